From an optimization exercise on the open Yosys and OpenROAD flow, aimed at small area; shortcuts taken in it are not production practice. Only simulation tests tie the RTL to the original design; equivalence was not proved. Runs are listed by start time; runs that overlapped did not see each other's results, and the first one shown may already differ from the original design. Some runs may be left out. An edit can pass the tests and still lose a function that they never use. No driver is modelled on the clock port, so clock power and skew are understated where the tree is cut down; a real chip needs a root buffer or a tree.

`flow/run.sh`:
```
#!/bin/bash
# synth_recipe.tcl (not shown) runs the flow's synth.tcl, then flattens the netlist and writes it again
# the make line also repeats each setting of config.mk as NAME=value (left out here)
make -C /OpenROAD-flow-scripts/flow DESIGN_CONFIG=/design/flow/config.mk WORK_HOME=/design/flow/orfs CLKGATE_MAP_FILE= SYNTH_SCRIPT=/design/flow/synth_recipe.tcl finish
```
`flow/config.mk`:
```
export PLATFORM = sky130hd
export DESIGN_NAME = lcd_rgb_colorbar
export DESIGN_NICKNAME = lcd_rgb_colorbar
export VERILOG_FILES = /design/flow/design.v
export SDC_FILE = /design/flow/constraint.sdc
export NUM_CORES = 4
export LEC_CHECK = 0
export CAP_MARGIN = 20
export CORE_MARGIN = 2
export CORE_UTILIZATION = 40
export SLEW_MARGIN = 20
```
`flow/constraint.sdc`:
```
create_clock -name core_clock -period 12.5 [get_ports {clk}]
set_input_delay 2.5000 -clock core_clock [delete_from_list [all_inputs] [get_ports {clk}]]
set_output_delay 2.5000 -clock core_clock [all_outputs]
set_load 0.01 [all_outputs]
```
`flow/design.v`:
```
module rd_id (
    input clk,
    input rst_n,
    input [23:0] lcd_rgb,
    output reg [15:0] lcd_id
);
    reg rd_flag;
    always @(posedge clk or negedge rst_n) begin
        if (!rst_n) begin
            rd_flag <= 1'b0;
        end else begin
            if (!rd_flag) begin
                rd_flag <= 1'b1;
            end
        end
    end
     always @(posedge clk or negedge rst_n) begin
        if (!rst_n) begin
            lcd_id <= 16'b0;
        end else begin
            if (!rd_flag) begin
                case ({lcd_rgb [7], lcd_rgb [15], lcd_rgb [23]})
                    3'b000 : lcd_id <= 16'h4342;
                    3'b001 : lcd_id <= 16'h7084;
                    3'b010 : lcd_id <= 16'h7016;
                    3'b100 : lcd_id <= 16'h4384;
                    3'b101 : lcd_id <= 16'h1018;
                    default: lcd_id <= 16'b0;
                endcase
            end
        end
    end
endmodule
module lcd_drive (
    input lcd_pclk,
    input rst_n,
    input [23:0] pixel_data,
    input [15:0] lcd_id,
    output reg [10:0] pixel_xpos,
    output reg [10:0] pixel_ypos,
    output reg [10:0] h_disp,
    output reg [10:0] v_disp,
    output lcd_clk,
    output reg lcd_de,
    output [23:0] lcd_rgb,
    output lcd_bl,
    output lcd_rst,
    output lcd_hs,
    output lcd_vs
);
    parameter  H_SYNC_4342 = 11'd41;
    parameter  H_BACK_4342 = 11'd2;
    parameter  H_DISP_4342 = 11'd480;
    parameter  H_FRONT_4342 = 11'd2;
    parameter  H_TOTAL_4342 = 11'd525;
    parameter  V_SYNC_4342 = 11'd10;
    parameter  V_BACK_4342 = 11'd2;
    parameter  V_DISP_4342 = 11'd272;
    parameter  V_FRONT_4342 = 11'd2;
    parameter  V_TOTAL_4342 = 11'd286;
    parameter  H_SYNC_7084   = 11'd128;   
    parameter  H_BACK_7084   = 11'd88;    
    parameter  H_DISP_7084   = 11'd800;   
    parameter  H_FRONT_7084  = 11'd40;    
    parameter  H_TOTAL_7084  = 11'd1056;  
    parameter  V_SYNC_7084   = 11'd2;     
    parameter  V_BACK_7084   = 11'd33;    
    parameter  V_DISP_7084   = 11'd480;   
    parameter  V_FRONT_7084  = 11'd10;    
    parameter  V_TOTAL_7084  = 11'd525;   
    parameter  H_SYNC_7016   = 11'd20;    
    parameter  H_BACK_7016   = 11'd140;   
    parameter  H_DISP_7016   = 11'd1024;  
    parameter  H_FRONT_7016  = 11'd160;   
    parameter  H_TOTAL_7016  = 11'd1344;  
    parameter  V_SYNC_7016   = 11'd3;     
    parameter  V_BACK_7016   = 11'd20;    
    parameter  V_DISP_7016   = 11'd600;   
    parameter  V_FRONT_7016  = 11'd12;    
    parameter  V_TOTAL_7016  = 11'd635;   
    parameter  H_SYNC_1018    = 11'd10;    
    parameter  H_BACK_1018    = 11'd80;    
    parameter  H_DISP_1018    = 11'd1280;  
    parameter  H_FRONT_1018   = 11'd70;    
    parameter  H_TOTAL_1018   = 11'd1440;  
    parameter  V_SYNC_1018    = 11'd3;     
    parameter  V_BACK_1018    = 11'd10;    
    parameter  V_DISP_1018    = 11'd800;   
    parameter  V_FRONT_1018   = 11'd10;    
    parameter  V_TOTAL_1018   = 11'd823;   
    parameter  H_SYNC_4384    = 11'd128;   
    parameter  H_BACK_4384    = 11'd88;    
    parameter  H_DISP_4384    = 11'd800;   
    parameter  H_FRONT_4384   = 11'd40;    
    parameter  H_TOTAL_4384   = 11'd1056;  
    parameter  V_SYNC_4384    = 11'd2;     
    parameter  V_BACK_4384    = 11'd33;    
    parameter  V_DISP_4384    = 11'd480;   
    parameter  V_FRONT_4384   = 11'd10;    
    parameter  V_TOTAL_4384   = 11'd525;   
    reg [10:0] cnt_h;
    reg [9:0] cnt_v;
    reg data_req;
    reg [10:0] h_sync;
    reg [10:0] h_back;
    reg [10:0] h_front;
    reg [10:0] h_total;
    reg [10:0] v_sync;
    reg [10:0] v_back;
    reg [10:0] v_front;
    reg [10:0] v_total;
    reg cfg_valid;
    assign lcd_clk = lcd_pclk;
    assign lcd_bl  = 1'b1;
    assign lcd_rst = 1'b1;
    assign lcd_hs  = 1'b1;
    assign lcd_vs  = 1'b1;
    assign lcd_rgb = lcd_de ? pixel_data : 24'b0;
    always @(posedge lcd_pclk or negedge rst_n) begin
        if (!rst_n) begin
            cfg_valid <= 1'b0;
        end else begin
            cfg_valid <= |lcd_id;
        end
    end
    always @(posedge lcd_pclk or negedge rst_n) begin
        if (!rst_n) begin
            cnt_h <= 11'b0;
        end else if (cfg_valid) begin
            if (cnt_h == h_total - 1) begin
                cnt_h <= 11'b0;
            end else begin
                cnt_h <= cnt_h + 1'b1;
            end
        end
    end
    always @(posedge lcd_pclk or negedge rst_n ) begin
        if (!rst_n) begin
            cnt_v <= 10'b0;
        end else if (cfg_valid) begin
            if (cnt_h == h_total - 1) begin
                if (cnt_v == v_total - 1) begin
                    cnt_v <= 10'b0;
                end else begin
                    cnt_v <= cnt_v + 1'b1;
                end
            end else begin
                cnt_v <= cnt_v;
            end
        end
    end
    always @(posedge lcd_pclk or negedge rst_n) begin
        if (!rst_n) begin
           lcd_de <= 1'b0;
        end else if (cfg_valid) begin
           if ((cnt_h > h_sync + h_back - 1) && (cnt_h < h_sync + h_back + h_disp) && (cnt_v > v_sync + v_back - 1) && (cnt_v < v_sync + v_back + v_disp))begin
                lcd_de <= 1'b1;
           end else begin
                lcd_de <= 1'b0;
           end
        end
    end
    always @(posedge lcd_pclk or negedge rst_n) begin
        if (!rst_n) begin
          data_req <= 1'b0;
        end else if (cfg_valid) begin
           if ((cnt_h > h_sync + h_back - 2) && (cnt_h < h_sync + h_back + h_disp - 1) && (cnt_v >v_sync + v_back - 1) && (cnt_v <v_sync + v_back + v_disp))begin
                data_req <= 1'b1;
           end else begin
                data_req <= 1'b0;
           end
        end
    end
    always @(posedge lcd_pclk or negedge rst_n) begin
        if (!rst_n) begin
            pixel_xpos <= 10'b0;
        end else if (data_req) begin
            pixel_xpos <= pixel_xpos + 1'b1;
        end else begin
            pixel_xpos <= 10'b0;
        end 
    end
    always @(posedge lcd_pclk or negedge rst_n) begin
        if (!rst_n) begin
            pixel_ypos <= 10'b0;
        end else if (!cfg_valid) begin
            pixel_ypos <= pixel_ypos;
        end else if ((cnt_v >=v_sync + v_back) && (cnt_v <v_sync + v_back + v_disp)) begin
            pixel_ypos <= cnt_v + 1'b1 - (v_sync + v_back);
        end else begin
            pixel_ypos <= 10'b0;
        end 
    end
    always @(posedge lcd_pclk) begin
        case (lcd_id)
            16'h4342 : begin
                h_disp <= H_DISP_4342;
                v_disp <= V_DISP_4342;
                h_sync <= H_SYNC_4342;
                h_back <= H_BACK_4342;
                h_front<= H_FRONT_4342;
                h_total<= H_TOTAL_4342;
                v_sync <= V_SYNC_4342;
                v_back <= V_BACK_4342;
                v_front<= V_FRONT_4342;
                v_total<= V_TOTAL_4342;
            end 
            16'h7084 : begin
                h_disp <= H_DISP_7084;
                v_disp <= V_DISP_7084;
                h_sync <= H_SYNC_7084;
                h_back <= H_BACK_7084;
                h_front<= H_FRONT_7084;
                h_total<= H_TOTAL_7084;
                v_sync <= V_SYNC_7084;
                v_back <= V_BACK_7084;
                v_front<= V_FRONT_7084;
                v_total<= V_TOTAL_7084;
            end 
            16'h7016 : begin
                h_disp <= H_DISP_7016;
                v_disp <= V_DISP_7016;
                h_sync <= H_SYNC_7016;
                h_back <= H_BACK_7016;
                h_front<= H_FRONT_7016;
                h_total<= H_TOTAL_7016;
                v_sync <= V_SYNC_7016;
                v_back <= V_BACK_7016;
                v_front<= V_FRONT_7016;
                v_total<= V_TOTAL_7016;
            end 
            16'h1018 : begin
                h_disp <= H_DISP_1018;
                v_disp <= V_DISP_1018;
                h_sync <= H_SYNC_1018;
                h_back <= H_BACK_1018;
                h_front<= H_FRONT_1018;
                h_total<= H_TOTAL_1018;
                v_sync <= V_SYNC_1018;
                v_back <= V_BACK_1018;
                v_front<= V_FRONT_1018;
                v_total<= V_TOTAL_1018;
            end 
            16'h4384 : begin
                h_disp <= H_DISP_4384;
                v_disp <= V_DISP_4384;
                h_sync <= H_SYNC_4384;
                h_back <= H_BACK_4384;
                h_front<= H_FRONT_4384;
                h_total<= H_TOTAL_4384;
                v_sync <= V_SYNC_4384;
                v_back <= V_BACK_4384;
                v_front<= V_FRONT_4384;
                v_total<= V_TOTAL_4384;
            end 
            default: ;
        endcase
    end
endmodule
module lcd_display (
    input lcd_pclk,
    input rst_n,    
    input [10:0] pixel_xpos,
    input [10:0] pixel_ypos,
    input [10:0] h_disp,
    input [10:0] v_disp,
    output reg [23:0] pixel_data
);
    parameter WHITE = 24'hFFFFFF;
    parameter BLACK = 24'h000000;
    parameter RED   = 24'hFF0000;
    parameter GREEN = 24'h00FF00;
    parameter BLUE  = 24'h0000FF;
    always@(posedge lcd_pclk or negedge rst_n)begin
        if(!rst_n)
            pixel_data <= BLACK;
        else begin
            if((pixel_xpos >= 0) && (pixel_xpos < h_disp/5*1)) begin
                pixel_data <= WHITE;
            end else if((pixel_xpos >= h_disp/5*1) && (pixel_xpos < h_disp/5*2)) begin
                pixel_data <= BLACK;
            end else if((pixel_xpos >= h_disp/5*2) && (pixel_xpos < h_disp/5*3)) begin
                pixel_data <= RED;
            end else if((pixel_xpos >= h_disp/5*3) && (pixel_xpos < h_disp/5*4)) begin
                pixel_data <= GREEN;
            end else begin
                pixel_data <= BLUE;
            end
        end
    end 
endmodule
module lcd_rgb_colorbar (
    input clk,
    input rst_n,
    input  [23:0] lcd_rgb_i,
    output lcd_de,
    output [23:0] lcd_rgb_o,
    output lcd_bl,
    output lcd_rst,
    output lcd_hs,
    output lcd_vs
);
    wire [23:0] pixel_data;
    wire [10:0] pixel_xpos;
    wire [10:0] pixel_ypos;
    wire [10:0] h_disp;
    wire [10:0] v_disp;
    wire [15:0] lcd_id;
    lcd_drive u_lcd_drive(
        .lcd_pclk (clk),
        .rst_n (rst_n),
        .lcd_id (lcd_id),
        .pixel_data (pixel_data),
        .pixel_xpos (pixel_xpos),
        .pixel_ypos (pixel_ypos),
        .h_disp (h_disp),
        .v_disp (v_disp),
        .lcd_clk (),
        .lcd_de (lcd_de),
        .lcd_rgb (lcd_rgb_o),
        .lcd_bl (lcd_bl),
        .lcd_rst (lcd_rst),
        .lcd_hs (lcd_hs),
        .lcd_vs (lcd_vs)
    );
    lcd_display u_lcd_display (
        .lcd_pclk (clk),
        .rst_n (rst_n),
        .pixel_xpos (pixel_xpos),
        .pixel_ypos (pixel_ypos),
        .h_disp (h_disp),
        .v_disp (v_disp),
        .pixel_data (pixel_data)
    );
    rd_id u_rd_id (
        .clk (clk),
        .rst_n (rst_n),
        .lcd_rgb (lcd_rgb_i),
        .lcd_id (lcd_id)
    );
endmodule
```
==> impl_results.md, run 1 <==
* Final std cells w/o fill at approximately 1500
* Async SR Flop Fraction at 0.754
* CP max FO at 12
* Tightest Hold Check Type: reg2reg
* Netlist cell types at 97
* Max Fclk at between 0.08 and 0.09 GHz
* Min Tclk post-route at around 11 ns
* Final worst slack at about 1.2 ns
* Initial antenna violation count at 0
* Gr ovfl total at 0
* Dpl hpwl at around 18000 um
* GRT Max-Usage Layer: met2
* Final non-filler cell area at approximately 0.011 sq mm
* Relative slew slack at 0.390
* DIE AREA at approximately 0.026 sq mm
* Clk root buf: clkbuf_16
* Final ANT Viol Nets at 0
* Global-route wire length before repair at roughly 40000 um
* FF-to-FF End: u_lcd_display.pixel_data[15]
* Placer Congestion at between 0.9 and 1
* Number of I/O pins at 55
* Mean Syn Cell Area at 8.18 sq um
* Post-synth EDFFs at 16
* Layout area overhead at 9.68%
* Placed cells at roughly 1500
* Synth top area share at 0.218
* CTS Hold Buffers Added at 0
* TritonCTS clock tree: done
* Flop-to-flop setup slack at roughly 1.2 ns
* Std-Cell Rows at 57
* Seq/Total Area, Yosys at 0.176
* DIE WIDTH at between 150 and 200 um
* CP max-delay cell: fa_1
* Top cell by count, worst path: ha_1
* CP arrival at 11.55 ns
* Initial Util at 0.403
* Synth area leaders: ha_1 22%, dfrtp_1 13%, xnor2_1 5.3%
* Worst Hold Depth at 1
* Max-cap violations at 0
* GR Layer Usage met1 at 0.263
* Layout cells sized above 1 at 0.0761
* Worst slew pin tran at between 0.9 and 1 ns
* GRT Util Overall at 0.188
* Worst r2r src: u_lcd_drive.v_back[0]
* Hold Path Sink: u_lcd_drive.pixel_xpos[0]
* CP Launch Type: register
* Vias in the first global route at approximately 8100
* Final net count at 1406
* DR iter-0 viols at ~510
* Yosys reg bits at 65
* Synth area leader: ha_1
* CP max stage delay at about 0.48 ns
* Clock Latency Late Sink at approximately 0.34 ns
* CP required at 12.71 ns
* First drt pass iteration count at 5
* Hold_ws at 0.497 ns
* H-tree Lvls at 3
* Die Span Y at 160 um
* WS Path Type: reg2reg
* Detailed-route via count at around 8500
* Period Utilization, post-route at 0.907
* Dpl cell area at roughly 0.01 sq mm
* Fill count at around 2500
* Place WS at ~0.29 ns
* Clk_skew at 0.00716 ns
* Final Hold Violating Endpoints at 0
* IO Port Bufs at 29
* CTS Sinks at 65
* Largest net degree at the start of global routing at 50
* Floorplan core area at ~0.024 sq mm
* Main synth FF type: dfrtp_1
* Crit path max-delay family: compound AO/OA/AOI/OAI gates
* Final setup fails at 0
* Met2 usage at 0.311
* Hold Crit Start: u_lcd_drive.pixel_xpos[0]
* Routed wire length at between 20000 and 25000 um
* Syn Inst Count at between 1000 and 1500
* Clock tree buffer depth at 2
* Vias/cell at between 5 and 6
* Outcome: finished clean
* Register-to-Register Path Depth at 64
* Final Max Tran Viols at 0
* Critical Path Start: u_lcd_drive.v_back[0]
* Syn. warnings at 3
* CP endpoint kind: register
* CTS buffer count at 9
* ANT cells at 0
* Mapped Area at 0.00971 sq mm
* Wire length per cell at between 15 and 20 um
* Grt met3 use at 0.0210
* Number of buffers and inverters on the critical path at 7
* # DRC at 0
* Reg clk slew, reported paths at around 0.050 ns
## sequential cells by signal, summed over array words and instances (netlist names)
name / flops
u_lcd_drive.cfg_valid: 1
u_lcd_drive.h_back: 1
u_lcd_drive.lcd_de: 1
u_lcd_drive.cnt_h: 11
u_lcd_drive.v_sync: 2
u_lcd_drive.cnt_v: 10
u_rd_id.rd_flag: 1
u_lcd_drive.h_disp: 1
u_lcd_drive.v_disp: 1
u_lcd_display.pixel_data: 3
u_lcd_drive.data_req: 1
u_lcd_drive.v_total: 7
u_lcd_drive.v_back: 2
u_lcd_drive.h_total: 2
u_rd_id.lcd_id: 10
u_lcd_drive.pixel_xpos: 11
## area by class of cell
type / instances / area, sq um / area share
inverter: 75 / 287 / 0.0269
clock buffer: 10 / 239 / 0.0224
sequential: 65 / 1710 / 0.160
clock inverter: 6 / 41.3 / 0.00388
timing repair buffer: 57 / 495 / 0.0465
tap: 324 / 405 / 0.0381
multi-input combinational: 996 / 7470 / 0.702
## layout by cell type (no fill, tap or decap), types with 5 or more instances in the layout
master,synthesis,routed
a211oi_1,7,6
a21boi_0,8,7
a21o_1,15,15
a21oi_1,78,76
a31oi_1,14,14
a41oi_1,6,6
and2_1,16,16
and3_1,11,10
buf_4,26,28
clkbuf_16,0,9
clkdlybuf4s50_1,0,28
conb_1,1,5
dfrtp_1,49,49
edfxtp_1,16,16
fa_1,7,7
ha_1,169,166
inv_1,70,70
mux2_2,5,5
mux2i_1,6,5
nand2_1,77,76
nand2b_1,41,41
nand3_1,32,32
nand4_1,27,27
nor2_1,86,85
nor2b_1,45,45
nor3_1,21,21
nor4_1,9,8
o211ai_1,6,6
o21a_1,7,7
o21ai_0,80,78
o21bai_1,8,7
o22ai_1,7,7
o31ai_1,7,7
or3_1,12,12
xnor2_1,59,59
xor2_1,28,28
## layer usage
layer	up-vias	share of wire
met1	3953	0.50
li1	4321	-
met2	165	0.45
met4	0	0.017
met5	-	0
met3	25	0.035
## worst max-delay path by stage
stage / to / slack [ns] / cells after the start
2_1_floorplan: u_lcd_display.pixel_data[7] / 0.86 / 68
3_3_place_gp: u_lcd_display.pixel_data[15] / 0.41 / 62
3_5_place_dp: u_lcd_display.pixel_data[15] / 0.29 / 62
4_1_cts: u_lcd_display.pixel_data[15] / 0.20 / 62
5_1_grt: u_lcd_display.pixel_data[15] / -0.04 / 64
6_report: u_lcd_display.pixel_data[15] / 1.16 / 64
## cell usage after synthesis, drive strengths merged (4+ instances only)
cell and instances:
a211oi 7, a21boi 10, a21o 15, a21oi 79, a22o 4, a311oi 4, a31oi 15, a41oi 6
and2 16, and3 11, buf 39, clkbuf 16, dfrtp 49, edfxtp 16, fa 7, ha 169
inv 74, mux2 5, mux2i 6, nand2 79, nand2b 41, nand3 33, nand4 27, nor2 87
nor2b 45, nor3 22, nor4 10, nor4b 4, o211ai 6, o21a 8, o21ai 86, o21bai 8
o22ai 7, o31ai 9, or2 5, or3 12, xnor2 59, xor2 28
## through the flow
stage | utilization | TNS (ns)
after floorplan | - | 0
after global placement | 0.426 | 0
after detailed placement | 0.426 | 0
after CTS | 0.438 | 0
after global routing | 0.442 | -0.0532
final | 0.442 | 0
## repair_timing
item	4_1_cts	5_1_grt
setup endpoints to repair	0	3
buffers inserted	0	3
resized for setup	0	20
## logic make-up (layout without fill, tap and decap cells)
group,Yosys count,count (layout),synth area share
flip-flops,65,65,0.176
XOR/XNOR,89,89,0.0831
adder cells (fa/ha/maj),176,176,0.232
AO/OA/AOI/OAI,307,307,0.208
multiplexers,11,11,0.0120
buffers and inverters,130,148,0.0642
AND/OR/NAND/NOR,408,408,0.224
other,1,5,0.000386
Power of run 1 is not shown: the default activity estimate is doubtful for this run.
==> inputs of run 2 (changes only) <==
==> flow/design.v (replaced) <==
module lcd_rgb_colorbar (
    input clk,
    input rst_n,
    input  [23:0] lcd_rgb_i,
    output lcd_de,
    output [23:0] lcd_rgb_o,
    output lcd_bl,
    output lcd_rst,
    output lcd_hs,
    output lcd_vs
);
    reg        run;
    reg  [2:0] pan;      
    reg [10:0] hc;       
    reg  [9:0] vc;       
    reg [10:0] ht1, hb, he, b1, b2, b3, b4;
    reg  [9:0] vt1, vb, ve;
    reg        pv;
    always @(*) begin
        pv = 1'b1;
        case (pan)
        3'b000:         begin ht1 = 524;  hb = 43+2;  he = 523+2;  b1 = 43+2+96;  b2 = 43+2+192;  b3 = 43+2+288;  b4 = 43+2+384;
                              vt1 = 285;  vb = 12;  ve = 284; end
        3'b001, 3'b100: begin ht1 = 1055; hb = 216+2; he = 1016+2; b1 = 216+2+160; b2 = 216+2+320; b3 = 216+2+480; b4 = 216+2+640;
                              vt1 = 524;  vb = 35;  ve = 515; end
        3'b010:         begin ht1 = 1343; hb = 160+2; he = 1184+2; b1 = 160+2+204; b2 = 160+2+408; b3 = 160+2+612; b4 = 160+2+816;
                              vt1 = 634;  vb = 23;  ve = 623; end
        3'b101:         begin ht1 = 1439; hb = 90+2;  he = 1370+2; b1 = 90+2+256;  b2 = 90+2+512;  b3 = 90+2+768;  b4 = 90+2+1024;
                              vt1 = 822;  vb = 13;  ve = 813; end
        default:        begin ht1 = 11'bx; hb = 11'bx; he = 11'bx; b1 = 11'bx; b2 = 11'bx; b3 = 11'bx; b4 = 11'bx;
                              vt1 = 10'bx; vb = 10'bx; ve = 10'bx; pv = 1'b0; end
        endcase
    end
    wire hwrap = (hc == ht1);
    wire vwrap = (vc == vt1);
    always @(posedge clk or negedge rst_n)
        if (!rst_n) run <= 1'b0;
        else        run <= 1'b1;
    always @(posedge clk) begin
        if (!run) pan <= {lcd_rgb_i[7], lcd_rgb_i[15], lcd_rgb_i[23]};
        if (!run || hwrap) hc <= 11'd0;
        else               hc <= hc + 11'd1;
        if (!run || (hwrap && vwrap)) vc <= 10'd0;
        else if (hwrap)               vc <= vc + 10'd1;
    end
    wire de = run && pv && (hc >= hb) && (hc < he) && (vc >= vb) && (vc < ve);
    wire [2:0] col = (hc < b1) ? 3'b111 : (hc < b2) ? 3'b000 : (hc < b3) ? 3'b100 :
                     (hc < b4) ? 3'b010 : 3'b001;
    wire [2:0] c = de ? col : 3'b000;
    assign lcd_de    = de;
    assign lcd_rgb_o = {{8{c[2]}}, {8{c[1]}}, {8{c[0]}}};
    assign lcd_bl  = 1'b1;
    assign lcd_rst = 1'b1;
    assign lcd_hs  = 1'b1;
    assign lcd_vs  = 1'b1;
endmodule
==> run 2 against run 1 <==
Net effect:
- cell area down 74%
- worst hold slack worse by 0.011 ns
- register-to-register slack better by 7.8 ns
- sequential share of layout area up 3.1 points
- highest routed layer unchanged
==> impl_results.md, run 2 <==
* Placer Congestion at 0.922 (+2.4%)
* Netlist cell types at 57 (-41%)
* Mean Syn Cell Area at 8.25 sq um (+0.82%)
* Floorplan core area at 0.00628 sq mm (-74%)
* Die Span Y at 84.3 um (-47%)
* Crit path max-delay family: simple AND/OR/NAND/NOR gates
* Routed wire length at 5740 um (-76%)
* Max FFs per register at 11
* Clock Latency Late Sink at 0.27 ns (-0.07 ns)
* Initial antenna violation count at 0 (unchanged)
* CTS buffer count at 3 (-6)
* Wire length per cell at 14.5 um (-5.2%)
* CP Launch Type: register
* Max-cap violations at 0 (unchanged)
* Largest net degree at the start of global routing at 15 (-70%)
* First drt pass iteration count at 4 (-1)
* Period Utilization, post-route at 0.571 (-0.336)
* Relative slew slack at 0.498 (+0.108)
* Detailed-route via count at 2257 (-73%)
* Main synth FF type: dfxtp_1
* RSZ-0062 raised after global routing: no
* CP max stage delay at 0.67 ns (+0.19 ns)
* Post-cts gate resize count at 0 (unchanged)
* Layout area overhead at 8.63%
* Gr ovfl total at 0 (unchanged)
* Vias/cell at 5.70 (+3.2%)
* # DRC at 0 (unchanged)
* Synth area leader: ha_1
* Number of buffers and inverters on the critical path at 3 (-4)
* CP endpoint kind: output port
* Syn Inst Count at 313 (-74%)
* Final ANT Viol Nets at 0 (unchanged)
* Final Hold Violating Endpoints at 0 (unchanged)
* GRT Util Overall at 0.164 (-0.0237)
* Clk root buf: clkbuf_8
* Register-to-Register Path Depth at 12 (-81%)
* Reg clk slew, reported paths at 0.09 ns (+0.04 ns)
* Clk_skew at 0.00409 ns (-0.00307 ns)
* WS Path Type: reg2out
* Max Fclk at 0.140 GHz (+59%)
* Number of I/O pins at 55 (unchanged)
* TritonCTS clock tree: done
* Outcome: finished clean
* Vias in the first global route at 2070 (-74%)
* Most frequent cells after synthesis: 42 x ha_1, 27 x nor2_1, 25 x buf_4
* CTS Sinks at 25 (-62%)
* Commonest non-fill, non-tap cell in the layout: ha_1
* Synth top area share at 0.204 (-0.0142)
* Count leader, synth: ha_1
* ANT cells at 0 (unchanged)
* Setup TNS at 0 ns (unchanged)
* H-tree Lvls at 1 (-2)
* CP max-delay cell: clkdlybuf4s50_1
* # Post-CTS Setup Buffers at 0 (unchanged)
* Yosys reg bits at 25 (-62%)
* Largest register by flop count: hc
* CP arrival at 4.64 ns (-6.91 ns)
* CP required at 10.00 ns (-2.71 ns)
* DR iter-0 viols at 110 (-78%)
* DIE AREA at 0.00711 sq mm (-72%)
* Worst Hold Depth at 1 (unchanged)
* Final setup fails at 0 (unchanged)
* Post-synth EDFFs at 3 (-13)
* Final net count at 388 (-72%)
* CP max FO at 8 (-4)
* CP Depth at 13 (-80%)
* DIE WIDTH at 84.3 um (-47%)
* Async SR Flop Fraction at 0.0400 (-0.714)
* Largest registers: hc x11, vc x10, pan x3
* Tightest Hold Check Type: reg2reg
* Initial Util at 0.411 (+0.00842)
* Clock tree buffer depth at 2 (unchanged)
* CTS Hold Buffers Added at 0 (unchanged)
* Final Max Tran Viols at 0 (unchanged)
* Mapped Area at 0.00258 sq mm (-73%)
* Commonest cells after routing, fill and taps aside: 42 x ha_1, 29 x clkdlybuf4s50_1, 27 x nor2_1
* Dpl hpwl at 4620 um (-75%)
* Min Tclk post-route at 7.14 ns (-4.20 ns)
* Seq/Total Area, Yosys at 0.207 (+0.0317)
* Global-route wire length before repair at 9800 um (-76%)
* Worst slew pin tran at 0.747 ns (-0.157 ns)
* Layout cells sized above 1 at 0.0408 (-0.0353)
* Std-Cell Rows at 29 (-49%)
* Synth area leaders: ha_1 20%, dfxtp_1 16%, buf_4 7.3%
* IO Port Bufs at 29 (unchanged)
* Syn. warnings at 1 (-2)
* Critical path cell sequence: xor2_1 -> nand2b_1 -> inv_1 -> nor2_1 -> inv_1 -> ha_1 -> nor2_1 -> a211oi_1 -> o221ai_1 -> nand4_1 -> and4b_1 -> a21boi_0 -> clkdlybuf4s50_1
==> run 2: cell count changes in the layout (fill, tap and decap cells not counted), moves of 22 or more <==
cell,previous run,this run
ha_1,166,42
nand2b_1,41,6
nor2b_1,45,3
xor2_1,28,6
dfrtp_1,49,1
xnor2_1,59,8
inv_1,70,15
buf_4,28,0
o21ai_0,78,14
a21oi_1,76,22
nor2_1,85,27
nand2_1,76,15
==> run 2: cell type report <==
| class | instances | area [sq um] |
|---|---|---|
| Fill cell | 622 | 3470 |
| Multi-Input combinational cell | 244 | 1770 |
| Sequential cell | 25 | 536 |
| Timing Repair Buffer | 29 | 290 |
| Tap cell | 77 | 96.3 |
| Inverter | 17 | 63.8 |
| Clock buffer | 3 | 41.3 |
| Clock inverter | 1 | 5.00 |
==> run 2: kinds of logic (layout without fill, tap and decap cells) <==
logic type / after synthesis / in the layout / synth area share
flops: 25 / 25 / 0.207
xor+xnor: 14 / 14 / 0.0475
compound gates: 76 / 76 / 0.201
simple gates: 104 / 104 / 0.215
mux: 3 / 3 / 0.0116
other cells: 1 / 5 / 0.00145
buf+inv: 48 / 50 / 0.112
fa+ha+maj: 42 / 42 / 0.204
==> run 2: worst paths after layout <==
path / start / end / slack (ns)
hold / removal: hc[0] / hc[0] / 0.49
min in group asynchronous: rst_n / run / 2.36
setup reg to reg: pan[0] / vc[2] / 8.94
setup / recovery: pan[0] / lcd_rgb_o[7] / 5.36
hold reg to reg: hc[0] / hc[0] / 0.49
max in group asynchronous: rst_n / run / 10.05
==> run 2: per-layer routing <==
metal	global-route usage	wire [um]
met5	0	0
met1	0.223	2770
met4	0.0548	84
met2	0.271	2640
met3	0.0197	244
==> run 2: stage by stage <==
stage / utilization / worst slack [ns] / cell area [sq um] / hold slack, ns / std cells
2_1_floorplan: - / 6.67 / 2600 / 0.441 / 317
3_3_place_gp: 0.439 / 5.61 / 2760 / 0.466 / 392
3_5_place_dp: 0.439 / 5.61 / 2760 / 0.471 / 392
4_1_cts: 0.447 / 5.30 / 2800 / 0.493 / 396
5_1_grt: 0.447 / 4.95 / 2800 / 0.509 / 396
6_report: 0.447 / 5.36 / 2800 / 0.485 / 396
Power of run 2 is not shown: the default activity estimate is doubtful for this run.
==> inputs of run 3 (changes only) <==
==> flow/design.v (replaced) <==
module lcd_rgb_colorbar (
    input clk,
    input rst_n,
    input  [23:0] lcd_rgb_i,
    output lcd_de,
    output [23:0] lcd_rgb_o,
    output lcd_bl,
    output lcd_rst,
    output lcd_hs,
    output lcd_vs
);
    reg run;
    reg [1:0] pan;
    reg [2:0] s;
    reg [7:0] p;
    reg [1:0] vs;
    reg [9:0] q;
    wire [2:0] st = {lcd_rgb_i[7], lcd_rgb_i[15], lcd_rgb_i[23]};
    reg [1:0] pan_in;
    reg ok_in;
    always @(*) begin
        ok_in = 1'b1;
        case (st)
        3'b000: pan_in = 2'd0;
        3'b001: pan_in = 2'd1;
        3'b010: pan_in = 2'd2;
        3'b100: pan_in = 2'd1;
        3'b101: pan_in = 2'd3;
        default: begin pan_in = 2'bx; ok_in = 1'b0; end
        endcase
    end
    reg [2:0] s_nx;
    reg [7:0] p_ld;
    always @(*) begin
        case ({pan, s})
        5'b00_000: begin s_nx = 3'd1; p_ld = 8'd42; end
        5'b00_001: begin s_nx = 3'd2; p_ld = 8'd95; end
        5'b00_010: begin s_nx = 3'd3; p_ld = 8'd95; end
        5'b00_011: begin s_nx = 3'd4; p_ld = 8'd95; end
        5'b00_100: begin s_nx = 3'd5; p_ld = 8'd95; end
        5'b00_101: begin s_nx = 3'd6; p_ld = 8'd95; end
        5'b00_110: begin s_nx = 3'd0; p_ld = 8'd1; end
        5'b00_111: begin s_nx = 3'd7; p_ld = 8'bx; end
        5'b01_000: begin s_nx = 3'd1; p_ld = 8'd215; end
        5'b01_001: begin s_nx = 3'd2; p_ld = 8'd159; end
        5'b01_010: begin s_nx = 3'd3; p_ld = 8'd159; end
        5'b01_011: begin s_nx = 3'd4; p_ld = 8'd159; end
        5'b01_100: begin s_nx = 3'd5; p_ld = 8'd159; end
        5'b01_101: begin s_nx = 3'd6; p_ld = 8'd159; end
        5'b01_110: begin s_nx = 3'd0; p_ld = 8'd39; end
        5'b01_111: begin s_nx = 3'd7; p_ld = 8'bx; end
        5'b10_000: begin s_nx = 3'd1; p_ld = 8'd159; end
        5'b10_001: begin s_nx = 3'd2; p_ld = 8'd203; end
        5'b10_010: begin s_nx = 3'd3; p_ld = 8'd203; end
        5'b10_011: begin s_nx = 3'd4; p_ld = 8'd203; end
        5'b10_100: begin s_nx = 3'd5; p_ld = 8'd203; end
        5'b10_101: begin s_nx = 3'd6; p_ld = 8'd207; end
        5'b10_110: begin s_nx = 3'd0; p_ld = 8'd159; end
        5'b10_111: begin s_nx = 3'd7; p_ld = 8'bx; end
        5'b11_000: begin s_nx = 3'd1; p_ld = 8'd89; end
        5'b11_001: begin s_nx = 3'd2; p_ld = 8'd255; end
        5'b11_010: begin s_nx = 3'd3; p_ld = 8'd255; end
        5'b11_011: begin s_nx = 3'd4; p_ld = 8'd255; end
        5'b11_100: begin s_nx = 3'd5; p_ld = 8'd255; end
        5'b11_101: begin s_nx = 3'd6; p_ld = 8'd255; end
        5'b11_110: begin s_nx = 3'd0; p_ld = 8'd69; end
        5'b11_111: begin s_nx = 3'd7; p_ld = 8'bx; end
        default: begin s_nx = 3'bx; p_ld = 8'bx; end
        endcase
    end
    reg [1:0] vs_nx;
    reg [9:0] q_ld;
    always @(*) begin
        case ({pan, vs})
        4'b00_00: begin vs_nx = 2'd1; q_ld = 10'd271; end
        4'b00_01: begin vs_nx = 2'd2; q_ld = 10'd1; end
        4'b00_10: begin vs_nx = 2'd0; q_ld = 10'd11; end
        4'b01_00: begin vs_nx = 2'd1; q_ld = 10'd479; end
        4'b01_01: begin vs_nx = 2'd2; q_ld = 10'd9; end
        4'b01_10: begin vs_nx = 2'd0; q_ld = 10'd34; end
        4'b10_00: begin vs_nx = 2'd1; q_ld = 10'd599; end
        4'b10_01: begin vs_nx = 2'd2; q_ld = 10'd11; end
        4'b10_10: begin vs_nx = 2'd0; q_ld = 10'd22; end
        4'b11_00: begin vs_nx = 2'd1; q_ld = 10'd799; end
        4'b11_01: begin vs_nx = 2'd2; q_ld = 10'd9; end
        4'b11_10: begin vs_nx = 2'd0; q_ld = 10'd12; end
        default: begin vs_nx = 2'bx; q_ld = 10'bx; end
        endcase
    end
    wire pe = (p == 8'd0);
    wire qe = (q == 10'd0);
    wire le = pe && (s == 3'd0);   
    always @(posedge clk or negedge rst_n)
        if (!rst_n) run <= 1'b0;
        else        run <= 1'b1;
    always @(posedge clk) begin
        if (!run) begin
            pan <= pan_in;
            s   <= ok_in ? 3'd0 : 3'd7;
            p   <= 8'd1;
            vs  <= 2'd2;
            q   <= 10'd0;
        end else begin
            if (pe) begin s <= s_nx; p <= p_ld; end
            else p <= p - 8'd1;
            if (le) begin
                if (qe) begin vs <= vs_nx; q <= q_ld; end
                else q <= q - 10'd1;
            end
        end
    end
    wire de = run && (vs == 2'd1) && (s == 3'd2 || s == 3'd3 || s == 3'd4 || s == 3'd5 || s == 3'd6);
    wire cr = de && (s == 3'd2 || s == 3'd4);
    wire cg = de && (s == 3'd2 || s == 3'd5);
    wire cb = de && (s == 3'd2 || s == 3'd6);
    assign lcd_de    = de;
    assign lcd_rgb_o = {{8{cr}}, {8{cg}}, {8{cb}}};
    assign lcd_bl  = 1'b1;
    assign lcd_rst = 1'b1;
    assign lcd_hs  = 1'b1;
    assign lcd_vs  = 1'b1;
endmodule
==> run 3 against run 2 <==
Net effect:
- sequential cell count increased by 1
- via count decreased by 27%
- synthesized cell count decreased by 20%
- die area decreased by 20%
- cell count decreased by 21%
- maximum frequency increased by 46%
- area after synthesis decreased by 21%
==> impl_results.md, run 3 <==
* CTS buffer count at 3 (unchanged)
* Flop-to-flop setup slack at 10.03 ns (+1.09 ns)
* IO Port Bufs at 29 (unchanged)
* Synth top area share at 0.197 (-0.00630)
* Commonest non-fill, non-tap cell in the layout: clkdlybuf4s50_1
* H-tree Lvls at 1 (unchanged)
* CTS Sinks at 26 (+4.0%)
* CTS Hold Buffers Added at 0 (unchanged)
* Final setup fails at 0 (unchanged)
* Seq/Total Area, Yosys at 0.284 (+0.0761)
* Relative slew slack at 0.601 (+0.103)
* Hold Path Sink: q[8]
* Netlist cell types at 55 (-3.5%)
* Worst Hold Depth at 2 (+1)
* DR iter-0 viols at 99 (-10%)
* Vias/cell at 5.22 (-8.4%)
* Mean Syn Cell Area at 8.12 sq um (-1.6%)
* Hold Crit Start: q[8]
* Tightest Hold Check Type: reg2reg
* CP arrival at 2.39 ns (-2.25 ns)
* Finished Core Util at 0.459 (+0.0128)
* CP endpoint kind: output port
* Worst slew pin tran at 0.599 ns (-0.148 ns)
* Fill count at 485 (-22%)
* Register-to-Register Path Depth at 6 (-6)
* Outcome: finished clean
* Mapped Area at 0.00203 sq mm (-21%)
* Count leader, synth: buf_4
* Syn Inst Count at 250 (-20%)
* Std-Cell Rows at 25 (-14%)
* RSZ-0062 raised after global routing: no
* Hold_ws at 0.502 ns (+0.0173 ns)
* Die Span Y at 75.2 um (-11%)
* Clock tree buffer depth at 2 (unchanged)
* Synth area leader: dfxtp_1
* # Post-CTS Setup Buffers at 0 (unchanged)
* Syn. warnings at 1 (unchanged)
* Most frequent cells after synthesis: 28 x buf_4, 21 x nand2_1, 20 x dfxtp_1
* CP max-delay cell: clkdlybuf4s50_1
* Yosys reg bits at 26 (+4.0%)
* CP max stage delay at 0.65 ns (-0.02 ns)
* Final Max Tran Viols at 0 (unchanged)
* Final ANT Viol Nets at 0 (unchanged)
* Max Fclk at 0.205 GHz (+46%)
* Clk root buf: clkbuf_8
* Max FFs per register at 10 (-1)
* Period Utilization, post-route at 0.391 (-0.180)
* Vias in the first global route at 1427 (-31%)
* Final Hold Violating Endpoints at 0 (unchanged)
* Gr ovfl total at 0 (unchanged)
* FF-to-FF End: q[8]
* Async SR Flop Fraction at 0.0385 (-0.00154)
* First drt pass iteration count at 4 (unchanged)
* Routed wire length at 4210 um (-27%)
* Min Tclk post-route at 4.89 ns (-2.25 ns)
* Detailed-route via count at 1639 (-27%)
* CP required at 10.00 ns (about the same)
* Layout cells sized above 1 at 0.0567 (+0.0159)
* # DRC at 0 (unchanged)
* DIE AREA at 0.00566 sq mm (-20%)
* WS Path Type: reg2out
* Wire length per cell at 13.4 um (-7.6%)
* Main synth FF type: dfxtp_1
* Floorplan core area at 0.00482 sq mm (-23%)
* Initial Util at 0.421 (+0.0101)
* Final net count at 283 (-27%)
* Dpl hpwl at 3040 um (-34%)
* TritonCTS clock tree: done
* Largest net degree at the start of global routing at 19 (+4)
* Post-cts gate resize count at 0 (unchanged)
* Critical path cell sequence: inv_1 -> ha_1 -> nand2_1 -> a21oi_1 -> clkdlybuf4s50_1
* Initial antenna violation count at 0 (unchanged)
* Placer Congestion at 0.784 (-15%)
* ANT cells at 0 (unchanged)
* Layout area overhead at 9.06%
* Largest register by flop count: q
* Post-synth EDFFs at 5 (+2)
* GRT Util Overall at 0.159 (-0.00547)
* Global-route wire length before repair at 7040 um (-28%)
* Reg clk slew, reported paths at 0.10 ns (about the same)
* CP Launch Type: register
* DIE WIDTH at 75.2 um (-11%)
* Commonest cells after routing, fill and taps aside: 29 x clkdlybuf4s50_1, 21 x nand2_1, 20 x dfxtp_1
* Largest registers: q x10, p x8, s x3
* CP max FO at 8 (unchanged)
* Number of I/O pins at 55 (unchanged)
* Worst r2r src: s[1]
* Clk_skew at 0.00157 ns (-0.00252 ns)
* Max-cap violations at 0 (unchanged)
* Clock Latency Late Sink at 0.27 ns (about the same)
* Synth area leaders: dfxtp_1 20%, buf_4 10%, edfxtp_1 7.4%
* Setup TNS at 0 ns (unchanged)
-- run 3: cell types whose count changed in the layout (fill, tap and decap cells not counted), moves of 4 or more --
| cell | before | now |
|---|---|---|
| or4_1 | 4 | 0 |
| a21boi_0 | 5 | 1 |
| o31ai_1 | 4 | 0 |
| nand2_1 | 15 | 21 |
| nand4_1 | 6 | 0 |
| mux2i_1 | 3 | 8 |
| ha_1 | 42 | 9 |
| nand3_1 | 16 | 8 |
| nor2_1 | 27 | 13 |
| nor3b_1 | 0 | 5 |
| a21oi_1 | 22 | 17 |
| xnor2_1 | 8 | 1 |
-- run 3: cell type report --
cell class | instances | area [sq um] | area share
multi-input cells | 175 | 1160 | 0.524
well taps | 67 | 83.8 | 0.0379
flip-flops and latches | 26 | 576 | 0.260
clock buffers | 4 | 55.1 | 0.0249
repair buffers | 29 | 290 | 0.131
inverters | 13 | 48.8 | 0.0220
-- run 3: per-stage QoR --
step	cells	instance area [sq um]	setup slack [ns]
5_1_grt	314	2210	7.44
4_1_cts	314	2210	7.62
3_5_place_dp	310	2160	7.92
3_3_place_gp	310	2160	7.95
6_report	314	2210	7.61
2_1_floorplan	254	2040	8.56
-- run 3: worst max-delay path by stage --
stage	depth (start not counted)	slack, ns	from	to
after floorplan	5	8.56	s[2]	lcd_rgb_o[16]
after global placement	5	7.95	s[1]	lcd_rgb_o[18]
after detailed placement	5	7.92	s[1]	lcd_rgb_o[20]
after CTS	5	7.62	s[1]	lcd_rgb_o[20]
after global routing	5	7.44	s[1]	lcd_rgb_o[21]
final	5	7.61	s[1]	lcd_rgb_o[20]
-- run 3: cell families after synthesis --
group / share of synthesized area
and+or+nand+nor: 0.210
AOI/OAI and AO/OA: 0.219
buffers and inverters: 0.152
DFF: 0.284
muxes: 0.0561
adders and majority gates: 0.0555
xor gates and xnor gates: 0.0216
other: 0.00185
-- run 3: critical path, delay by kind of cell (launching register included) --
family / cells / cell delay (ns)
AO/OA/AOI/OAI: 1 / 0.45
adder cells (fa/ha/maj): 1 / 0.26
buffers and inverters: 2 / 0.80
flip-flops: 1 / 0.52
AND/OR/NAND/NOR: 1 / 0.07
-- run 3: metal layers --
| layer | part of all wire | up-vias | global-route usage | routed length [um] |
|---|---|---|---|---|
| li1 | - | 856 | - | - |
| met1 | 0.51 | 745 | 0.242 | 2150 |
| met2 | 0.45 | 33 | 0.236 | 1900 |
| met3 | 0.029 | 5 | 0.0201 | 122 |
| met4 | 0.0095 | 0 | 0.0409 | 40 |
| met5 | 0 | - | 0 | 0 |
Power of run 3 is not shown: the default activity estimate is doubtful for this run.
==> inputs of run 4 (changes only) <==
==> flow/design.v (replaced) <==
module lcd_rgb_colorbar (
    input clk,
    input rst_n,
    input  [23:0] lcd_rgb_i,
    output lcd_de,
    output [23:0] lcd_rgb_o,
    output lcd_bl,
    output lcd_rst,
    output lcd_hs,
    output lcd_vs
);
    reg run;
    reg [1:0] pan;
    reg [2:0] s;
    reg [7:0] p;
    reg [0:0] vs;
    reg [9:0] q;
    wire [2:0] st = {lcd_rgb_i[7], lcd_rgb_i[15], lcd_rgb_i[23]};
    reg [1:0] pan_in;
    reg ok_in;
    always @(*) begin
        ok_in = 1'b1;
        case (st)
        3'b000: pan_in = 2'd3;
        3'b001: pan_in = 2'd0;
        3'b010: pan_in = 2'd2;
        3'b100: pan_in = 2'd0;
        3'b101: pan_in = 2'd1;
        default: begin pan_in = 2'bx; ok_in = 1'b0; end
        endcase
    end
    reg [7:0] p_in;
    reg [9:0] q_in;
    always @(*) begin
        case (pan_in)
        2'd0: begin p_in = 8'd254; q_in = 10'd46; end
        2'd1: begin p_in = 8'd254; q_in = 10'd319; end
        2'd2: begin p_in = 8'd254; q_in = 10'd280; end
        2'd3: begin p_in = 8'd254; q_in = 10'd639; end
        endcase
    end
    reg [2:0] s_nx;
    reg [7:0] p_ld;
    always @(*) begin
        case ({pan, s})
        5'b00_100: begin s_nx = 3'd3; p_ld = 8'd40; end
        5'b00_011: begin s_nx = 3'd7; p_ld = 8'd96; end
        5'b00_111: begin s_nx = 3'd6; p_ld = 8'd96; end
        5'b00_110: begin s_nx = 3'd5; p_ld = 8'd96; end
        5'b00_101: begin s_nx = 3'd2; p_ld = 8'd96; end
        5'b00_010: begin s_nx = 3'd1; p_ld = 8'd96; end
        5'b00_001: begin s_nx = 3'd4; p_ld = 8'd216; end
        5'b00_000: begin s_nx = 3'd0; p_ld = 8'bx; end
        5'b01_100: begin s_nx = 3'd3; p_ld = 8'd166; end
        5'b01_011: begin s_nx = 3'd7; p_ld = 8'd0; end
        5'b01_111: begin s_nx = 3'd6; p_ld = 8'd0; end
        5'b01_110: begin s_nx = 3'd5; p_ld = 8'd0; end
        5'b01_101: begin s_nx = 3'd2; p_ld = 8'd0; end
        5'b01_010: begin s_nx = 3'd1; p_ld = 8'd0; end
        5'b01_001: begin s_nx = 3'd4; p_ld = 8'd186; end
        5'b01_000: begin s_nx = 3'd0; p_ld = 8'bx; end
        5'b10_100: begin s_nx = 3'd3; p_ld = 8'd96; end
        5'b10_011: begin s_nx = 3'd7; p_ld = 8'd52; end
        5'b10_111: begin s_nx = 3'd6; p_ld = 8'd52; end
        5'b10_110: begin s_nx = 3'd5; p_ld = 8'd52; end
        5'b10_101: begin s_nx = 3'd2; p_ld = 8'd52; end
        5'b10_010: begin s_nx = 3'd1; p_ld = 8'd48; end
        5'b10_001: begin s_nx = 3'd4; p_ld = 8'd96; end
        5'b10_000: begin s_nx = 3'd0; p_ld = 8'bx; end
        5'b11_100: begin s_nx = 3'd3; p_ld = 8'd213; end
        5'b11_011: begin s_nx = 3'd7; p_ld = 8'd160; end
        5'b11_111: begin s_nx = 3'd6; p_ld = 8'd160; end
        5'b11_110: begin s_nx = 3'd5; p_ld = 8'd160; end
        5'b11_101: begin s_nx = 3'd2; p_ld = 8'd160; end
        5'b11_010: begin s_nx = 3'd1; p_ld = 8'd160; end
        5'b11_001: begin s_nx = 3'd4; p_ld = 8'd254; end
        5'b11_000: begin s_nx = 3'd0; p_ld = 8'bx; end
        default: begin s_nx = 3'bx; p_ld = 8'bx; end
        endcase
    end
    reg [0:0] vs_nx;
    reg [9:0] q_ld;
    always @(*) begin
        case ({pan, vs})
        3'b00_0: begin vs_nx = 1'd1; q_ld = 10'd750; end
        3'b00_1: begin vs_nx = 1'd0; q_ld = 10'd854; end
        3'b01_0: begin vs_nx = 1'd1; q_ld = 10'd144; end
        3'b01_1: begin vs_nx = 1'd0; q_ld = 10'd560; end
        3'b10_0: begin vs_nx = 1'd1; q_ld = 10'd726; end
        3'b10_1: begin vs_nx = 1'd0; q_ld = 10'd93; end
        3'b11_0: begin vs_nx = 1'd1; q_ld = 10'd37; end
        3'b11_1: begin vs_nx = 1'd0; q_ld = 10'd319; end
        default: begin vs_nx = 1'bx; q_ld = 10'bx; end
        endcase
    end
    wire pe = (p == 8'd255);
    wire qe = (q == 10'd798);
    wire le = pe && (s == 3'd4);   
    always @(posedge clk or negedge rst_n)
        if (!rst_n) run <= 1'b0;
        else        run <= 1'b1;
    always @(posedge clk) begin
        if (!run) begin
            pan <= pan_in;
            s   <= ok_in ? 3'd4 : 3'd0;
            p   <= p_in;
            vs  <= 1'd0;
            q   <= q_in;
        end else begin
            if (pe) begin s <= s_nx; p <= p_ld; end
            else p <= p + 8'd1;
            if (le) begin
                if (qe) begin vs <= vs_nx; q <= q_ld; end
                else q <= {q[8:0], q[9] ^ q[2]};
            end
        end
    end
    wire de = run && (vs == 1'd1) && (s == 3'd7 || s == 3'd6 || s == 3'd5 || s == 3'd2 || s == 3'd1);
    wire cr = de && (s == 3'd7 || s == 3'd5);
    wire cg = de && (s == 3'd7 || s == 3'd2);
    wire cb = de && (s == 3'd7 || s == 3'd1);
    assign lcd_de    = de;
    assign lcd_rgb_o = {{8{cr}}, {8{cg}}, {8{cb}}};
    assign lcd_bl  = 1'b1;
    assign lcd_rst = 1'b1;
    assign lcd_hs  = 1'b1;
    assign lcd_vs  = 1'b1;
endmodule
==> flow/flow/run.sh (new file) <==
#!/bin/bash
# Own layout flow: the standard ORFS flow with three changes.
#  1. Synthesis is synth_recipe.tcl unchanged except that ABC maps the logic
#     with an area-oriented script (flow/abc_area.script); registers are
#     mapped before ABC, so they are the standard synthesis's.
#  2. Port buffers are sky130_fd_sc_hd__buf_1 (buffer_ports -buffer_cell).
#  3. CTS builds the clock tree from clkbuf_8 buffers, without dummy loads.
# Each tool's full output is kept in a log file in this folder.
set -euo pipefail
W=$(pwd)
F=$W/flow
{ echo "set ::own_abc_script $F/abc_area.script"; cat "$F/abc_hook.tcl" "$W/synth_recipe.tcl"; } > "$W/own_synth.tcl"
sed "s#SYNTH_SCRIPT=[^ ]*#SYNTH_SCRIPT=$W/own_synth.tcl ADDER_MAP_FILE=#" "$W/standard.sh" > "$W/own_standard.sh"
export BUFFER_PORTS_ARGS="-buffer_cell sky130_fd_sc_hd__buf_1"
export CTS_ARGS="-sink_clustering_enable -repair_clock_nets -dont_use_dummy_load -buf_list sky130_fd_sc_hd__clkbuf_8"
bash "$W/own_standard.sh" synth > "$W/log_synth.txt" 2>&1
bash "$W/own_standard.sh" finish > "$W/log_layout.txt" 2>&1
test -f "$W/out/final.def"
==> flow/flow/abc_area.script (new file) <==
strash
&get -n
&deepsyn -T 20
&put
dch -f
map -a
topo
==> flow/flow/abc_hook.tcl (new file) <==
# Replace the ABC script that ORFS's synth.tcl passes to yosys abc.
proc abc {args} {
  set out {}
  set skip 0
  foreach a $args {
    if {$skip} { set skip 0; continue }
    if {$a eq "-script"} { set skip 1; continue }
    lappend out $a
  }
  yosys abc -script $::own_abc_script {*}$out
}
==> flow/standard.sh (new file) <==
#!/bin/bash
# synth_recipe.tcl (not shown) runs the flow's synth.tcl, then flattens the netlist and writes it again
# the make line also repeats each setting of config.mk as NAME=value (left out here)
make -C /OpenROAD-flow-scripts/flow DESIGN_CONFIG=/design/flow/config.mk WORK_HOME=/design/flow/orfs CLKGATE_MAP_FILE= SYNTH_SCRIPT=/design/flow/synth_recipe.tcl "${@:-finish}"
removed: flow/run.sh
==> run 4 against run 3 <==
Net effect:
- worst hold slack better by 0.014 ns
- clock-buffer cell count is 1 lower
- routed wire length is 32% lower
- highest routed layer unchanged
- area after synthesis is 26% lower
- cell count is 22% lower
==> impl_results.md, run 4 <==
* Mean Syn Cell Area at 7.96 sq um (-2.0%)
* Synth top area share at 0.300 (+0.102)
* Syn. warnings at 1 (unchanged)
* Final worst slack at 7.87 ns (+0.260 ns)
* Min Tclk post-route at 4.63 ns (-0.260 ns)
* DIE AREA at 0.00427 sq mm (-25%)
* Dpl hpwl at 2190 um (-28%)
* Syn Inst Count at 189 (-24%)
* Crit path to: lcd_rgb_o[4]
* Largest register by flop count: q
* WS Path Type: reg2out
* Largest net degree at the start of global routing at 23 (+4)
* Vias/cell at 4.72 (-9.5%)
* Final net count at 226 (-20%)
* Main synth FF type: edfxtp_1
* Netlist cell types at 27 (-51%)
* IO Port Bufs at 29 (unchanged)
* CP required at 10.00 ns (about the same)
* Most frequent cells after synthesis: 28 x buf_4, 28 x nor2_1, 27 x clkinv_1
* Yosys reg bits at 25 (-3.8%)
* Number of I/O pins at 55 (unchanged)
* Synth area leaders: edfxtp_1 30%, buf_4 14%, dfxtp_1 12%
* Final setup fails at 0 (unchanged)
* ANT cells at 0 (unchanged)
* Commonest non-fill, non-tap cell in the layout: buf_1
* Max Fclk at 0.216 GHz (+5.6%)
* Period Utilization, post-route at 0.370 (-0.0208)
* First drt pass iteration count at 4 (unchanged)
* Layout area overhead at 1.50%
* Register-to-Register Path Depth at 11 (+5)
* Vias in the first global route at 1041 (-27%)
* CTS Sinks at 25 (-3.8%)
* Clk root buf: clkbuf_8
* CTS buffer count at 3 (unchanged)
* Dpl cell area at 0.00149 sq mm (-31%)
* Fill count at 420 (-13%)
* Reg clk slew, reported paths at 0.09 ns (about the same)
* CP endpoint kind: output port
* Hold Crit Start: p[5]
* Critical Path Start: run
* FF-to-FF End: q[2]
* Clock Latency Late Sink at 0.27 ns (about the same)
* Worst slew pin tran at 0.734 ns (+0.135 ns)
* Async SR Flop Fraction at 0.0400 (+0.00154)
* Worst r2r src: p[0]
* Final non-filler cell area at 0.00153 sq mm (-31%)
* Max-cap violations at 0 (unchanged)
* Layout cells sized above 1 at 0.0253 (-0.0314)
* # Post-CTS Setup Buffers at 0 (unchanged)
* CP Launch Type: register
* Finished Core Util at 0.420 (-0.0394)
* Placer Congestion at 0.772 (-1.4%)
* Max FFs per register at 10 (unchanged)
* Clock tree buffer depth at 2 (unchanged)
* Detailed-route via count at 1162 (-29%)
* Post-cts gate resize count at 0 (unchanged)
* Post-synth EDFFs at 15 (+10)
* CP max-delay cell: dfrtp_1
* GRT Util Overall at 0.151 (-0.00773)
* Outcome: finished clean
* Die Span Y at 65.3 um (-13%)
* TritonCTS clock tree: done
* Place WS at 8.17 ns (+0.244 ns)
* Final Max Tran Viols at 0 (unchanged)
* DIE WIDTH at 65.3 um (-13%)
* Setup TNS at 0 ns (unchanged)
* Final Hold Violating Endpoints at 0 (unchanged)
* Floorplan core area at 0.00363 sq mm (-25%)
* Seq/Total Area, Yosys at 0.436 (+0.152)
* Std-Cell Rows at 22 (-12%)
* CP arrival at 2.13 ns (-0.26 ns)
* # DRC at 0 (unchanged)
* CTS Hold Buffers Added at 0 (unchanged)
* Clk_skew at 0.00529 ns (+0.00373 ns)
* CP max FO at 22 (+14)
* RSZ-0062 raised after global routing: no
* Final ANT Viol Nets at 0 (unchanged)
* Largest registers: q x10, p x8, s x3
* Initial antenna violation count at 0 (unchanged)
* H-tree Lvls at 1 (unchanged)
* Tightest Hold Check Type: reg2reg
* DR iter-0 viols at 39 (-61%)
* Global-route wire length before repair at 5020 um (-29%)
* Gr ovfl total at 0 (unchanged)
* Commonest cells after routing, fill and taps aside: 29 x buf_1, 28 x nor2_1, 27 x clkinv_1
* Flop-to-flop setup slack at 9.82 ns (-0.21 ns)
* Relative slew slack at 0.510 (-0.0901)
* Wire length per cell at 11.7 um (-13%)
* Initial Util at 0.414 (-0.00739)
* CP max stage delay at 0.82 ns (+0.17 ns)
* Critical path cell sequence: nand2_1 -> a21oi_1 -> nand2_1 -> a21oi_1 -> buf_1
* Mapped Area at 0.00150 sq mm (-26%)
* Routed wire length at 2880 um (-32%)
* Synth area leader: edfxtp_1
-- run 4: cell types whose count changed after synthesis, sizes merged, moves of 8 or more --
cell,change
clkinv,+27
dfxtp,-11
edfxtp,+10
ha,-9
inv,-13
mux2i,-8
nor2,+15
-- run 4: critical path: cells and delay by family (launching register included) --
family,cells,cell delay (ns)
DFF,1,0.82
AOI/OAI and AO/OA,2,0.56
and+or+nand+nor,2,0.26
buffers and inverters,1,0.20
-- run 4: worst min-delay path by stage --
stage	endpoint	slack, ns	cells after the start
final	p[5]	0.52	2
after global routing	p[5]	0.57	2
after CTS	p[5]	0.52	2
after detailed placement	p[5]	0.51	2
after global placement	p[5]	0.50	2
after floorplan	p[5]	0.49	2
-- run 4: stage by stage --
step / hold WS, ns / std cells
after floorplan: 0.487 / 193
after global placement: 0.502 / 243
after detailed placement: 0.508 / 243
after CTS: 0.518 / 246
after global routing: 0.566 / 246
final: 0.517 / 246
-- run 4: logic make-up (layout without fill, tap and decap cells) --
group                  count (synthesis)  in the layout  synth area share
XOR/XNOR                               3              3            0.0175
other                                  1              5           0.00249
buffers and inverters                 55             60             0.207
flip-flops                            25             25             0.436
AO/OA/AOI/OAI                         40             40             0.159
AND/OR/NAND/NOR                       65             65             0.178
-- run 4: area by class of cell --
| cell class | instances | area, sq um | share of cell area |
|---|---|---|---|
| inverter | 27 | 101 | 0.0664 |
| sequential | 25 | 656 | 0.430 |
| timing repair buffer | 30 | 116 | 0.0762 |
| tap | 48 | 60.1 | 0.0393 |
| clock buffer | 3 | 41.3 | 0.0270 |
| multi-input combinational | 113 | 552 | 0.361 |
-- run 4: layer usage --
metal  up-vias  part of all wire  global-route usage
li1        615                 -                   -
met1       531              0.51               0.226
met2        12              0.45               0.224
met4         0             0.011              0.0391
met5         -                 0                   0
met3         4             0.020              0.0257
Power of run 4 is not shown: the default activity estimate is doubtful for this run.
==> inputs of run 5 (changes only) <==
==> flow/design.v (replaced) <==
module lcd_rgb_colorbar (
    input clk,
    input rst_n,
    input  [23:0] lcd_rgb_i,
    output lcd_de,
    output [23:0] lcd_rgb_o,
    output lcd_bl,
    output lcd_rst,
    output lcd_hs,
    output lcd_vs
);
    wire run = (s != 3'd7);
    reg [1:0] pan;
    reg [2:0] s;
    reg [8:0] p;
    reg [0:0] vs;
    reg [9:0] q;
    wire [2:0] st = {lcd_rgb_i[7], lcd_rgb_i[15], lcd_rgb_i[23]};
    reg [1:0] pan_in;
    reg ok_in;
    always @(*) begin
        ok_in = 1'b1;
        case (st)
        3'b000: pan_in = 2'd2;
        3'b001: pan_in = 2'd3;
        3'b010: pan_in = 2'd0;
        3'b100: pan_in = 2'd3;
        3'b101: pan_in = 2'd1;
        default: begin pan_in = 2'bx; ok_in = 1'b0; end
        endcase
    end
    reg [8:0] p_in;
    reg [9:0] q_in;
    always @(*) begin
        case (pan_in)
        2'd0: begin p_in = 9'd144; q_in = 10'd364; end
        2'd1: begin p_in = 9'd219; q_in = 10'd520; end
        2'd2: begin p_in = 9'd402; q_in = 10'd17; end
        2'd3: begin p_in = 9'd355; q_in = 10'd359; end
        endcase
    end
    reg [2:0] s_nx;
    reg [8:0] p_ld;
    always @(*) begin
        case ({pan, s})
        5'b00_101: begin s_nx = 3'd4; p_ld = 9'd84; end
        5'b00_100: begin s_nx = 3'd0; p_ld = 9'd84; end
        5'b00_000: begin s_nx = 3'd1; p_ld = 9'd84; end
        5'b00_001: begin s_nx = 3'd3; p_ld = 9'd84; end
        5'b00_011: begin s_nx = 3'd6; p_ld = 9'd37; end
        5'b00_110: begin s_nx = 3'd5; p_ld = 9'd161; end
        5'b01_101: begin s_nx = 3'd4; p_ld = 9'd16; end
        5'b01_100: begin s_nx = 3'd0; p_ld = 9'd16; end
        5'b01_000: begin s_nx = 3'd1; p_ld = 9'd16; end
        5'b01_001: begin s_nx = 3'd3; p_ld = 9'd16; end
        5'b01_011: begin s_nx = 3'd6; p_ld = 9'd16; end
        5'b01_110: begin s_nx = 3'd5; p_ld = 9'd65; end
        5'b10_101: begin s_nx = 3'd4; p_ld = 9'd205; end
        5'b10_100: begin s_nx = 3'd0; p_ld = 9'd205; end
        5'b10_000: begin s_nx = 3'd1; p_ld = 9'd205; end
        5'b10_001: begin s_nx = 3'd3; p_ld = 9'd205; end
        5'b10_011: begin s_nx = 3'd6; p_ld = 9'd205; end
        5'b10_110: begin s_nx = 3'd5; p_ld = 9'd402; end
        5'b11_101: begin s_nx = 3'd4; p_ld = 9'd65; end
        5'b11_100: begin s_nx = 3'd0; p_ld = 9'd65; end
        5'b11_000: begin s_nx = 3'd1; p_ld = 9'd65; end
        5'b11_001: begin s_nx = 3'd3; p_ld = 9'd65; end
        5'b11_011: begin s_nx = 3'd6; p_ld = 9'd65; end
        5'b11_110: begin s_nx = 3'd5; p_ld = 9'd16; end
        default: begin s_nx = 3'bx; p_ld = 9'bx; end
        endcase
    end
    reg [0:0] vs_nx;
    reg [9:0] q_ld;
    always @(*) begin
        case ({pan, vs})
        3'b00_0: begin vs_nx = 1'd1; q_ld = 10'd492; end
        3'b00_1: begin vs_nx = 1'd0; q_ld = 10'd719; end
        3'b01_0: begin vs_nx = 1'd1; q_ld = 10'd984; end
        3'b01_1: begin vs_nx = 1'd0; q_ld = 10'd729; end
        3'b10_0: begin vs_nx = 1'd1; q_ld = 10'd647; end
        3'b10_1: begin vs_nx = 1'd0; q_ld = 10'd520; end
        3'b11_0: begin vs_nx = 1'd1; q_ld = 10'd757; end
        3'b11_1: begin vs_nx = 1'd0; q_ld = 10'd538; end
        default: begin vs_nx = 1'bx; q_ld = 10'bx; end
        endcase
    end
    wire pe = (p == 9'd320);
    wire qe = (q == 10'd608);
    wire le = pe && (s == 3'd5);   
    always @(posedge clk or negedge rst_n)
        if (!rst_n) s <= 3'd7;
        else if (!run) s <= 3'd5;
        else if (pe) s <= s_nx;
    always @(posedge clk) begin
        if (!run) begin
            pan <= pan_in;
            p   <= p_in;
            vs  <= 1'd0;
            q   <= ok_in ? q_in : 10'd0;
        end else begin
            if (pe) begin p <= p_ld; end
            else p <= {p[7:0], p[8] ^ p[3]};
            if (le) begin
                if (qe) begin vs <= vs_nx; q <= q_ld; end
                else q <= {q[8:0], q[9] ^ q[6]};
            end
        end
    end
    wire de = (vs == 1'd1) && (s == 3'd4 || s == 3'd0 || s == 3'd1 || s == 3'd3 || s == 3'd6);
    wire cr = de && (s == 3'd4 || s == 3'd1);
    wire cg = de && (s == 3'd4 || s == 3'd3);
    wire cb = de && (s == 3'd4 || s == 3'd6);
    assign lcd_de    = de;
    assign lcd_rgb_o = {{8{cr}}, {8{cg}}, {8{cb}}};
    assign lcd_bl  = 1'b1;
    assign lcd_rst = 1'b1;
    assign lcd_hs  = 1'b1;
    assign lcd_vs  = 1'b1;
endmodule
==> flow/flow/run.sh (replaced) <==
#!/bin/bash
# Own layout flow: the standard ORFS flow with these changes.
#  1. Synthesis is synth_recipe.tcl unchanged except that ABC maps the logic
#     with an area-oriented script (flow/abc_area.script); registers are
#     mapped before ABC, so they are the standard synthesis's.
#  2. Port buffers are sky130_fd_sc_hd__buf_1 (buffer_ports -buffer_cell).
#  3. CTS builds the clock tree from clkbuf_8 buffers, without dummy loads.
#  4. After CTS the root clock buffer is removed when it only drives the
#     few leaf buffers, which the clock port then drives (flow/post_cts.tcl).
# Each tool's full output is kept in a log file in this folder.
set -euo pipefail
W=$(pwd)
F=$W/flow
{ echo "set ::own_abc_script $F/abc_area.script"; cat "$F/abc_hook.tcl" "$W/synth_recipe.tcl"; } > "$W/own_synth.tcl"
sed "s#SYNTH_SCRIPT=[^ ]*#SYNTH_SCRIPT=$W/own_synth.tcl ADDER_MAP_FILE=#" "$W/standard.sh" > "$W/own_standard.sh"
export BUFFER_PORTS_ARGS="-buffer_cell sky130_fd_sc_hd__buf_1"
export CTS_ARGS="-sink_clustering_enable -repair_clock_nets -dont_use_dummy_load -buf_list sky130_fd_sc_hd__clkbuf_8"
export POST_CTS_TCL="$F/post_cts.tcl"
bash "$W/own_standard.sh" synth > "$W/log_synth.txt" 2>&1
bash "$W/own_standard.sh" finish > "$W/log_layout.txt" 2>&1
test -f "$W/out/final.def"
==> flow/flow/abc_area.script (replaced) <==
strash
&get -n
&deepsyn -T 20
&put
dch -f
amap
topo
==> flow/flow/post_cts.tcl (new file) <==
# After CTS: the tree is one root buffer driving the leaf buffers. Drive the
# leaf buffers from the clock port directly and remove the root buffer (the
# port then feeds only the leaf buffers), then re-legalize.
set block [ord::get_db_block]
set clk_port_net [$block findNet clk]
foreach it [$clk_port_net getITerms] {
  set inst [$it getInst]
  set master [[$inst getMaster] getName]
  if {![string match "sky130_fd_sc_hd__clkbuf_*" $master]} { continue }
  set out_net ""
  foreach o [$inst getITerms] {
    if {[$o isOutputSignal]} { set out_net [$o getNet] }
  }
  if {$out_net eq ""} { continue }
  set loads {}
  set only_bufs 1
  foreach l [$out_net getITerms] {
    if {[$l getInst] eq $inst} { continue }
    lappend loads $l
    if {![string match "sky130_fd_sc_hd__clkbuf_*" [[[$l getInst] getMaster] getName]]} { set only_bufs 0 }
  }
  if {!$only_bufs || [llength $loads] > 4 || [llength $loads] == 0} { continue }
  puts "post_cts: removing root clock buffer [$inst getName] ([llength $loads] leaf buffers)"
  foreach l $loads { $l disconnect; $l connect $clk_port_net }
  $it disconnect
  odb::dbInst_destroy $inst
  odb::dbNet_destroy $out_net
}
detailed_placement
estimate_parasitics -placement
==> run 5 against run 4 <==
Net effect:
- synthesized cell count decreased by 11%
- die area shrank 5.9%
- highest routed layer unchanged
- area after synthesis down 6.3%
- cell count fell by 10%
- critical path depth grew 1
- utilization decreased by 0.27 points
- non-clock buffer count is 1 lower
- sequential cell count is the same
- clock-buffer cell count decreased by 1
- maximum frequency rose by 15%
- routed wire length fell by 8.9%
==> impl_results.md, run 5 <==
* DIE AREA at 0.00401 sq mm (-5.9%)
* Top cell by count, worst path: nor2_1
* Largest register by flop count: q
* Commonest non-fill, non-tap cell in the layout: nor2_1
* Global-route wire length before repair at 4480 um (-11%)
* Initial antenna violation count at 0 (unchanged)
* Die Span Y at 63.3 um (-3.0%)
* Critical path cell sequence: nand2_1 -> clkinv_1 -> nor2_1 -> o21ai_0 -> nor2_1 -> buf_1
* Largest net degree at the start of global routing at 15 (-35%)
* Initial Util at 0.419 (+0.00499)
* Outcome: finished clean
* Routed wire length at 2620 um (-8.9%)
* Vias/cell at 4.90 (+3.8%)
* Finished Core Util at 0.417 (-0.00270)
* Final net count at 203 (-10%)
* Synth area leaders: edfxtp_1 26%, buf_4 15%, dfxtp_1 14%
* Clk_skew at 0.0156 ns (+0.0103 ns)
* Syn Inst Count at 169 (-11%)
* Tightest Hold Check Type: reg2reg
* Async SR Flop Fraction at 0.120 (+0.0800)
* Gr ovfl total at 0 (unchanged)
* Setup TNS at 0 ns (unchanged)
* Dpl cell area at 0.00138 sq mm (-7.3%)
* WS Path Type: reg2out
* RSZ-0062 raised after global routing: no
* Count leader, synth: nor2_1
* Final setup fails at 0 (unchanged)
* Std-Cell Rows at 21 (-4.5%)
* Relative slew slack at 0.431 (-0.0798)
* CP endpoint kind: output port
* CP max-delay cell: dfstp_2
* Mapped Area at 0.00141 sq mm (-6.3%)
* CP arrival at 1.53 ns (-0.60 ns)
* Number of I/O pins at 55 (unchanged)
* DIE WIDTH at 63.3 um (-3.0%)
* # DRC at 0 (unchanged)
* Max Fclk at 0.248 GHz (+15%)
* Synth top area share at 0.256 (-0.0437)
* Floorplan core area at 0.00336 sq mm (-7.4%)
* CP Launch Type: register
* GRT Util Overall at 0.138 (-0.0127)
* Wire length per cell at 11.9 um (+1.4%)
* Max-cap violations at 0 (unchanged)
* Final Hold Violating Endpoints at 0 (unchanged)
* Commonest cells after routing, fill and taps aside: 32 x nor2_1, 29 x buf_1, 19 x clkinv_1
* Layout cells sized above 1 at 0.0286 (+0.00332)
* Max FFs per register at 10 (unchanged)
* Min Tclk post-route at 4.03 ns (-0.597 ns)
* DR iter-0 viols at 22 (-44%)
* Seq/Total Area, Yosys at 0.454 (+0.0179)
* CP required at 10.00 ns (about the same)
* Final Max Tran Viols at 0 (unchanged)
* CP max FO at 8 (-64%)
* Post-synth EDFFs at 12 (-3)
* First drt pass iteration count at 4 (unchanged)
* Detailed-route via count at 1084 (-6.7%)
* Number of buffers and inverters on the critical path at 2 (+1)
* Final non-filler cell area at 0.00140 sq mm (-8.0%)
* Final ANT Viol Nets at 0 (unchanged)
* Worst slew pin tran at 0.851 ns (+0.117 ns)
* Mean Syn Cell Area at 8.34 sq um (+4.8%)
* Period Utilization, post-route at 0.322 (-0.0478)
* Main synth FF type: edfxtp_1
* ANT cells at 0 (unchanged)
* Dpl hpwl at 2090 um (-4.8%)
* IO Port Bufs at 29 (unchanged)
* Vias in the first global route at 982 (-5.7%)
* Most frequent cells after synthesis: 32 x nor2_1, 28 x buf_4, 19 x clkinv_1
* Syn. warnings at 1 (unchanged)
* CP max stage delay at 0.41 ns (-0.41 ns)
* CTS Sinks at 25 (unchanged)
* Synth area leader: edfxtp_1
* Yosys reg bits at 25 (unchanged)
* Placer Congestion at 0.931 (+21%)
* Reg clk slew, reported paths at 0.09 ns (about the same)
* Clock Latency Late Sink at 0.15 ns (-0.12 ns)
* Largest registers: q x10, p x9, s x3
* Netlist cell types at 27 (unchanged)
* Crit path max-delay family: simple AND/OR/NAND/NOR gates
* Layout area overhead at -0.355%
[run 5: layout make-up]
| type | count | area [sq um] |
|---|---|---|
| Fill cell | 363 | 1960 |
| Clock buffer | 2 | 27.5 |
| Inverter | 19 | 71.3 |
| Tap cell | 46 | 57.6 |
| Sequential cell | 25 | 639 |
| Multi-Input combinational cell | 100 | 499 |
| Timing Repair Buffer | 29 | 109 |
[run 5: metal layers]
| layer | global-route usage | wire length, um | vias up |
|---|---|---|---|
| met5 | 0 | 0 | - |
| met4 | 0.0217 | 27 | 0 |
| met3 | 0.0286 | 129 | 5 |
| met2 | 0.232 | 1230 | 31 |
| met1 | 0.187 | 1230 | 492 |
| li1 | - | - | 556 |
[run 5: worst paths after layout]
check                           slack (ns)   from  cells past startpoint            to
max in group asynchronous            10.14  rst_n                      1          s[0]
worst max-delay path                  8.47   s[2]                      6  lcd_rgb_o[9]
worst min-delay path                  0.47   p[1]                      2          p[2]
min in group asynchronous             2.34  rst_n                      1          s[1]
worst min register to register        0.47   p[1]                      2          p[2]
worst max register to register        9.69   s[1]                      6          q[0]
[run 5: metrics by stage]
stage	std cells	worst slack, ns	hold WS, ns
2_1_floorplan	172	8.72	0.432
3_3_place_gp	219	8.62	0.448
3_5_place_dp	219	8.63	0.461
5_1_grt	221	8.26	0.495
6_report	221	8.47	0.473
[run 5: logic make-up after synthesis]
family,after synthesis,synth area share
buffers and inverters,47,0.200
other,1,0.00266
flip-flops,25,0.454
AND/OR/NAND/NOR,62,0.196
AO/OA/AOI/OAI,34,0.147
[run 5: worst min-delay path: cells and delay by family (launching register included)]
family | cells | cell delay [ns]
flops | 1 | 0.34
simple gates | 2 | 0.11
Power of run 5 is not shown: the default activity estimate is doubtful for this run.
==> inputs of run 6 (changes only) <==
==> flow/flow/run.sh (replaced) <==
#!/bin/bash
# Own layout flow: the standard ORFS flow with these changes.
#  1. Synthesis is synth_recipe.tcl unchanged except for ABC's logic mapping:
#     flow/abc_hook.tcl maps the logic with each flow/abc*.script and keeps
#     the smallest result. Registers are mapped before ABC, so they are the
#     standard synthesis's.
#  2. Port buffers are sky130_fd_sc_hd__buf_1 (buffer_ports -buffer_cell).
#  3. CTS builds the clock tree from clkbuf_8 buffers, without dummy loads.
#  4. After CTS the root clock buffer is removed when it only drives the
#     few leaf buffers, which the clock port then drives (flow/post_cts.tcl).
#  5. One tie cell drives all the constant outputs (SKIP_REPAIR_TIE_FANOUT).
#  6. Global placement is not timing driven (the clock period leaves ample
#     slack), and Yosys's port buffers are removed at floorplan instead.
# Each tool's full output is kept in a log file in this folder.
set -euo pipefail
W=$(pwd)
F=$W/flow
{ echo "set ::own_abc_scripts [lsort [glob $F/abc*.script]]"; echo "set ::own_abc_stat $W/own_abc_stat.txt"; cat "$F/abc_hook.tcl" "$W/synth_recipe.tcl"; } > "$W/own_synth.tcl"
sed "s#SYNTH_SCRIPT=[^ ]*#SYNTH_SCRIPT=$W/own_synth.tcl ADDER_MAP_FILE=#" "$W/standard.sh" > "$W/own_standard.sh"
export BUFFER_PORTS_ARGS="-buffer_cell sky130_fd_sc_hd__buf_1"
export CTS_ARGS="-sink_clustering_enable -repair_clock_nets -dont_use_dummy_load -buf_list sky130_fd_sc_hd__clkbuf_8"
export POST_CTS_TCL="$F/post_cts.tcl"
export SKIP_REPAIR_TIE_FANOUT=1
export GPL_TIMING_DRIVEN=0
export REMOVE_ABC_BUFFERS=1
bash "$W/own_standard.sh" synth > "$W/log_synth.txt" 2>&1
bash "$W/own_standard.sh" finish > "$W/log_layout.txt" 2>&1
test -f "$W/out/final.def"
==> flow/flow/abc1.script (new file) <==
strash
&get -n
&deepsyn -T 20
&put
dch -f
amap
topo
==> flow/flow/abc2.script (new file) <==
strash
&get -n
&deepsyn -T 20 -S 7
&put
dch -f
map -a
topo
==> flow/flow/abc3.script (new file) <==
strash
dc2
balance; rewrite; refactor; balance; rewrite; rewrite -z; balance; refactor -z; rewrite -z; balance
dc2
balance; rewrite; refactor; balance; rewrite; rewrite -z; balance; refactor -z; rewrite -z; balance
dch -f
amap
topo
==> flow/flow/abc4.script (new file) <==
strash
&get -n
&deepsyn -T 20 -S 13
&put
dch -f
amap
topo
==> flow/flow/abc_hook.tcl (replaced) <==
# Replace the ABC step of ORFS's synth.tcl: map the logic with each script in
# ::own_abc_scripts and keep the smallest result (registers are not touched:
# they are mapped before ABC runs).
proc abc {args} {
  set out {}
  set skip 0
  set lib ""
  set prev ""
  foreach a $args {
    if {$skip} { set skip 0; continue }
    if {$a eq "-script"} { set skip 1; continue }
    if {$prev eq "-liberty" && $lib eq ""} { set lib $a }
    set prev $a
    lappend out $a
  }
  yosys design -save own_pre_abc
  set best_area 1e30
  set best_script ""
  foreach scr $::own_abc_scripts {
    yosys design -load own_pre_abc
    yosys abc -script $scr {*}$out
    yosys tee -q -o $::own_abc_stat stat -liberty $lib
    set fh [open $::own_abc_stat r]; set txt [read $fh]; close $fh
    if {[regexp {Chip area for module[^:]*:\s*([0-9.]+)} $txt -> area]} {
      puts "own_abc: $scr -> $area"
      if {$area < $best_area} {
        set best_area $area
        set best_script $scr
        yosys design -save own_best_abc
      }
    }
  }
  puts "own_abc: kept $best_script ($best_area)"
  yosys design -load own_best_abc
}
removed: flow/flow/abc_area.script
==> run 6 against run 5 <==
Net effect:
- sequential cell count is the same
- synthesized cell count is the same
- setup slack lost 0.023 ns
- register-to-register slack gained 0.04 ns
- cell area shrank 0.80%
- clock skew shrank 0.013 ns
- die area is the same
- first-iteration DRC count grew 41%
==> impl_results.md, run 6 <==
* Worst slew pin tran at 0.872 ns (+0.0215 ns)
* Largest register by flop count: q
* Final setup fails at 0 (unchanged)
* Final Max Tran Viols at 0 (unchanged)
* CTS Sinks at 25 (unchanged)
* Std-Cell Rows at 21 (unchanged)
* Max-cap violations at 0 (unchanged)
* Vias/cell at 4.88 (-0.59%)
* CP endpoint kind: output port
* Die Span Y at 63.3 um (unchanged)
* CP max-delay cell: dfstp_2
* Dpl hpwl at 2050 um (-1.6%)
* DIE AREA at 0.00401 sq mm (unchanged)
* Final ANT Viol Nets at 0 (unchanged)
* Met3 WL at 58 um (-55%)
* Most frequent cells after synthesis: 32 x nor2_1, 28 x buf_4, 19 x clkinv_1
* Main synth FF type: edfxtp_1
* Clk_skew at 0.00231 ns (-0.0133 ns)
* Commonest non-fill, non-tap cell in the layout: nor2_1
* Commonest cells after routing, fill and taps aside: 32 x nor2_1, 29 x buf_1, 19 x clkinv_1
* Setup TNS at 0 ns (unchanged)
* Synth area leader: edfxtp_1
* Yosys reg bits at 25 (unchanged)
* Final net count at 200 (-1.5%)
* IO Port Bufs at 29 (unchanged)
* Initial Util at 0.419 (unchanged)
* Max Fclk at 0.247 GHz (-0.57%)
* Floorplan core area at 0.00336 sq mm (unchanged)
* GRT Util Overall at 0.132 (-0.00628)
* Syn. warnings at 1 (unchanged)
* Synth top area share at 0.256 (unchanged)
* Top cell by count, worst path: nor2_1
* RSZ-0062 raised after global routing: no
* Count leader, synth: nor2_1
* Mean Syn Cell Area at 8.34 sq um (unchanged)
* Reg clk slew, reported paths at 0.08 ns (about the same)
* Number of buffers and inverters on the critical path at 2 (unchanged)
* Layout area overhead at -1.15%
* Post-synth EDFFs at 12 (unchanged)
* Routed wire length at 2550 um (-2.6%)
* Clock Latency Late Sink at 0.14 ns (about the same)
* Tightest Hold Check Type: reg2reg
* Vias in the first global route at 994 (+1.2%)
* Placed cells at 216 (-1.4%)
* Largest net degree at the start of global routing at 14 (-1)
* CP arrival at 1.55 ns (+0.02 ns)
* Synth area leaders: edfxtp_1 26%, buf_4 15%, dfxtp_1 14%
* CP max stage delay at 0.41 ns (about the same)
* Wire length per cell at 11.7 um (-1.2%)
* CP required at 10.00 ns (about the same)
* Syn Inst Count at 169 (unchanged)
* WS Path Type: reg2out
* Final Hold Violating Endpoints at 0 (unchanged)
* Crit path max-delay family: simple AND/OR/NAND/NOR gates
* Detailed-route via count at 1063 (-1.9%)
* Period Utilization, post-route at 0.324 (+0.00185)
* CP Launch Type: register
* Initial antenna violation count at 0 (unchanged)
* # DRC at 0 (unchanged)
* Met2 WL at 1240 um (+0.32%)
* Final std cells w/o fill at 218 (-1.4%)
* DIE WIDTH at 63.3 um (unchanged)
* Layout cells sized above 1 at 0.0291 (+0.000498)
* Outcome: finished clean
* Largest registers: q x10, p x9, s x3
* Min Tclk post-route at 4.05 ns (+0.0231 ns)
* Async SR Flop Fraction at 0.120 (unchanged)
* Global-route wire length before repair at 4310 um (-3.9%)
* ANT cells at 0 (unchanged)
* Netlist cell types at 27 (unchanged)
* Critical path cell sequence: nand2_1 -> clkinv_1 -> nor2_1 -> o21ai_0 -> nor2_1 -> buf_1
* Gr ovfl total at 0 (unchanged)
* Uppermost layer routed: met4
* Mapped Area at 0.00141 sq mm (unchanged)
* DR iter-0 viols at 31 (+41%)
* Placer Congestion at 0.925 (-0.62%)
* Max FFs per register at 10 (unchanged)
* Met1 WL at 1220 um (-0.24%)
* Relative slew slack at 0.416 (-0.0144)
* Seq/Total Area, Yosys at 0.454 (unchanged)
* Number of I/O pins at 55 (unchanged)
* CP max FO at 8 (unchanged)
* First drt pass iteration count at 4 (unchanged)
-- run 6: metrics by stage --
| step | util | hold slack (ns) | cell area [sq um] | worst slack, ns |
|---|---|---|---|---|
| after detailed placement | 0.406 | 0.468 | 1370 | 8.61 |
| final | 0.414 | 0.477 | 1390 | 8.45 |
| after global placement | 0.406 | 0.449 | 1370 | 8.63 |
| after global routing | 0.414 | 0.503 | 1390 | 8.22 |
| after floorplan | - | 0.432 | 1200 | 8.19 |
-- run 6: worst paths after layout --
check                       from       endpoint  slack [ns]  cells past startpoint
max in group asynchronous  rst_n           s[1]       10.12                      1
setup reg to reg            s[1]           q[0]        9.73                      6
hold reg to reg             p[6]           p[7]        0.48                      2
hold / removal              p[6]           p[7]        0.48                      2
min in group asynchronous  rst_n           s[0]        2.35                      1
setup / recovery            s[2]  lcd_rgb_o[12]        8.45                      6
-- run 6: final cells by class --
type	instances	area (sq um)
clock buffers	2	27.5
fillers	370	1970
inverters	19	71.3
multi-input cells	97	488
flip-flops and latches	25	639
well taps	46	57.6
repair buffers	29	109
-- run 6: cells by family after synthesis --
| kind of cell | share of synthesized area |
|---|---|
| AOI/OAI and AO/OA | 0.147 |
| buffers and inverters | 0.200 |
| DFF | 0.454 |
| other | 0.00266 |
| and+or+nand+nor | 0.196 |
-- run 6: worst min-delay path, cell delays in order (launching register included) --
cell,delay (ns)
dfxtp_1,0.31
clkinv_1,0.04
o21ai_0,0.08
-- run 6: layer usage --
layer  vias up  global-route usage
li1        558                   -
met1       489               0.182
met2        13               0.218
met3         3              0.0179
met4         0              0.0326
met5         -                   0
Power of run 6 is not shown: the default activity estimate is doubtful for this run.
==> inputs of run 7 (changes only) <==
==> flow/flow/run.sh (replaced) <==
#!/bin/bash
# Own layout flow: the standard ORFS flow with these changes.
#  1. Synthesis is synth_recipe.tcl unchanged except for ABC's logic mapping:
#     flow/abc_hook.tcl maps the logic with each flow/abc*.script (abc1-8
#     run &deepsyn with different seeds) and keeps the smallest result.
#     Registers are mapped before ABC, so they are the standard synthesis's.
#  2. Port buffers are sky130_fd_sc_hd__buf_1 (buffer_ports -buffer_cell).
#  3. CTS builds the clock tree from buf_6 buffers, without dummy loads.
#  4. After CTS the root clock buffer is removed when it only drives the
#     few leaf buffers, which the clock port then drives (flow/post_cts.tcl).
#  5. One tie cell drives all the constant outputs (SKIP_REPAIR_TIE_FANOUT).
#  6. Global placement is not timing driven (the clock period leaves ample
#     slack), and Yosys's port buffers are removed at floorplan instead.
# Each tool's full output is kept in a log file in this folder.
set -euo pipefail
W=$(pwd)
F=$W/flow
{ echo "set ::own_abc_scripts [lsort [glob $F/abc*.script]]"; echo "set ::own_abc_stat $W/own_abc_stat.txt"; cat "$F/abc_hook.tcl" "$W/synth_recipe.tcl"; } > "$W/own_synth.tcl"
sed "s#SYNTH_SCRIPT=[^ ]*#SYNTH_SCRIPT=$W/own_synth.tcl ADDER_MAP_FILE=#" "$W/standard.sh" > "$W/own_standard.sh"
export BUFFER_PORTS_ARGS="-buffer_cell sky130_fd_sc_hd__buf_1"
export CTS_ARGS="-sink_clustering_enable -repair_clock_nets -dont_use_dummy_load -buf_list sky130_fd_sc_hd__buf_6"
export POST_CTS_TCL="$F/post_cts.tcl"
export SKIP_REPAIR_TIE_FANOUT=1
export GPL_TIMING_DRIVEN=0
export REMOVE_ABC_BUFFERS=1
bash "$W/own_standard.sh" synth > "$W/log_synth.txt" 2>&1
bash "$W/own_standard.sh" finish > "$W/log_layout.txt" 2>&1
test -f "$W/out/final.def"
==> flow/flow/abc0.script (new file) <==
strash
dc2
balance; rewrite; refactor; balance; rewrite; rewrite -z; balance; refactor -z; rewrite -z; balance
dc2
balance; rewrite; refactor; balance; rewrite; rewrite -z; balance; refactor -z; rewrite -z; balance
dch -f
amap
topo
==> flow/flow/abc1.script (replaced) <==
strash
&get -n
&deepsyn -T 25 -S 1
&put
dch -f
amap
topo
==> flow/flow/abc2.script (replaced) <==
strash
&get -n
&deepsyn -T 25 -S 2
&put
dch -f
amap
topo
==> flow/flow/abc3.script (replaced) <==
strash
&get -n
&deepsyn -T 25 -S 3
&put
dch -f
amap
topo
==> flow/flow/abc4.script (replaced) <==
strash
&get -n
&deepsyn -T 25 -S 4
&put
dch -f
amap
topo
==> flow/flow/abc5.script (new file) <==
strash
&get -n
&deepsyn -T 25 -S 5
&put
dch -f
amap
topo
==> flow/flow/abc6.script (new file) <==
strash
&get -n
&deepsyn -T 25 -S 6
&put
dch -f
amap
topo
==> flow/flow/abc7.script (new file) <==
strash
&get -n
&deepsyn -T 25 -S 7
&put
dch -f
amap
topo
==> flow/flow/abc8.script (new file) <==
strash
&get -n
&deepsyn -T 25 -S 8
&put
dch -f
amap
topo
--- a/flow/flow/post_cts.tcl
+++ b/flow/flow/post_cts.tcl
@@ -6,7 +6,7 @@
 foreach it [$clk_port_net getITerms] {
   set inst [$it getInst]
   set master [[$inst getMaster] getName]
-  if {![string match "sky130_fd_sc_hd__clkbuf_*" $master]} { continue }
+  if {![string match "sky130_fd_sc_hd__*buf_*" $master]} { continue }
   set out_net ""
   foreach o [$inst getITerms] {
     if {[$o isOutputSignal]} { set out_net [$o getNet] }
@@ -17,7 +17,7 @@
   foreach l [$out_net getITerms] {
     if {[$l getInst] eq $inst} { continue }
     lappend loads $l
-    if {![string match "sky130_fd_sc_hd__clkbuf_*" [[[$l getInst] getMaster] getName]]} { set only_bufs 0 }
+    if {![string match "sky130_fd_sc_hd__*buf_*" [[[$l getInst] getMaster] getName]]} { set only_bufs 0 }
   }
   if {!$only_bufs || [llength $loads] > 4 || [llength $loads] == 0} { continue }
   puts "post_cts: removing root clock buffer [$inst getName] ([llength $loads] leaf buffers)"
==> run 7 against run 6 <==
Net effect:
- sequential share of layout area increased by 0.25 points
- maximum frequency decreased by 4.4%
- utilization decreased by 0.22 points
- critical path type unchanged
- area after synthesis decreased by 0.18%
- first-iteration DRC count increased by 32%
- clock skew increased by 0.016 ns
- non-clock buffer count unchanged
- clock-buffer cell count unchanged
- still clean
- highest routed layer unchanged
- critical path depth decreased by 1
- global-route usage increased by 0.56 points
- die area decreased by 0.16%
- cell count increased by 0.92%
==> impl_results.md, run 7 <==
* Synth top area share at 0.256 (+0.000455)
* CP max-delay cell: a211oi_1
* CP max stage delay at 0.63 ns (+0.22 ns)
* Vias/cell at 4.80 (-1.6%)
* Hold Path Sink: p[1]
* ANT cells at 0 (unchanged)
* Critical path cell sequence: clkinv_1 -> nor2_1 -> clkinv_1 -> a211oi_1 -> buf_1
* Setup TNS at 0 ns (unchanged)
* Number of buffers and inverters on the critical path at 3 (+1)
* Max-cap violations at 0 (unchanged)
* Routed wire length at 2620 um (+2.7%)
* CP required at 10.00 ns (about the same)
* Multi-input logic area at 493 sq um (+1.0%)
* CP Launch Type: register
* Vias in the first global route at 966 (-2.8%)
* Floorplan core area at 0.00336 sq mm (unchanged)
* Initial antenna violation count at 0 (unchanged)
* Main synth FF type: edfxtp_1
* Number of I/O pins at 55 (unchanged)
* RSZ-0062 raised after global routing: no
* Async SR Flop Fraction at 0.120 (unchanged)
* Netlist cell types at 29 (+7.4%)
* DIE AREA at 0.00401 sq mm (-0.16%)
* Placer Congestion at 0.809 (-13%)
* Largest registers: q x10, p x9, s x3
* Max Fclk at 0.236 GHz (-4.4%)
* Crit path max-delay family: compound AO/OA/AOI/OAI gates
* Period Utilization, post-route at 0.339 (+0.0151)
* Dpl hpwl at 2080 um (+1.4%)
* WS Path Type: reg2out
* Final ANT Viol Nets at 0 (unchanged)
* Wire length per cell at 11.9 um (+1.7%)
* DR iter-0 viols at 41 (+32%)
* Top cell by count, worst path: clkinv_1
* Worst slew pin tran at 0.924 ns (+0.0514 ns)
* Final setup fails at 0 (unchanged)
* Yosys reg bits at 25 (unchanged)
* Register-to-Register Path Depth at 6 (unchanged)
* FF-to-FF End: q[5]
* Seq/Total Area, Yosys at 0.455 (+0.000808)
* Commonest cells after routing, fill and taps aside: 40 x nor2_1, 29 x buf_1, 17 x clkinv_1
* IO Port Bufs at 29 (unchanged)
* Initial Util at 0.418 (-0.000744)
* Detailed-route via count at 1056 (-0.66%)
* Layout area overhead at -1.51%
* Max FFs per register at 10 (unchanged)
* Worst Hold Depth at 1 (-1)
* Worst r2r src: s[2]
* # DRC at 0 (unchanged)
* Syn. warnings at 1 (unchanged)
* Global-route wire length before repair at 4440 um (+3.2%)
* Die Span Y at 63.3 um (about the same)
* DIE WIDTH at 63.3 um (about the same)
* Largest net degree at the start of global routing at 16 (+2)
* Synth area leader: edfxtp_1
* Final Hold Violating Endpoints at 0 (unchanged)
* Mapped Area at 0.00141 sq mm (-0.18%)
* Commonest non-fill, non-tap cell in the layout: nor2_1
* Post-synth EDFFs at 12 (unchanged)
* CP endpoint kind: output port
* Min Tclk post-route at 4.24 ns (+0.188 ns)
* Outcome: finished clean
* Final Max Tran Viols at 0 (unchanged)
* First drt pass iteration count at 4 (unchanged)
* CP max FO at 8 (unchanged)
* Flop-to-flop setup slack at 9.24 ns (-0.49 ns)
* Gr ovfl total at 0 (unchanged)
* Relative slew slack at 0.378 (-0.0378)
* Most frequent cells after synthesis: 40 x nor2_1, 28 x buf_4, 17 x clkinv_1, 17 x o21ai_0, 12 x edfxtp_1
* Count leader, synth: nor2_1
* Reg clk slew, reported paths at 0.08 ns (about the same)
* Mean Syn Cell Area at 8.22 sq um (-1.3%)
* Synth area leaders: edfxtp_1 26%, buf_4 15%, dfxtp_1 14%
* Tightest Hold Check Type: reg2reg
* Fill count at 361 (-2.4%)
* Area taken by flip-flops and latches at 639 sq um (unchanged)
* Hold Crit Start: p[0]
* Std-Cell Rows at 21 (unchanged)
* Largest register by flop count: q
* Layout cells sized above 1 at 0.0287 (-0.000334)
* CP arrival at 1.74 ns (+0.19 ns)
* Clk_skew at 0.0185 ns (+0.0162 ns)
* Syn Inst Count at 171 (+1.2%)
* GRT Util Overall at 0.137 (+0.00556)
* CTS Sinks at 25 (unchanged)
* Final net count at 202 (+1.0%)
* Clock Latency Late Sink at 0.13 ns (about the same)
run 7: per-stage QoR:
| step | utilization | hold slack, ns | worst slack [ns] | cell area (sq um) | cells |
|---|---|---|---|---|---|
| 6_report | 0.412 | 0.459 | 8.26 | 1390 | 220 |
| 5_1_grt | 0.412 | 0.495 | 8.06 | 1390 | 220 |
| 3_5_place_dp | 0.405 | 0.439 | 8.37 | 1360 | 218 |
| 3_3_place_gp | 0.405 | 0.435 | 8.43 | 1360 | 218 |
| 2_1_floorplan | - | 0.418 | 7.46 | 1200 | 143 |
run 7: area by class of cell:
class | instances | area share
timing repair buffer | 29 | 0.0786
inverter | 17 | 0.0461
multi-input combinational | 101 | 0.356
clock buffer | 2 | 0.0163
tap | 46 | 0.0416
sequential | 25 | 0.462
run 7: worst max-delay path by stage:
stage	from	end	slack, ns	depth (start not counted)
detailed placement	s[2]	lcd_rgb_o[16]	8.37	6
global placement	vs	lcd_rgb_o[18]	8.43	5
floorplan	s[2]	lcd_rgb_o[16]	7.46	5
finish	vs	lcd_rgb_o[16]	8.26	5
global route	vs	lcd_rgb_o[18]	8.06	5
run 7: cells by family after synthesis:
logic type      count (synthesis)  synth area share
buf+inv                        45             0.195
other cells                     1           0.00267
compound gates                 34             0.146
flops                          25             0.455
simple gates                   66             0.202
run 7: layer usage:
layer,vias to the layer above,routed length [um],track usage
li1,559,-,-
met1,481,1270,0.198
met2,14,1270,0.215
met3,2,65,0.0161
met4,0,15,0.0435
met5,-,0,0
Power of run 7 is not shown: the default activity estimate is doubtful for this run.
==> inputs of run 8 (changes only) <==
==> flow/design.v (replaced) <==
module lcd_rgb_colorbar (
    input clk,
    input rst_n,
    input  [23:0] lcd_rgb_i,
    output lcd_de,
    output [23:0] lcd_rgb_o,
    output lcd_bl,
    output lcd_rst,
    output lcd_hs,
    output lcd_vs
);
    wire run = (s != 3'd7);
    reg [1:0] pan;
    reg [2:0] s;
    reg [8:0] p;
    reg [0:0] vs;
    reg [9:0] q;
    wire [2:0] st = {lcd_rgb_i[7], lcd_rgb_i[15], lcd_rgb_i[23]};
    reg [1:0] pan_in;
    reg ok_in;
    always @(*) begin
        ok_in = 1'b1;
        case (st)
        3'b000: pan_in = 2'd0;
        3'b001: pan_in = 2'd1;
        3'b010: pan_in = 2'd2;
        3'b100: pan_in = 2'd1;
        3'b101: pan_in = 2'd3;
        default: begin pan_in = 2'bx; ok_in = 1'b0; end
        endcase
    end
    reg [8:0] p_in;
    reg [9:0] q_in;
    always @(*) begin
        case (pan_in)
        2'd0: begin p_in = 9'd102; q_in = 10'd6; end
        2'd1: begin p_in = 9'd231; q_in = 10'd268; end
        2'd2: begin p_in = 9'd429; q_in = 10'd387; end
        2'd3: begin p_in = 9'd52; q_in = 10'd3; end
        endcase
    end
    reg [2:0] s_nx;
    reg [8:0] p_ld;
    always @(*) begin
        case ({pan, s})
        5'b00_000: begin s_nx = 3'd2; p_ld = 9'd227; end
        5'b00_010: begin s_nx = 3'd5; p_ld = 9'd227; end
        5'b00_101: begin s_nx = 3'd4; p_ld = 9'd227; end
        5'b00_100: begin s_nx = 3'd6; p_ld = 9'd227; end
        5'b00_110: begin s_nx = 3'd3; p_ld = 9'd227; end
        5'b00_011: begin s_nx = 3'd0; p_ld = 9'd102; end
        5'b01_000: begin s_nx = 3'd2; p_ld = 9'd180; end
        5'b01_010: begin s_nx = 3'd5; p_ld = 9'd180; end
        5'b01_101: begin s_nx = 3'd4; p_ld = 9'd180; end
        5'b01_100: begin s_nx = 3'd6; p_ld = 9'd180; end
        5'b01_110: begin s_nx = 3'd3; p_ld = 9'd180; end
        5'b01_011: begin s_nx = 3'd0; p_ld = 9'd460; end
        5'b10_000: begin s_nx = 3'd2; p_ld = 9'd238; end
        5'b10_010: begin s_nx = 3'd5; p_ld = 9'd238; end
        5'b10_101: begin s_nx = 3'd4; p_ld = 9'd238; end
        5'b10_100: begin s_nx = 3'd6; p_ld = 9'd238; end
        5'b10_110: begin s_nx = 3'd3; p_ld = 9'd14; end
        5'b10_011: begin s_nx = 3'd0; p_ld = 9'd125; end
        5'b11_000: begin s_nx = 3'd2; p_ld = 9'd460; end
        5'b11_010: begin s_nx = 3'd5; p_ld = 9'd460; end
        5'b11_101: begin s_nx = 3'd4; p_ld = 9'd460; end
        5'b11_100: begin s_nx = 3'd6; p_ld = 9'd460; end
        5'b11_110: begin s_nx = 3'd3; p_ld = 9'd460; end
        5'b11_011: begin s_nx = 3'd0; p_ld = 9'd180; end
        default: begin s_nx = 3'bx; p_ld = 9'bx; end
        endcase
    end
    reg [0:0] vs_nx;
    reg [9:0] q_ld;
    always @(*) begin
        case ({pan, vs})
        3'b00_1: begin vs_nx = 1'd0; q_ld = 10'd163; end
        3'b00_0: begin vs_nx = 1'd1; q_ld = 10'd3; end
        3'b01_1: begin vs_nx = 1'd0; q_ld = 10'd895; end
        3'b01_0: begin vs_nx = 1'd1; q_ld = 10'd858; end
        3'b10_1: begin vs_nx = 1'd0; q_ld = 10'd300; end
        3'b10_0: begin vs_nx = 1'd1; q_ld = 10'd537; end
        3'b11_1: begin vs_nx = 1'd0; q_ld = 10'd488; end
        3'b11_0: begin vs_nx = 1'd1; q_ld = 10'd774; end
        default: begin vs_nx = 1'bx; q_ld = 10'bx; end
        endcase
    end
    wire pe = (p == 9'd498);
    wire qe = (q == 10'd430);
    wire le = pe && (s == 3'd0);   
    always @(posedge clk or negedge rst_n)
        if (!rst_n) s <= 3'd7;
        else if (!run) s <= 3'd0;
        else if (pe) s <= s_nx;
    always @(posedge clk) begin
        if (!run) begin
            pan <= pan_in;
            p   <= p_in;
            vs  <= 1'd1;
            q   <= ok_in ? q_in : 10'd0;
        end else begin
            if (pe) begin p <= p_ld; end
            else p <= {p[7:0], p[8] ^ p[3]};
            if (le) begin
                if (qe) begin vs <= vs_nx; q <= q_ld; end
                else q <= {q[8:0], q[9] ^ q[2]};
            end
        end
    end
    wire de = (vs == 1'd0) && (s == 3'd2 || s == 3'd5 || s == 3'd4 || s == 3'd6 || s == 3'd3);
    wire cr = de && (s == 3'd2 || s == 3'd4);
    wire cg = de && (s == 3'd2 || s == 3'd6);
    wire cb = de && (s == 3'd2 || s == 3'd3);
    assign lcd_de    = de;
    assign lcd_rgb_o = {{8{cr}}, {8{cg}}, {8{cb}}};
    assign lcd_bl  = 1'b1;
    assign lcd_rst = 1'b1;
    assign lcd_hs  = 1'b1;
    assign lcd_vs  = 1'b1;
endmodule
==> run 8 against run 7 <==
Net effect:
- highest routed layer unchanged
- area after synthesis is 1.2% lower
- routed wire length grew 1.4%
- worst hold slack improved by 0.017 ns
- register-to-register slack improved by 0.74 ns
- critical path depth up 2
- maximum frequency down 12%
- utilization is 0.16 points lower
- still clean
- sequential cell count did not move
- clock skew barely moved
- cell area fell by 1.2%
- via count shrank 2.6%
==> impl_results.md, run 8 <==
* Worst slew pin tran at 0.707 ns (-0.217 ns)
* Syn. warnings at 1 (unchanged)
* Mean Syn Cell Area at 8.58 sq um (+4.3%)
* Most frequent cells after synthesis: 28 x buf_4, 23 x nor2_1, 18 x clkinv_1
* WS Path Type: reg2out
* Vias/cell at 4.88 (+1.6%)
* Layout area overhead at -1.53% (about the same)
* Final setup fails at 0 (unchanged)
* Max FFs per register at 10 (unchanged)
* Number of I/O pins at 55 (unchanged)
* Tightest Hold Check Type: reg2reg
* Post-synth EDFFs at 12 (unchanged)
* Period Utilization, post-route at 0.386 (+0.0467)
* IO Port Bufs at 29 (unchanged)
* Synth area leaders: edfxtp_1 26%, buf_4 15%, dfxtp_1 14%
* First drt pass iteration count at 4 (unchanged)
* Final net count at 193 (-4.5%)
* Clk_skew at 0.0187 ns (+0.000201 ns)
* Global-route wire length before repair at 4610 um (+3.7%)
* DIE WIDTH at 63.0 um (-0.55%)
* Setup TNS at 0 ns (unchanged)
* ANT cells at 0 (unchanged)
* Wire length per cell at 12.6 um (+5.7%)
* Final std cells w/o fill at 211 (-4.1%)
* Detailed-route via count at 1029 (-2.6%)
* Largest net degree at the start of global routing at 14 (-2)
* CP max stage delay at 0.55 ns (-0.08 ns)
* Seq/Total Area, Yosys at 0.460 (+0.00532)
* Dpl hpwl at 2080 um (about the same)
* Max Fclk at 0.207 GHz (-12%)
* Relative slew slack at 0.525 (+0.147)
* Final ANT Viol Nets at 0 (unchanged)
* Yosys reg bits at 25 (unchanged)
* Placer Congestion at 0.860 (+6.3%)
* CP Launch Type: register
* Commonest cells after routing, fill and taps aside: 29 x buf_1, 23 x nor2_1, 18 x clkinv_1
* Critical path cell sequence: clkinv_1 -> nor2_1 -> clkinv_1 -> nand2_1 -> nor2_1 -> and3_1 -> buf_1
* Clock Latency Late Sink at 0.13 ns (about the same)
* Initial Util at 0.417 (-0.00158)
* Routed wire length at 2660 um (+1.4%)
* Netlist cell types at 30 (+3.4%)
* Largest register by flop count: q
* Min Tclk post-route at 4.83 ns (+0.583 ns)
* Max-cap violations at 0 (unchanged)
* Reg clk slew, reported paths at 0.07 ns (about the same)
* Mapped Area at 0.00139 sq mm (-1.2%)
* Synth top area share at 0.259 (+0.00300)
* # DRC at 0 (unchanged)
* Layout cells sized above 1 at 0.0303 (+0.00157)
* Count leader, synth: buf_4
* Placed cells at 209 (-4.1%)
* Commonest non-fill, non-tap cell in the layout: buf_1
* DIE AREA at 0.00396 sq mm (-1.1%)
* CP endpoint kind: output port
* RSZ-0062 raised after global routing: no
* Final Max Tran Viols at 0 (unchanged)
* CP required at 10.00 ns (about the same)
* Outcome: finished clean
* GRT Util Overall at 0.143 (+0.00515)
* Syn Inst Count at 162 (-5.3%)
* CTS Sinks at 25 (unchanged)
* Final Hold Violating Endpoints at 0 (unchanged)
* Gr ovfl total at 0 (unchanged)
* Initial antenna violation count at 0 (unchanged)
* Die Span Y at 63.0 um (-0.55%)
* CP max-delay cell: dfstp_2
* CP max FO at 13 (+5)
* Async SR Flop Fraction at 0.120 (unchanged)
* Floorplan core area at 0.00334 sq mm (-0.78%)
* Synth area leader: edfxtp_1
* Largest registers: q x10, p x9, s x3
* Vias in the first global route at 988 (+2.3%)
* CP arrival at 2.33 ns (+0.59 ns)
* Main synth FF type: edfxtp_1
* Std-Cell Rows at 21 (unchanged)
* DR iter-0 viols at 42 (+2.4%)
-- run 8: changes by cell type after synthesis, sizes merged, moves of 2 or more --
cell    previous run  this run
o21ai             17        15
nor2              40        23
nand3              2         4
o22ai              1         4
o32ai              3         1
a221oi             0         2
nor2b              1         3
-- run 8: worst max-delay path, delay by kind of cell (launching register included) --
family	cells	cell delay, ns
flops	1	0.55
simple gates	4	0.94
buf+inv	3	0.72
-- run 8: worst paths after layout --
kind,end,from,slack [ns],cells past startpoint
worst min register to register,p[7],p[6],0.48,2
worst max-delay path,lcd_rgb_o[20],s[0],7.67,7
min in group asynchronous,s[0],rst_n,2.38,1
worst min-delay path,p[7],p[6],0.48,2
max in group asynchronous,s[2],rst_n,10.10,1
worst max register to register,p[6],s[0],9.98,6
-- run 8: final cells by class --
class                      instances  area (sq um)
timing repair buffer              29           109
fill                             364          1970
inverter                          18          67.6
multi-input combinational         91           473
tap                               46          57.6
clock buffer                       2          22.5
sequential                        25           639
-- run 8: routing by layer --
layer | track usage | vias to the layer above | wire, um
met1 | 0.183 | 475 | 1270
met2 | 0.241 | 12 | 1280
met4 | 0.0417 | 0 | 44
met3 | 0.0288 | 4 | 63
li1 | - | 538 | -
met5 | 0 | - | 0
-- run 8: logic make-up (layout without fill, tap and decap cells) --
kind of cell / count (synthesis) / count (layout) / share of synthesized area
buffers and inverters: 46 / 49 / 0.200
flip-flops: 25 / 25 / 0.460
AND/OR/NAND/NOR: 52 / 52 / 0.167
other: 1 / 1 / 0.00270
AO/OA/AOI/OAI: 38 / 38 / 0.171
-- run 8: stage by stage --
stage               setup slack [ns]  hold slack [ns]  cell area, sq um   util
finish                          7.67            0.475              1370  0.410
global route                    7.44            0.492              1370  0.410
detailed placement              7.83            0.455              1350  0.403
global placement                7.82            0.449              1350  0.403
floorplan                       7.67            0.434              1180      -
Power of run 8 is not shown: the default activity estimate is doubtful for this run.
==> inputs of run 9 (changes only) <==
--- a/flow/flow/run.sh
+++ b/flow/flow/run.sh
@@ -1,7 +1,7 @@
 #!/bin/bash
 # Own layout flow: the standard ORFS flow with these changes.
 #  1. Synthesis is synth_recipe.tcl unchanged except for ABC's logic mapping:
-#     flow/abc_hook.tcl maps the logic with each flow/abc*.script (abc1-8
+#     flow/abc_hook.tcl maps the logic with each flow/abc*.script (abc1-16
 #     run &deepsyn with different seeds) and keeps the smallest result.
 #     Registers are mapped before ABC, so they are the standard synthesis's.
 #  2. Port buffers are sky130_fd_sc_hd__buf_1 (buffer_ports -buffer_cell).
==> flow/flow/abc10.script (new file) <==
strash
&get -n
&deepsyn -T 25 -S 10
&put
dch -f
amap
topo
==> flow/flow/abc11.script (new file) <==
strash
&get -n
&deepsyn -T 25 -S 11
&put
dch -f
amap
topo
==> flow/flow/abc12.script (new file) <==
strash
&get -n
&deepsyn -T 25 -S 12
&put
dch -f
amap
topo
==> flow/flow/abc13.script (new file) <==
strash
&get -n
&deepsyn -T 25 -S 13
&put
dch -f
amap
topo
==> flow/flow/abc14.script (new file) <==
strash
&get -n
&deepsyn -T 25 -S 14
&put
dch -f
amap
topo
==> flow/flow/abc15.script (new file) <==
strash
&get -n
&deepsyn -T 25 -S 15
&put
dch -f
amap
topo
==> flow/flow/abc16.script (new file) <==
strash
&get -n
&deepsyn -T 25 -S 16
&put
dch -f
amap
topo
==> flow/flow/abc9.script (new file) <==
strash
&get -n
&deepsyn -T 25 -S 9
&put
dch -f
amap
topo
==> run 9 against run 8 <==
Net effect:
- still clean on timing, DRC and antenna
- cell count stayed put
- synthesized cell count stayed put
- register-to-register slack hardly changed
- sequential cell count stayed put
- non-clock buffer count stayed put
- maximum frequency stayed put
- utilization stayed put
- global-route usage stayed put
==> impl_results.md, run 9 <==
* CP Launch Type: register
* Main synth FF type: edfxtp_1
* Global-route wire length before repair at 4610 um (unchanged)
* First drt pass iteration count at 4 (unchanged)
* Commonest non-fill, non-tap cell in the layout: buf_1
* Mapped Area at 0.00139 sq mm (unchanged)
* Syn Inst Count at 162 (unchanged)
* Largest net degree at the start of global routing at 14 (unchanged)
* Vias/cell at 4.88 (unchanged)
* Critical path cell sequence: clkinv_1 -> nor2_1 -> clkinv_1 -> nand2_1 -> nor2_1 -> and3_1 -> buf_1
* Commonest cells after routing, fill and taps aside: 29 x buf_1, 23 x nor2_1, 18 x clkinv_1
* Finished Core Util at 0.410 (unchanged)
* Async SR Flop Fraction at 0.120 (unchanged)
* Worst slew pin tran at 0.707 ns (unchanged)
* CP max-delay cell: dfstp_2
* Layout cells sized above 1 at 0.0303 (unchanged)
* Final setup fails at 0 (unchanged)
* # DRC at 0 (unchanged)
* CP max stage delay at 0.55 ns (about the same)
* CP endpoint kind: output port
* Synth area leader: edfxtp_1
* Number of buffers and inverters on the critical path at 3 (unchanged)
* Max FFs per register at 10 (unchanged)
* Max Fclk at 0.207 GHz (unchanged)
* Std-Cell Rows at 21 (unchanged)
* Crit path max-delay family: simple AND/OR/NAND/NOR gates
* Relative slew slack at 0.525 (unchanged)
* CTS Sinks at 25 (unchanged)
* Mean Syn Cell Area at 8.58 sq um (unchanged)
* Post-synth EDFFs at 12 (unchanged)
* Largest register by flop count: q
* Detailed-route via count at 1029 (unchanged)
* Reg clk slew, reported paths at 0.07 ns (about the same)
* Netlist cell types at 30 (unchanged)
* Placer Congestion at 0.860 (unchanged)
* Final Max Tran Viols at 0 (unchanged)
* Final net count at 193 (unchanged)
* Period Utilization, post-route at 0.386 (unchanged)
* Hold_ws at 0.475 ns (unchanged)
* Vias in the first global route at 988 (unchanged)
* WS Path Type: reg2out
* DIE AREA at 0.00396 sq mm (unchanged)
* Largest registers: q x10, p x9, s x3
* Yosys reg bits at 25 (unchanged)
* Most frequent cells after synthesis: 28 x buf_4, 23 x nor2_1, 18 x clkinv_1
* Min Tclk post-route at 4.83 ns (unchanged)
* IO Port Bufs at 29 (unchanged)
* Initial antenna violation count at 0 (unchanged)
* Setup TNS at 0 ns (unchanged)
* Fill count at 364 (unchanged)
* Outcome: finished clean
* ANT cells at 0 (unchanged)
* Synth top area share at 0.259 (unchanged)
* Final ANT Viol Nets at 0 (unchanged)
* Clk_skew at 0.0187 ns (unchanged)
* CP arrival at 2.33 ns (about the same)
* Syn. warnings at 1 (unchanged)
* DIE WIDTH at 63.0 um (unchanged)
* Tightest Hold Check Type: reg2reg
* Layout area overhead at -1.53% (unchanged)
* Routed wire length at 2660 um (unchanged)
* Clock Latency Late Sink at 0.13 ns (about the same)
* Count leader, synth: buf_4
* Dpl hpwl at 2080 um (unchanged)
* GRT Util Overall at 0.143 (unchanged)
* Synth area leaders: edfxtp_1 26%, buf_4 15%, dfxtp_1 14%
* Seq/Total Area, Yosys at 0.460 (unchanged)
* Initial Util at 0.417 (unchanged)
* Die Span Y at 63.0 um (unchanged)
* Wire length per cell at 12.6 um (unchanged)
* Gr ovfl total at 0 (unchanged)
* RSZ-0062 raised after global routing: no
* Final Hold Violating Endpoints at 0 (unchanged)
* DR iter-0 viols at 42 (unchanged)
* Floorplan core area at 0.00334 sq mm (unchanged)
* CP max FO at 13 (unchanged)
* Number of I/O pins at 55 (unchanged)
* Max-cap violations at 0 (unchanged)
* CP required at 10.00 ns (about the same)
[run 9: routing by layer]
layer,global-route usage,vias up,share of wire
met3,0.0288,4,0.024
met4,0.0417,0,0.017
met5,0,-,0
met1,0.183,475,0.48
met2,0.241,12,0.48
li1,-,538,-
[run 9: worst paths after layout]
kind | from | endpoint | slack [ns] | cells past startpoint
worst max-delay path | s[0] | lcd_rgb_o[20] | 7.67 | 7
worst min-delay path | p[6] | p[7] | 0.48 | 2
worst max register to register | s[0] | p[6] | 9.98 | 6
worst min register to register | p[6] | p[7] | 0.48 | 2
max in group asynchronous | rst_n | s[2] | 10.10 | 1
min in group asynchronous | rst_n | s[0] | 2.38 | 1
[run 9: kinds of logic (layout without fill, tap and decap cells)]
kind of cell	Yosys count	count (layout)	synth area share
AND/OR/NAND/NOR	52	52	0.167
other	1	1	0.00270
buffers and inverters	46	49	0.200
flip-flops	25	25	0.460
AO/OA/AOI/OAI	38	38	0.171
[run 9: layout make-up]
class,instances,area (sq um),area share
timing repair buffer,29,109,0.0795
inverter,18,67.6,0.0494
tap,46,57.6,0.0420
clock buffer,2,22.5,0.0165
sequential,25,639,0.467
multi-input combinational,91,473,0.346
[run 9: through the flow]
stage / setup slack, ns / instances / area [sq um]
after global routing: 7.44 / 211 / 1370
final: 7.67 / 211 / 1370
after detailed placement: 7.83 / 209 / 1350
after global placement: 7.82 / 209 / 1350
after floorplan: 7.67 / 134 / 1180
[run 9: worst register-to-register path: cells and delay by family, from the launching register on]
| family | cells | cell delay, ns |
|---|---|---|
| buffers and inverters | 2 | 0.58 |
| and+or+nand+nor | 1 | 0.43 |
| DFF | 1 | 0.55 |
| AOI/OAI and AO/OA | 3 | 0.87 |
Power of run 9 is not shown: the default activity estimate is doubtful for this run.

port drivers added, routing unchanged:
No port has a modelled driver above. Below, the same layouts with a new extraction and two added sets of constraints.
Step 1 assumes that a clkbuf_16 drives the clock port and a buf_2 every other input.
Step 2 also shifts input and output timing later by t, the mid clock arrival at the registers, as if the neighbouring blocks saw the same clock.
Three values: ideal, step 1, step 2; two values: the first two.
run | t, ns | slack for setup (ns) | worst setup path after step 2 | clock arrival spread, ns | worst slew at a driven data input, ns
run 1 | 0.378 | 1.159 / 1.159 / 1.159 | register to register | 0.007 / 0.007 | 0.03
run 2 | 0.293 | 5.361 / 5.337 / 5.630 | register to output | 0.004 / 0.004 | 0.03
run 3 | 0.298 | 7.612 / 7.586 / 7.885 | register to output | 0.002 / 0.001 | 0.03
run 4 | 0.289 | 7.872 / 7.849 / 8.139 | register to output | 0.005 / 0.005 | 0.03
run 5 | 0.170 | 8.469 / 8.440 / 8.610 | register to output | 0.015 / 0.015 | 0.03
run 6 | 0.172 | 8.446 / 8.414 / 8.587 | register to output | 0.002 / 0.003 | 0.03
run 7 | 0.150 | 8.258 / 8.227 / 8.377 | register to output | 0.018 / 0.019 | 0.03
run 8 | 0.151 | 7.675 / 7.640 / 7.791 | register to output | 0.019 / 0.019 | 0.03
run 9 | 0.151 | 7.675 / 7.640 / 7.791 | register to output | 0.019 / 0.019 | 0.03
After both steps every run listed still meets setup and hold.
